Background: an optimization exercise with open tools, aiming at small area and a short achievable clock period. Do not read the settings as production practice. Only simulation tests tie the RTL to the original design; equivalence was not proved. Order is by start time. A run may have started before the one above it ended, and the first run may already hold edits. Not every run is shown, and edits may drop behaviour that the tests do not exercise. Power and IR drop assume default switching activity.

==> design/flow/design.v <==
module ALU 
#(
        parameter WIDTH = 32
)
(
input          [2:0]    select,
input          [WIDTH-1:0]  a,
input          [WIDTH-1:0]  b,
output 							zero,
output reg		[WIDTH-1:0]  y
);          
reg z;
always @ (*)
begin
    case (select)
        3'b000:   y = a + b;
        3'b001:	y = a & b;
        3'b010:	y = a | b;
        3'b011:	y = a ^ b;
        3'b100:	y = ~a;
        3'b101:	y = a << 1;
        3'b110:	y = a >> 1;         
        3'b111:	y = 32'h0;           
        default:        y = 32'h0;
    endcase
	 	z = (y == 32'h0) ? 1:0;  
end
assign zero = z;
endmodule
module MUX4to1 #(
parameter WIDTH = 32
)(
	input [WIDTH-1:0] a,
	input [WIDTH-1:0] b,
	input [WIDTH-1:0] c,
	input [WIDTH-1:0] d,
	input [1:0] selec,
   output reg [WIDTH-1:0] SrcB
);
always @(*)
begin
case (selec) 
	0: begin
		SrcB = a;
	end
	1: begin
		SrcB = b;
	end
	2: begin
		SrcB = c;
	end
	3: begin
		SrcB = d;
	end
endcase	
end
endmodule
module register #(
parameter WHIDT = 32
)
(
		input		[WHIDT-1 : 0] d, 
		input 	clk, 
		input		reset, 
		output 	[WHIDT-1 : 0] q
);
		reg 		[WHIDT-1 : 0] q6;
   always @(posedge clk or negedge reset) begin
      if (!reset)
         q6 <= 0;
      else 
         q6 <= d;
   end
  assign q = q6;
endmodule
module registro_pc #(
parameter WHIDT = 32
)
(
		input		[WHIDT-1 : 0] d, 
		input 	clk, 
		input		reset, 
		input		enable,
		output 	[WHIDT-1 : 0] q
);
		reg 		[WHIDT-1 : 0] q6;
   always @(posedge clk or negedge reset) begin
      if (!reset)
         q6 <= 32'h400_000;
      else if(enable)
         q6 <= d;
   end
  assign q = q6;
endmodule
module sign_extend (
	input [15:0] sign_ext_i,
	output wire [31:0] sign_ext_o
);
assign sign_ext_o = {{16{sign_ext_i[15]}},sign_ext_i};
endmodule
module mux2to1 #(
  parameter DATA_WIDTH = 32
)(
   input [(DATA_WIDTH-1):0] x,
   input [(DATA_WIDTH-1):0] y,
	input Sel,
	output [(DATA_WIDTH-1):0] Data_out
);
assign Data_out = Sel ? x : y ; 
endmodule 
module single_port_ram #(
	parameter DATA_WIDTH=32,
	parameter MEMORY_DEPTH = 64
)
(
	input write_enable,		 
	input clk,
	input [DATA_WIDTH-1:0] WriteData, 
	input [DATA_WIDTH-1:0]  address,  
	output [DATA_WIDTH-1:0]  ReadData 
);
	reg [DATA_WIDTH-1:0] ram[MEMORY_DEPTH-1:0];
	localparam [DATA_WIDTH-1:0] ReadDataAux = 32'h1001_0000;
	wire [DATA_WIDTH-1:0] offset = address - ReadDataAux;
	always @ (posedge clk)
	begin
		if (write_enable)
			ram[offset[7:2]] <= WriteData;
	end
	assign ReadData = ram[offset[7:2]];
endmodule
module single_port_rom #(
	parameter DATA_WIDTH = 32,
	parameter ADDR_WIDTH = 64
)
(
	input [(DATA_WIDTH-1):0] addr,
	output [(DATA_WIDTH-1):0] q
);
	reg [DATA_WIDTH-1:0] rom [ADDR_WIDTH-1:0];
	localparam [(DATA_WIDTH-1):0] x = 32'h400_000;
	wire [(DATA_WIDTH-1):0] offset = addr - x;
	initial 
	begin 
		$readmemh("text.dat",rom);
	end
	assign q = rom[offset[7:2]];
endmodule
module memory_system
#(
	parameter MEMORY_DEPTH = 32,
	parameter DATA_WIDTH = 32
	)
	(
	input while_enable_i,
	input [(DATA_WIDTH-1):0] write_data, 
	input [(DATA_WIDTH-1):0] address_i,	 
	input clk,
	output [(DATA_WIDTH-1):0] instruction_o
	);
	wire [(DATA_WIDTH-1):0] rom_o;	 
	wire [(DATA_WIDTH-1):0] ram_o;	 
	wire addrs;
	localparam [(DATA_WIDTH-1):0] x = 32'h1000_0000;
	assign addrs = (address_i < x) ? 1 : 0;
	single_port_rom romx (	.addr(address_i),.q(rom_o));
	single_port_ram ramx(.write_enable(while_enable_i),.clk(clk),.WriteData(write_data),
	.address(address_i),.ReadData(ram_o));
	mux2to1 mux(.x(rom_o), .y(ram_o), .Sel(addrs), .Data_out(instruction_o));
endmodule
module memory_system_wrapper
#(
	parameter MEMORY_DEPTH = 32,
	parameter DATA_WIDTH = 32
	)
	(
	input while_enable_i,
	input [(DATA_WIDTH-1):0] write_data, 
	input [(DATA_WIDTH-1):0] address_i,	 
	input clk,
	output [(DATA_WIDTH-1):0] ReadData
	);
	memory_system conexion( 
	.while_enable_i(while_enable_i),
	.write_data(write_data), 
	.address_i(address_i), 
	.clk(clk),
	.instruction_o(ReadData)
	);
	endmodule
module ff #(
parameter WHIDT = 32
)
(
		input		[WHIDT-1 : 0] d, 
		input 	clk, 
		input		reset, 
		input		enable,
		output 	[WHIDT-1 : 0] q
);
		reg 		[WHIDT-1 : 0] q6;
   always @(posedge clk or negedge reset) begin
      if (!reset)
         q6 <= 0;
      else if(enable)
         q6 <= d;
   end
  assign q = q6;
endmodule
module cp5x32 
#( 
parameter WIDTH = 32, 
parameter SIZE = 5
)(
input [SIZE-1:0] entrada,  
output reg [WIDTH-1:0] salida
);
always @(*) begin 
case(entrada)
			default:	salida = 32'b00000000_00000000_00000000_00000000;
		5'b00001	:	salida = 32'b00000000_00000000_00000000_00000010;
		5'b00010	:	salida = 32'b00000000_00000000_00000000_00000100;
		5'b00011	:	salida = 32'b00000000_00000000_00000000_00001000;
		5'b00100	:	salida = 32'b00000000_00000000_00000000_00010000;
		5'b00101	:	salida = 32'b00000000_00000000_00000000_00100000;
		5'b00110	:	salida = 32'b00000000_00000000_00000000_01000000;
		5'b00111	:	salida = 32'b00000000_00000000_00000000_10000000;
		5'b01000	:	salida = 32'b00000000_00000000_00000001_00000000;
		5'b01001	:	salida = 32'b00000000_00000000_00000010_00000000;
		5'b01010	:	salida = 32'b00000000_00000000_00000100_00000000;
		5'b01011	:	salida = 32'b00000000_00000000_00001000_00000000;
		5'b01100	:	salida = 32'b00000000_00000000_00010000_00000000;
		5'b01101	:	salida = 32'b00000000_00000000_00100000_00000000;
		5'b01110	:	salida = 32'b00000000_00000000_01000000_00000000;
		5'b01111	:	salida = 32'b00000000_00000000_10000000_00000000;
		5'b10000	:	salida = 32'b00000000_00000001_00000000_00000000;
		5'b10001	:	salida = 32'b00000000_00000010_00000000_00000000;
		5'b10010	:	salida = 32'b00000000_00000100_00000000_00000000;
		5'b10011	:	salida = 32'b00000000_00001000_00000000_00000000;
		5'b10100	:	salida = 32'b00000000_00010000_00000000_00000000;
		5'b10101	:	salida = 32'b00000000_00100000_00000000_00000000;
		5'b10110	:	salida = 32'b00000000_01000000_00000000_00000000;
		5'b10111	:	salida = 32'b00000000_10000000_00000000_00000000;
		5'b11000	:	salida = 32'b00000001_00000000_00000000_00000000;
		5'b11001	:	salida = 32'b00000010_00000000_00000000_00000000;
		5'b11010	:	salida = 32'b00000100_00000000_00000000_00000000;
		5'b11011	:	salida = 32'b00001000_00000000_00000000_00000000;
		5'b11100	:	salida = 32'b00010000_00000000_00000000_00000000;
		5'b11101	:	salida = 32'b00100000_00000000_00000000_00000000;
		5'b11110	:	salida = 32'b01000000_00000000_00000000_00000000;
		5'b11111	:	salida = 32'b10000000_00000000_00000000_00000000;
	endcase
	end
endmodule
module MUX32_1
#(
	parameter WIDTH = 32,
	parameter SIZE = 5
	)
   (
	input [WIDTH-1:0] data_0, data_1, data_2, data_3, data_4, data_5,
	input [WIDTH-1:0] data_6, data_7, data_8, data_9, data_10, data_11,
	input [WIDTH-1:0] data_12, data_13, data_14, data_15, data_16, data_17,
	input [WIDTH-1:0] data_18, data_19, data_20, data_21, data_22, data_23,
	input [WIDTH-1:0] data_24, data_25, data_26, data_27, data_28, data_29,
	input [WIDTH-1:0] data_30, data_31,
   input [SIZE-1:0]selec,
   output reg [WIDTH-1:0] data_out
	);
always @(*)
begin
case (selec) 
	1: begin
		data_out = data_1;
	end
	2: begin
		data_out = data_2;
	end
	3: begin
		data_out = data_3;
	end
	4: begin
		data_out = data_4;
	end
	5: begin
		data_out = data_5;
	end
	6: begin
		data_out = data_6;
	end
	7: begin
		data_out = data_7;
	end
	8: begin
		data_out = data_8;
	end
	9: begin
		data_out = data_9;
	end
	10: begin
		data_out = data_10;
	end
	11: begin
		data_out = data_11;
	end
	12: begin
		data_out = data_12;
	end
	13: begin
		data_out = data_13;
	end
	14: begin
		data_out = data_14;
	end
	15: begin
		data_out = data_15;
	end
	16: begin
		data_out = data_16;
	end
	17: begin
		data_out = data_17;
	end
	18: begin
		data_out = data_18;
	end
	19: begin
		data_out = data_19;
	end
	20: begin
		data_out = data_20;
	end
	21: begin
		data_out = data_21;
	end
	22: begin
		data_out = data_22;
	end
	23: begin
		data_out = data_23;
	end	
	24: begin
		data_out = data_24;
	end	
	25: begin
		data_out = data_25;
	end	
	26: begin
		data_out = data_26;
	end	
	27: begin
		data_out = data_27;
	end	
	28: begin
		data_out = data_28;
	end	
	29: begin
		data_out = data_29;
	end	
	30: begin
		data_out = data_30;
	end	
	31: begin
		data_out = data_31;
	end
	default: 
	begin 
		data_out = data_0;
	end
endcase	
end
endmodule
module Registers_32
#(
	parameter WIDTH = 32
)
(
	input [WIDTH-1:0] Rd,
	input clk, reset,
	input reg_write_i,
	input [WIDTH-1:0] CP_o,
	output [WIDTH-1:0] Q, Q1, Q2, Q3, Q4, Q5, Q6, Q7, Q8, Q9, Q10, Q11, Q12, Q13, Q14, Q15,
	output [WIDTH-1:0] Q16, Q17, Q18, Q19, Q20, Q21, Q22, Q23, Q24, Q25, Q26, Q27, Q28, Q29, Q30, Q31
	);
	wire [WIDTH-1 : 0] Enable_dec;
generate
	genvar i;
		for (i = 0; i < WIDTH; i = i+1)
		begin: Reg
			and dec (Enable_dec[i], reg_write_i, CP_o[i]);
	end
endgenerate 
	ff Reg0 (.d(Rd), .clk(clk), .reset(reset), .enable(Enable_dec[0]), .q(Q));
	ff Reg1 (.d(Rd), .clk(clk), .reset(reset), .enable(Enable_dec[1]), .q(Q1));
	ff Reg2 (.d(Rd), .clk(clk), .reset(reset), .enable(Enable_dec[2]), .q(Q2));
	ff Reg3 (.d(Rd), .clk(clk), .reset(reset), .enable(Enable_dec[3]), .q(Q3));
	ff Reg4 (.d(Rd), .clk(clk), .reset(reset), .enable(Enable_dec[4]), .q(Q4));
	ff Reg5 (.d(Rd), .clk(clk), .reset(reset), .enable(Enable_dec[5]), .q(Q5));
	ff Reg6 (.d(Rd), .clk(clk), .reset(reset), .enable(Enable_dec[6]), .q(Q6));
	ff Reg7 (.d(Rd), .clk(clk), .reset(reset), .enable(Enable_dec[7]), .q(Q7));
	ff Reg8 (.d(Rd), .clk(clk), .reset(reset), .enable(Enable_dec[8]), .q(Q8));
	ff Reg9 (.d(Rd), .clk(clk), .reset(reset), .enable(Enable_dec[9]), .q(Q9));
	ff Reg10 (.d(Rd), .clk(clk), .reset(reset), .enable(Enable_dec[10]), .q(Q10));
	ff Reg11 (.d(Rd), .clk(clk), .reset(reset), .enable(Enable_dec[11]), .q(Q11));
	ff Reg12 (.d(Rd), .clk(clk), .reset(reset), .enable(Enable_dec[12]), .q(Q12));
	ff Reg13 (.d(Rd), .clk(clk), .reset(reset), .enable(Enable_dec[13]), .q(Q13));
	ff Reg14 (.d(Rd), .clk(clk), .reset(reset), .enable(Enable_dec[14]), .q(Q14));
	ff Reg15 (.d(Rd), .clk(clk), .reset(reset), .enable(Enable_dec[15]), .q(Q15));
	ff Reg16 (.d(Rd), .clk(clk), .reset(reset), .enable(Enable_dec[16]), .q(Q16));
	ff Reg17 (.d(Rd), .clk(clk), .reset(reset), .enable(Enable_dec[17]), .q(Q17));
	ff Reg18 (.d(Rd), .clk(clk), .reset(reset), .enable(Enable_dec[18]), .q(Q18));
	ff Reg19 (.d(Rd), .clk(clk), .reset(reset), .enable(Enable_dec[19]), .q(Q19));
	ff Reg20 (.d(Rd), .clk(clk), .reset(reset), .enable(Enable_dec[20]), .q(Q20));
	ff Reg21 (.d(Rd), .clk(clk), .reset(reset), .enable(Enable_dec[21]), .q(Q21));
	ff Reg22 (.d(Rd), .clk(clk), .reset(reset), .enable(Enable_dec[22]), .q(Q22));
	ff Reg23 (.d(Rd), .clk(clk), .reset(reset), .enable(Enable_dec[23]), .q(Q23));
	ff Reg24 (.d(Rd), .clk(clk), .reset(reset), .enable(Enable_dec[24]), .q(Q24));
	ff Reg25 (.d(Rd), .clk(clk), .reset(reset), .enable(Enable_dec[25]), .q(Q25));
	ff Reg26 (.d(Rd), .clk(clk), .reset(reset), .enable(Enable_dec[26]), .q(Q26));
	ff Reg27 (.d(Rd), .clk(clk), .reset(reset), .enable(Enable_dec[27]), .q(Q27));
	ff Reg28 (.d(Rd), .clk(clk), .reset(reset), .enable(Enable_dec[28]), .q(Q28));
	ff Reg29 (.d(Rd), .clk(clk), .reset(reset), .enable(Enable_dec[29]), .q(Q29));
	ff Reg30 (.d(Rd), .clk(clk), .reset(reset), .enable(Enable_dec[30]), .q(Q30));
	ff Reg31 (.d(Rd), .clk(clk), .reset(reset), .enable(Enable_dec[31]), .q(Q31));
endmodule 
module reg_file #(
parameter WIDTH = 32,
parameter SIZE = 5
)(
input clk,
input reset,
input	reg_write_i, 		 
input [SIZE-1:0] read_register_1_i,  
input [SIZE-1:0] read_register_2_i,  
input [SIZE-1:0] write_register_i,   
input [WIDTH-1:0] write_data_i,		 
output [WIDTH-1:0] read_data_1_o, 
output [WIDTH-1:0] read_data_2_o  
);
wire [WIDTH-1:0] Q [0:32];
wire [WIDTH-1:0] cp_o;
cp5x32 rd (.entrada(write_register_i), .salida(cp_o));
Registers_32 R32(
.Rd(write_data_i),
.clk(clk), 
.reset(reset),
.reg_write_i(reg_write_i),
.CP_o(cp_o),
.Q(Q[0]), .Q1(Q[1]), .Q2(Q[2]), .Q3(Q[3]), .Q4(Q[4]), .Q5(Q[5]), .Q6(Q[6]), .Q7(Q[7]), .Q8(Q[8]),
.Q9(Q[9]), .Q10(Q[10]), .Q11(Q[11]), .Q12(Q[12]), .Q13(Q[13]), .Q14(Q[14]), .Q15(Q[15]),
.Q16(Q[16]), .Q17(Q[17]), .Q18(Q[18]), .Q19(Q[19]), .Q20(Q[20]), .Q21(Q[21]), .Q22(Q[22]), .Q23(Q[23]),
.Q24(Q[24]), .Q25(Q[25]), .Q26(Q[26]), .Q27(Q[27]), .Q28(Q[28]), .Q29(Q[29]), .Q30(Q[30]), .Q31(Q[31])
	);
MUX32_1 MUX1 (
	.data_0(Q[0]), .data_1(Q[1]), .data_2(Q[2]), .data_3(Q[3]), .data_4(Q[4]), .data_5(Q[5]),
	.data_6(Q[6]), .data_7(Q[7]), .data_8(Q[8]), .data_9(Q[9]), .data_10(Q[10]), .data_11(Q[11]),
	.data_12(Q[12]), .data_13(Q[13]), .data_14(Q[14]), .data_15(Q[15]), .data_16(Q[16]), .data_17(Q[17]),
	.data_18(Q[18]), .data_19(Q[19]), .data_20(Q[20]), .data_21(Q[21]), .data_22(Q[22]), .data_23(Q[23]),
	.data_24(Q[24]), .data_25(Q[25]), .data_26(Q[26]), .data_27(Q[27]), .data_28(Q[28]), .data_29(Q[29]),
	.data_30(Q[30]), .data_31(Q[31]), .selec(read_register_1_i), .data_out(read_data_1_o)
	);
MUX32_1 MUX2 (
	.data_0(Q[0]), .data_1(Q[1]), .data_2(Q[2]), .data_3(Q[3]), .data_4(Q[4]), .data_5(Q[5]),
	.data_6(Q[6]), .data_7(Q[7]), .data_8(Q[8]), .data_9(Q[9]), .data_10(Q[10]), .data_11(Q[11]),
	.data_12(Q[12]), .data_13(Q[13]), .data_14(Q[14]), .data_15(Q[15]), .data_16(Q[16]), .data_17(Q[17]),
	.data_18(Q[18]), .data_19(Q[19]), .data_20(Q[20]), .data_21(Q[21]), .data_22(Q[22]), .data_23(Q[23]),
	.data_24(Q[24]), .data_25(Q[25]), .data_26(Q[26]), .data_27(Q[27]), .data_28(Q[28]), .data_29(Q[29]),
	.data_30(Q[30]), .data_31(Q[31]), .selec(read_register_2_i), .data_out(read_data_2_o)
	);
endmodule
module wrapper_register_file #(
	parameter WIDTH = 32,
	parameter SIZE = 5
)(
	input clk,
	input reset,
	input	reg_write_WE3_i, 						 
	input [SIZE-1:0] read_register_A1_i,  
	input [SIZE-1:0] read_register_A2_i,  
	input [SIZE-1:0] write_register_A3_i,   
	input [WIDTH-1:0] write_data_WD3_i,		 
	output [WIDTH-1:0] read_data_RD1_o, 
	output [WIDTH-1:0] read_data_RD2_o  
);
reg_file registerfile (
	.clk(clk), 
	.reset(reset), 
	.reg_write_i(reg_write_WE3_i),
	.read_register_1_i(read_register_A1_i), 
	.read_register_2_i(read_register_A2_i),
	.write_register_i(write_register_A3_i), 
	.write_data_i(write_data_WD3_i),	
	.read_data_1_o(read_data_RD1_o),
	.read_data_2_o(read_data_RD2_o) 
);
endmodule 
module data_path #(
	parameter WIDTH = 32
)(
	input clk, 
	input reset,
	input ALUSrcA,		
	input	[2:0]ALUControl,
	input [1:0]ALUSrcB,
	input PC_enable,  
	input IorD,			
	input MemWrite,	
	input IRWrite,		
	input RegDst,		
	input MemtoReg,	
	input RegWrite,	
	input PCSrc,		
	output zero,
	output [5:0] op,   
	output [5:0]Funct,	 
	output [7:0]GPIO,
	output [WIDTH-1:0] ffwd_disp,
	output [WIDTH-1:0] ffrd_disp,
	output [WIDTH-1:0] RD1_disp,
	output [WIDTH-1:0] RD2_disp,
	output [WIDTH-1:0] SrcB_disp
);
	wire [WIDTH-1:0] in_PC;
	wire [WIDTH-1:0] ffpc_o;
	wire [WIDTH-1:0] ffrd_o;
	wire [WIDTH-1:0] ffwd_o;
	wire [WIDTH-1:0] MUX2X1_1_o;
	wire [WIDTH-1:0] WD3_i;
	wire [WIDTH-1:0] ReadData_o;
	wire [4:0] A3_o;					 
	wire zero_1;
	wire [WIDTH-1:0] ALUResult;
	wire [WIDTH-1:0] ALU_o;
	wire [WIDTH-1:0] RD1_i;
	wire [WIDTH-1:0] RD2_i;
	wire [WIDTH-1:0] RD1_o;
	wire [WIDTH-1:0] RD2_o;
	wire  [4:0] rs_A1;
	wire  [4:0] rt_A2;
	wire  [4:0] rd_A3;
	wire	[WIDTH-1:0] SrcA;
	wire	[WIDTH-1:0] SrcB;
	wire [15:0] sign_extend_i;
	wire	[WIDTH-1:0] sign_extend_o;
	assign rs_A1 = ffrd_o [25:21];
	assign rt_A2 = ffrd_o [20:16];
	assign rd_A3 = ffrd_o [15:11];
	assign op [5:0] = ffrd_o [31:26];
	assign Funct [5:0] = ffrd_o [5:0];
	assign sign_extend_i = ffrd_o [15:0];
	assign zero = zero_1;
	assign GPIO [7:0] = ALUResult [7:0];
	assign ffrd_disp [WIDTH-1:0] = ffrd_o [WIDTH-1:0];
	assign ffwd_disp [WIDTH-1:0] = ffwd_o [WIDTH-1:0];
	assign RD1_disp [WIDTH-1:0] = RD1_o [WIDTH-1:0];
	assign RD2_disp [WIDTH-1:0] = RD2_o [WIDTH-1:0];
	assign SrcB_disp [WIDTH-1:0] = SrcB [WIDTH-1:0];
	registro_pc PC (
	.d(in_PC), 					 
	.clk(clk),
	.reset(reset),
	.enable(PC_enable),
	.q(ffpc_o)					 
	);
	mux2to1 first( 
	.x(ffpc_o), 
	.y(ALU_o), 
	.Sel(IorD),
	.Data_out(MUX2X1_1_o)
	);
	memory_system_wrapper data_memory(
	.while_enable_i(MemWrite),		 
	.write_data(RD2_o), 				 
	.address_i(MUX2X1_1_o),			 
	.clk(clk),							 
	.ReadData(ReadData_o)			 
	);
	ff RD (								 
	.d(ReadData_o), 					 
	.clk(clk),
	.reset(reset),
	.enable(IRWrite),
	.q(ffrd_o)							 
	);
	register RD_WD3 (					 
	.d(ReadData_o), 					 
	.clk(clk),
	.reset(reset),
	.q(ffwd_o)							 
	);
	mux2to1 RD_WD3_1( 
	.x(ALU_o), 
	.y(ffwd_o), 
	.Sel(MemtoReg),
	.Data_out(WD3_i)
	);
	mux2to1
	#(.DATA_WIDTH(5)) A3( 
	.x(rt_A2), 
	.y(rd_A3), 
	.Sel(RegDst),
	.Data_out(A3_o)
	);
	wrapper_register_file reg_file(
	.clk(clk),
	.reset(reset),
	.reg_write_WE3_i(RegWrite), 		 
	.read_register_A1_i(rs_A1), 	 
	.read_register_A2_i(rt_A2), 	 
	.write_register_A3_i(A3_o),	 
	.write_data_WD3_i(WD3_i),		 
   .read_data_RD1_o(RD1_i),		 
	.read_data_RD2_o(RD2_i) 		 
);
	register RD1_A (
	.d(RD1_i), 					 
	.clk(clk),
	.reset(reset),
	.q(RD1_o)					 
	);
	mux2to1 RD1_A_1( 
	.x(ffpc_o), 
	.y(RD1_o), 
	.Sel(ALUSrcA),
	.Data_out(SrcA)					 
	);
	register RD2_B (
	.d(RD2_i), 					 
	.clk(clk),
	.reset(reset),
	.q(RD2_o)					 
	);
	sign_extend Signlmm(
	.sign_ext_i(sign_extend_i),
	.sign_ext_o(sign_extend_o)
	);
	MUX4to1 Src(
	.a(RD2_o),   
	.b(32'h4),						
	.c(sign_extend_o),
	.d(sign_extend_o << 2),
	.selec(ALUSrcB),
   .SrcB(SrcB)					 
	);
	 ALU ALUC(
	.select(ALUControl),
	.a(SrcA),
	.b(SrcB),
	.zero(zero_1),
	.y(ALUResult)
	);
	register ALUR (
	.d(ALUResult), 			 
	.clk(clk),
	.reset(reset),
	.q(ALU_o)					 
	);
	mux2to1 ALU_result( 
	.x(ALUResult), 
	.y(ALU_o), 
	.Sel(PCSrc),
	.Data_out(in_PC)					 
	);
endmodule
==> design/flow/text.dat <==
20090003
200a0007
200b0001
01294820
01495020
01495820
ad73d1f7
360fb556
adb3263b
35bd6cdb
ac76ee88
2114a962
8d94d42a
8dba68b3
21c1a371
13477611
03b74025
ad30acad
8faaa9e3
00865824
adf629b2
024fe826
137a2446
8e718003
10df6410
ad6eb58f
34583cb2
00686800
01ff5020
00c13000
36808fda
21636b9b
11ac5f50
ae91e0d4
35b9d63b
110d9f90
ad8be920
3407017f
03426800
ac7b0574
12b07340
10db4436
00359826
02fdd800
8d423d0d
8f6b1bd7
37617639
22883752
acd1519a
00076000
135c7e9e
1251e65b
34f99036
8dcf742c
afb36344
ac706b43
8f4891da
3505ed56
1232c761
364bbac5
230433e5
ae8c822e
220c55e4
03d12020
==> design/flow/run.sh <==
#!/bin/bash
# synth_recipe.tcl (not shown) runs the flow's synth.tcl, then flattens the netlist and writes it again
# the make line also repeats each setting of config.mk as NAME=value (left out here)
make -C /OpenROAD-flow-scripts/flow DESIGN_CONFIG=/design/flow/config.mk WORK_HOME=/design/flow/orfs CLKGATE_MAP_FILE= SYNTH_SCRIPT=/design/flow/synth_recipe.tcl finish
==> design/flow/config.mk <==
export PLATFORM = sky130hd
export DESIGN_NAME = data_path
export DESIGN_NICKNAME = data_path
export VERILOG_FILES = /design/flow/design.v
export SDC_FILE = /design/flow/constraint.sdc
export NUM_CORES = 4
export LEC_CHECK = 0
export CAP_MARGIN = 20
export CORE_MARGIN = 2
export CORE_UTILIZATION = 25
export PLACE_DENSITY = 0.45
export SLEW_MARGIN = 20
==> design/flow/constraint.sdc <==
create_clock -name core_clock -period 11.5 [get_ports {clk}]
set_input_delay 2.3000 -clock core_clock [delete_from_list [all_inputs] [get_ports {clk}]]
set_output_delay 2.3000 -clock core_clock [all_outputs]
set_load 0.01 [all_outputs]
==> results.ini, run 1 <==
[routing]
ant_nets=0
drt_wl_total_um=679000
vias=113000
drtIter0Drc=16800
wl_per_cell_um=33.2
drt-pass1-iter-count=10
drc=0
vias_per_cell=5.53

[clock_network]
htree_levels=5
cts_tree=yes
clock-sinks=3232
cts.repair_timing.setup_buffer_count=0
clockBufferDepth=4
clk_latency_ns=1.04
cts_buffers=358
cts_root_buf=clkbuf_16
postCtsHoldBufs=0
cts_resized=0
clk_pin_slew_ns=0.06

[worst_setup_path]
r2r_cells=12
startpoint_type=input pin
critPathKind=in -> out
crit_fanout=15
cp.arrival_ns=8.39
crit_required_ns=9.20
cp-end-kind=output pin
r2r_setup_slack_ns=6.06

[sta]
fin_setup_tns_ns=0
period_needed_ns=10.69
clock-skew-final_ns=0.0951
period_share=0.930
drv_slew=0
worst_slack_ns=0.807
worst-slew-pin-transition_ns=1.35
setup_viol=0
relSlewSlack=0.0958
rsz0062_at_grt=false
final-hold-violation-count=0
max_freq_ghz=0.0935

[synth]
synth_top_cell_area_share=0.436
synth_compound_area_frac=0.143
yosys.area_share.adder=0.00751
netlist_area_um2=141000
synthDistinctLibCells=87
yosys_warnings=10
ys.flop_type=edfxtp_1
synth_xor_area_frac=0.000994
synth_mux_area_frac=0.0127
synth_edf_count=2048
postSynthCellCount=12800
ys_seq_area_frac=0.647
async_flop_share=0.366
synthSimpleGateAreaFrac=0.155
synthTopCellsByCount=2396 x nand2_1, 2048 x edfxtp_1, 1189 x nand3_1
ys_seq_elements=3232
synth_area_leaders=edfxtp_1 44%, dfrtp_1 21%, nand2_1 6.4%, nand3_1 4.2%, a21oi_1 3.4%
avgSynthCellArea_um2=11.1
synth_most_common_cell=nand2_1
synth_top_family_by_area=simple AND/OR/NAND/NOR gates
synth_top_area_cell=edfxtp_1

[min_path]
hold_depth=2
hold_path.class=reg -> reg

[global_route]
grt_usage=0.229
grt_pass1_wl_um=920000
grt-busiest-layer=met2
grt_antenna_before_repair=69
use_met3=0.0545
first_global_vias=105000
grt_max_degree=146
met2_usage=0.340
grt_use_met1=0.311
overflow=0

[floorplanning]
die_w_um=755
start_util=0.251
dieArea_um2=570000
placementRows=275
ios=197
coreArea_um2=561000
die_y_um=755

[placement]
post-place-ws_ns=0.983
dp_hpwl_um=395000
finalWeightedCongestion=0.910
portBuffers=196
placed_area_um2=153000
dp_cells=19800

[final_layout]
final_cells=20500
area_growth_syn_to_layout_pct=16.9
fin_area_um2=165000
drive_gt1_frac=0.0973
nets=12700
largest_reg_flops=2048

[power_and_ir_drop]
vdd_drop_max_v=0.000147
p_per_area_nw_per_um2=276
leakage_uw=0.0602

[outcome]
status=no timing/DRC/antenna violations

[run]
cap_viol_max_count=0

## stage by stage
stage	util	hold slack, ns	total power [uW]
finish	0.294	0.482	45500
global route	0.293	0.503	47000
CTS	0.293	0.486	45200
detailed placement	0.273	0.479	33700
global placement	0.273	0.473	33600
floorplan	-	0.444	24900
## power by group
group	switching, uW	total, uW	internal (uW)
sequential	2790	18100	15300
combinational	11500	15800	4330
clock	5050	11500	6450
total	19400	45500	26100
## final timing paths
path	start	endpoint
max in group asynchronous	reset	RD2_B.q6[3]
hold reg to reg	PC.q6[22]	PC.q6[22]
setup reg to reg	PC.q6[3]	RD.q6[10]
setup / recovery	ALUSrcB[0]	zero
hold / removal	PC.q6[22]	PC.q6[22]
min in group asynchronous	reset	reg_file.registerfile.R32.Reg5.q6[18]
## critical path, stage by stage
cell	delay, ns
clkdlybuf4s50_1	0.63
buf_4	0.30
mux2_2	0.36
a22o_1	0.23
ha_1	0.43
o211ai_1	0.16
nor3_1	0.64
nor2_1	0.13
o21ai_0	0.32
mux2i_1	0.16
a2111oi_0	0.72
buf_4	0.23
nand4_1	0.10
nor4_1	0.50
nand4_1	0.24
nor4_2	0.26
clkdlybuf4s50_1	0.67
## layout by cell type (no fill, tap or decap), types with 101 or more instances in the layout
| cell | Yosys | layout |
|---|---|---|
| nand4_1 | 115 | 115 |
| edfxtp_1 | 2048 | 2048 |
| clkdlybuf4s50_1 | 0 | 187 |
| a221oi_1 | 173 | 173 |
| a22o_1 | 175 | 175 |
| dfrtp_1 | 1183 | 1151 |
| and3_1 | 144 | 144 |
| a21oi_1 | 955 | 954 |
| nor2_1 | 1080 | 929 |
| o21ai_0 | 317 | 316 |
| nor2_4 | 0 | 149 |
| a22oi_1 | 609 | 609 |
| buf_4 | 22 | 390 |
| nand3_1 | 1189 | 1187 |
| nand2_1 | 2396 | 2392 |
| clkbuf_16 | 0 | 362 |
| a311oi_1 | 275 | 275 |
| clkbuf_1 | 750 | 101 |
## cell families after synthesis
kind of cell,count (synthesis)
AOI/OAI and AO/OA,2958
buffers and inverters,1182
adders and majority gates,84
muxes,169
xor gates and xnor gates,16
DFF,3232
and+or+nand+nor,5113
## metal layers
| layer | wire, um | vias up | share of wire |
|---|---|---|---|
| li1 | - | 47000 | - |
| met1 | 281000 | 57800 | 0.41 |
| met2 | 292000 | 6557 | 0.43 |
| met3 | 65900 | 1652 | 0.097 |
| met4 | 39300 | 14 | 0.058 |
| met5 | 98 | - | 0.00014 |
## area by class of cell
class                           count  area [um2]
Inverter                           95         379
Sequential cell                  3232       91200
Multi-Input combinational cell   8340       46700
Tap cell                         7479        9360
Clock inverter                    150        1440
Antenna cell                       33        82.6
Clock buffer                      499        9930
Fill cell                       57800      396000
Timing Repair Buffer              622        5600
==> run 2, diff against run 1 <==
==> design/flow/design.v (replaced) <==
module data_path #(
	parameter WIDTH = 32
)(
	input clk,
	input reset,
	input ALUSrcA,
	input [2:0] ALUControl,
	input [1:0] ALUSrcB,
	input PC_enable,
	input IorD,
	input MemWrite,
	input IRWrite,
	input RegDst,
	input MemtoReg,
	input RegWrite,
	input PCSrc,
	output zero,
	output [5:0] op,
	output [5:0] Funct,
	output [7:0] GPIO,
	output [WIDTH-1:0] ffwd_disp,
	output [WIDTH-1:0] ffrd_disp,
	output [WIDTH-1:0] RD1_disp,
	output [WIDTH-1:0] RD2_disp,
	output [WIDTH-1:0] SrcB_disp
);
	integer k;
	genvar g;
	reg [31:0] pc, ir, mdr, ra, rb, alu_out;
	wire [31:0] imm  = {{16{ir[15]}}, ir[15:0]};
	wire [31:0] imm4 = {imm[29:0], 2'b00};
	wire [4:0] rs = ir[25:21];
	wire [4:0] rt = ir[20:16];
	wire [4:0] rd = ir[15:11];
	wire [31:0] srca = ALUSrcA ? pc : ra;
	reg  [31:0] srcb;
	always @(*) begin
		case (ALUSrcB)
			2'd0: srcb = rb;
			2'd1: srcb = 32'd4;
			2'd2: srcb = imm;
			default: srcb = imm4;
		endcase
	end
	wire [31:0] s_ab = ra + rb;
	wire [31:0] s_a4 = ra + 32'd4;
	wire [31:0] s_ai = ra + imm;
	wire [31:0] s_aj = ra + imm4;
	wire [31:0] s_pb = pc + rb;
	wire [31:0] s_p4 = pc + 32'd4;
	wire [31:0] s_pi = pc + imm;
	wire [31:0] s_pj = pc + imm4;
	reg [31:0] sum;
	always @(*) begin
		case ({ALUSrcA, ALUSrcB})
			3'd0: sum = s_ab;
			3'd1: sum = s_a4;
			3'd2: sum = s_ai;
			3'd3: sum = s_aj;
			3'd4: sum = s_pb;
			3'd5: sum = s_p4;
			3'd6: sum = s_pi;
			default: sum = s_pj;
		endcase
	end
	reg [31:0] y;
	always @(*) begin
		case (ALUControl)
			3'd0: y = sum;
			3'd1: y = srca & srcb;
			3'd2: y = srca | srcb;
			3'd3: y = srca ^ srcb;
			3'd4: y = ~srca;
			3'd5: y = {srca[30:0], 1'b0};
			3'd6: y = {1'b0, srca[31:1]};
			default: y = 32'd0;
		endcase
	end
	wire za = ~|ra;
	wire zp = ~|pc;
	wire zb = ~|rb;
	wire zi = ~|ir[15:0];        
	reg [7:0] z_add, z_and, z_or, z_xor;
	always @(*) begin
		z_add[0] = ~|s_ab; z_add[1] = ~|s_a4; z_add[2] = ~|s_ai; z_add[3] = ~|s_aj;
		z_add[4] = ~|s_pb; z_add[5] = ~|s_p4; z_add[6] = ~|s_pi; z_add[7] = ~|s_pj;
		z_and[0] = ~|(ra & rb); z_and[1] = ~ra[2]; z_and[2] = ~|(ra & imm); z_and[3] = ~|(ra & imm4);
		z_and[4] = ~|(pc & rb); z_and[5] = ~pc[2]; z_and[6] = ~|(pc & imm); z_and[7] = ~|(pc & imm4);
		z_or[0] = za & zb; z_or[1] = 1'b0; z_or[2] = za & zi; z_or[3] = za & zi;
		z_or[4] = zp & zb; z_or[5] = 1'b0; z_or[6] = zp & zi; z_or[7] = zp & zi;
		z_xor[0] = (ra == rb); z_xor[1] = (ra == 32'd4); z_xor[2] = (ra == imm); z_xor[3] = (ra == imm4);
		z_xor[4] = (pc == rb); z_xor[5] = (pc == 32'd4); z_xor[6] = (pc == imm); z_xor[7] = (pc == imm4);
	end
	wire [1:0] z_not = {&pc, &ra};
	wire [1:0] z_shl = {~|pc[30:0], ~|ra[30:0]};
	wire [1:0] z_shr = {~|pc[31:1], ~|ra[31:1]};
	reg zf;
	always @(*) begin
		case (ALUControl)
			3'd0: zf = z_add[{ALUSrcA, ALUSrcB}];
			3'd1: zf = z_and[{ALUSrcA, ALUSrcB}];
			3'd2: zf = z_or[{ALUSrcA, ALUSrcB}];
			3'd3: zf = z_xor[{ALUSrcA, ALUSrcB}];
			3'd4: zf = z_not[ALUSrcA];
			3'd5: zf = z_shl[ALUSrcA];
			3'd6: zf = z_shr[ALUSrcA];
			default: zf = 1'b1;
		endcase
	end
	wire [31:0] adr = IorD ? pc : alu_out;
	wire [5:0] idx = adr[7:2];
	wire isrom = ~|adr[31:28];
	reg [63:0] msel;
	always @(*) begin
		for (k = 0; k < 64; k = k + 1)
			msel[k] = (idx == k);
	end
	reg [31:0] rom [0:63];
	initial begin
		$readmemh("text.dat", rom);
	end
	wire [31:0] romq = rom[idx];
	wire [31:0] ramw [0:63];
	generate
		for (g = 0; g < 64; g = g + 1) begin : ram
			reg [31:0] q;
			always @(posedge clk)
				if (MemWrite && msel[g])
					q <= rb;
			assign ramw[g] = q;
		end
	endgenerate
	reg [31:0] ramq;
	always @(*) begin
		ramq = 32'd0;
		for (k = 0; k < 64; k = k + 1)
			ramq = ramq | (ramw[k] & {32{msel[k]}});
	end
	wire [31:0] memq = isrom ? romq : ramq;
	wire [31:0] wd = MemtoReg ? alu_out : mdr;
	reg [31:0] rwe, sel1, sel2;
	reg [31:1] rv;
	always @(*) begin
		for (k = 0; k < 32; k = k + 1) begin
			rwe[k] = RegWrite && (k != 0) && ((RegDst ? rt : rd) == k);
			sel1[k] = (k != 0) && (rs == k);
			sel2[k] = (k != 0) && (rt == k);
		end
	end
	wire [31:0] rfw [1:31];
	generate
		for (g = 1; g < 32; g = g + 1) begin : rf
			reg [31:0] q;
			always @(posedge clk)
				if (rwe[g])
					q <= wd;
			assign rfw[g] = q;
		end
	endgenerate
	always @(posedge clk or negedge reset) begin
		if (!reset)
			rv <= 31'd0;
		else
			rv <= rv | rwe[31:1];
	end
	reg [31:0] rd1, rd2;
	always @(*) begin
		rd1 = 32'd0;
		rd2 = 32'd0;
		for (k = 1; k < 32; k = k + 1) begin
			rd1 = rd1 | (rfw[k] & {32{sel1[k] & rv[k]}});
			rd2 = rd2 | (rfw[k] & {32{sel2[k] & rv[k]}});
		end
	end
	always @(posedge clk or negedge reset) begin
		if (!reset) begin
			pc <= 32'h0040_0000;
			ir <= 32'd0;
			mdr <= 32'd0;
			ra <= 32'd0;
			rb <= 32'd0;
			alu_out <= 32'd0;
		end else begin
			if (PC_enable)
				pc <= PCSrc ? y : alu_out;
			if (IRWrite)
				ir <= memq;
			mdr <= memq;
			ra <= rd1;
			rb <= rd2;
			alu_out <= y;
		end
	end
	assign zero = zf;
	assign op = ir[31:26];
	assign Funct = ir[5:0];
	assign GPIO = y[7:0];
	assign ffwd_disp = mdr;
	assign ffrd_disp = ir;
	assign RD1_disp = ra;
	assign RD2_disp = rb;
	assign SrcB_disp = srcb;
endmodule
==> run 2 against run 1 <==
Net effect:
- die area grew 0.43%
- critical path depth decreased by 2
- clock skew increased by 0.0020 ns
- combinational power decreased by 8%
- worst hold slack worse by 0.0049 ns
- sequential power fell by 12%
- setup slack gained 0.26 ns
- register-to-register slack got worse by 0.94 ns
- final cell count decreased by 11%
- total power down 8.1%
- core utilization rose by 0.14 points
- first-iteration DRC count grew 41%
==> results.ini, run 2 <==
[outcome]
status=no timing/DRC/antenna violations

[synth]
yosys.area_share.adder=0.0223
ys.flop_type=edfxtp_1
netlist_area_um2=142000
yosys_warnings=1
ys_seq_area_frac=0.684
synth_most_common_cell=edfxtp_1
synth_top_family_by_area=compound AO/OA/AOI/OAI gates
synth_xor_area_frac=0.0137
synth_top_cell_area_share=0.645
synth_top_area_cell=edfxtp_1
synthTopCellsByCount=3040 x edfxtp_1, 1066 x a22oi_1, 627 x clkbuf_1
synthSimpleGateAreaFrac=0.0755
avgSynthCellArea_um2=14.2
synthDistinctLibCells=90
postSynthCellCount=9978
ys_seq_elements=3263
synth_mux_area_frac=0.0129
synth_edf_count=3040
async_flop_share=0.0683
synth_compound_area_frac=0.167
synth_area_leaders=edfxtp_1 64%, a22oi_1 5.7%, dfrtp_1 3.9%, a221oi_1 2.7%, a22o_1 2.6%

[sta]
clock-skew-final_ns=0.0971
fin_setup_tns_ns=0
drv_slew=0
period_needed_ns=10.43
setup_viol=0
period_share=0.907
worst-slew-pin-transition_ns=1.28
final-hold-violation-count=0
rsz0062_at_grt=false
max_freq_ghz=0.0959
relSlewSlack=0.143

[global_route]
overflow=0
grt_pass1_wl_um=1060000
first_global_vias=105000
grt_max_degree=70
grt_antenna_before_repair=74
grt_usage=0.275

[floorplanning]
placementRows=276
die_w_um=756
start_util=0.251
dieArea_um2=572000
ios=197
coreArea_um2=565000
die_y_um=756

[worst_setup_path]
cp-startpoint=ALUControl[1]
crit_fanout=6
cp.arrival_ns=8.13
cp-end-kind=output pin
critPathKind=in -> out
startpoint_type=input pin
crit_required_ns=9.20
rr_startpoint=pc[4]

[clock_network]
postCtsHoldBufs=0
cts_resized=0
clock-sinks=3263
cts.repair_timing.setup_buffer_count=0
clk_latency_ns=1.07
cts_buffers=345
clockBufferDepth=4
htree_levels=5
cts_root_buf=clkbuf_16
cts_tree=yes
clk_pin_slew_ns=0.06

[routing]
drtIter0Drc=23600
ant_nets=0
drt-pass1-iter-count=9
vias_per_cell=6.30
drc=0
vias=114000
wl_per_cell_um=45.5
drt_wl_total_um=824000

[run]
cap_viol_max_count=0

[final_layout]
final_common_cell=edfxtp_1
reg_top3=ram.q: 2048 flops, rf.q: 992 flops
seq_area_um2=97000
mostFrequentLayoutCells=3040 x edfxtp_1, 1066 x a22oi_1, 479 x buf_4
fillerInstances=56400
drive_gt1_frac=0.137
largest_reg_flops=2048
nets=10500
area_growth_syn_to_layout_pct=17.7
final_cells=18100
multiInputGateArea_um2=42400

[placement]
dp_cells=17400
portBuffers=196
dp_hpwl_um=493000
finalWeightedCongestion=1.01

[min_path]
hold_path.startpoint=rv[22]
hold_path.class=reg -> reg

[power_and_ir_drop]
vdd_drop_max_v=0.000149
leakage_uw=0.0545
p_per_area_nw_per_um2=251

[run 2: cells by family (layout without fill, tap and decap cells)]
| kind of cell | count (synthesis) | in the layout |
|---|---|---|
| fa+ha+maj | 249 | 249 |
| simple gates | 2050 | 2050 |
| compound gates | 3167 | 3167 |
| xor+xnor | 221 | 221 |
| mux | 158 | 158 |
| flops | 3263 | 3263 |
| other cells | 0 | 38 |
| buf+inv | 870 | 1459 |
[run 2: where the power goes]
part | total (uW) | switching, uW | internal [uW]
registers | 15900 | 1060 | 14900
logic | 14500 | 10800 | 3660
clock network | 11400 | 4990 | 6420
[run 2: layer usage]
layer,GRT usage,vias to the layer above,wire length (um)
met2,0.411,10500,353000
met5,0,-,102
met4,0.151,16,54100
met3,0.0724,2312,103000
li1,-,41800,-
met1,0.363,59500,315000
[run 2: final cells by class]
cell class                 count  area share
antenna                       38    0.000571
clock buffer                 445      0.0560
clock inverter               186      0.0113
inverter                     137     0.00309
multi-input combinational   5845       0.255
sequential                  3263       0.582
tap                         7506      0.0564
timing repair buffer         691      0.0356
[run 2: worst max-delay path, cell delays in order]
cell	delay, ns
clkdlybuf4s50_1	0.58
nor2_1	0.32
nor2_1	0.12
buf_4	0.20
or3_1	0.34
or4_1	0.41
or4_1	0.49
or4_1	0.42
nor4_1	0.35
and4b_1	0.27
nand4_1	0.12
a22oi_1	0.41
a31oi_1	0.19
o41ai_2	0.90
clkdlybuf4s50_1	0.70
[run 2: final timing paths]
kind	to	slack [ns]	cells after the start
worst max-delay path	zero	1.07	15
worst min-delay path	rv[22]	0.48	1
min in group asynchronous	pc[26]	1.25	1
worst max register to register	ir[5]	5.12	15
max in group asynchronous	rb[5]	7.71	3
worst min register to register	rv[22]	0.48	1
[run 2: metrics by stage]
stage                     hold WS [ns]  instance area, um2  power, uW  utilization  worst slack, ns
final                            0.477              167000      41800        0.295             1.07
after global routing             0.490              166000      42400        0.295             1.12
after CTS                        0.475              166000      41100        0.295             1.11
after detailed placement         0.462              155000      29900        0.275             1.13
after global placement           0.460              155000      29900        0.275            0.948
after floorplan                  0.446              142000      21900            -             3.88
==> run 3, diff against run 2 <==
--- a/design/flow/design.v
+++ b/design/flow/design.v
@@ -44,22 +44,32 @@
 	end
-	wire [31:0] s_ab = ra + rb;
-	wire [31:0] s_a4 = ra + 32'd4;
-	wire [31:0] s_ai = ra + imm;
-	wire [31:0] s_aj = ra + imm4;
-	wire [31:0] s_pb = pc + rb;
-	wire [31:0] s_p4 = pc + 32'd4;
-	wire [31:0] s_pi = pc + imm;
-	wire [31:0] s_pj = pc + imm4;
-	reg [31:0] sum;
-	always @(*) begin
-		case ({ALUSrcA, ALUSrcB})
-			3'd0: sum = s_ab;
-			3'd1: sum = s_a4;
-			3'd2: sum = s_ai;
-			3'd3: sum = s_aj;
-			3'd4: sum = s_pb;
-			3'd5: sum = s_p4;
-			3'd6: sum = s_pi;
-			default: sum = s_pj;
-		endcase
+	reg [7:0] co, cs;
+	always @(*) begin
+		for (k = 0; k < 8; k = k + 1) begin
+			co[k] = (ALUControl == k);
+			cs[k] = ({ALUSrcA, ALUSrcB} == k);
+		end
+	end
+	wire [31:0] sum = srca + srcb;
+	wire [8:0] la [0:1];
+	assign la[0] = ra[8:0];
+	assign la[1] = pc[8:0];
+	wire [7:0] lb [0:3];
+	assign lb[0] = rb[7:0];
+	assign lb[1] = 8'd4;
+	assign lb[2] = imm[7:0];
+	assign lb[3] = imm4[7:0];
+	reg [7:0] lsum, gpio;
+	integer ka, kb;
+	always @(*) begin
+		lsum = 8'd0;
+		for (ka = 0; ka < 2; ka = ka + 1)
+			for (kb = 0; kb < 4; kb = kb + 1)
+				lsum = lsum | ({8{cs[ka*4+kb]}} & (la[ka][7:0] + lb[kb]));
+		gpio = ({8{co[0]}} & lsum)
+			| ({8{co[1]}} & (srca[7:0] & srcb[7:0]))
+			| ({8{co[2]}} & (srca[7:0] | srcb[7:0]))
+			| ({8{co[3]}} & (srca[7:0] ^ srcb[7:0]))
+			| ({8{co[4]}} & ~srca[7:0])
+			| ({8{co[5]}} & {srca[6:0], 1'b0})
+			| ({8{co[6]}} & srca[8:1]);
 	end
@@ -78,33 +88,40 @@
 	end
-	wire za = ~|ra;
-	wire zp = ~|pc;
-	wire zb = ~|rb;
-	wire zi = ~|ir[15:0];        
-	reg [7:0] z_add, z_and, z_or, z_xor;
-	always @(*) begin
-		z_add[0] = ~|s_ab; z_add[1] = ~|s_a4; z_add[2] = ~|s_ai; z_add[3] = ~|s_aj;
-		z_add[4] = ~|s_pb; z_add[5] = ~|s_p4; z_add[6] = ~|s_pi; z_add[7] = ~|s_pj;
-		z_and[0] = ~|(ra & rb); z_and[1] = ~ra[2]; z_and[2] = ~|(ra & imm); z_and[3] = ~|(ra & imm4);
-		z_and[4] = ~|(pc & rb); z_and[5] = ~pc[2]; z_and[6] = ~|(pc & imm); z_and[7] = ~|(pc & imm4);
-		z_or[0] = za & zb; z_or[1] = 1'b0; z_or[2] = za & zi; z_or[3] = za & zi;
-		z_or[4] = zp & zb; z_or[5] = 1'b0; z_or[6] = zp & zi; z_or[7] = zp & zi;
-		z_xor[0] = (ra == rb); z_xor[1] = (ra == 32'd4); z_xor[2] = (ra == imm); z_xor[3] = (ra == imm4);
-		z_xor[4] = (pc == rb); z_xor[5] = (pc == 32'd4); z_xor[6] = (pc == imm); z_xor[7] = (pc == imm4);
-	end
-	wire [1:0] z_not = {&pc, &ra};
-	wire [1:0] z_shl = {~|pc[30:0], ~|ra[30:0]};
-	wire [1:0] z_shr = {~|pc[31:1], ~|ra[31:1]};
-	reg zf;
-	always @(*) begin
-		case (ALUControl)
-			3'd0: zf = z_add[{ALUSrcA, ALUSrcB}];
-			3'd1: zf = z_and[{ALUSrcA, ALUSrcB}];
-			3'd2: zf = z_or[{ALUSrcA, ALUSrcB}];
-			3'd3: zf = z_xor[{ALUSrcA, ALUSrcB}];
-			3'd4: zf = z_not[ALUSrcA];
-			3'd5: zf = z_shl[ALUSrcA];
-			3'd6: zf = z_shr[ALUSrcA];
-			default: zf = 1'b1;
-		endcase
-	end
+	function [37:0] zflags;
+		input [31:0] p, a, b, i;
+		reg [31:0] m, m4;
+		reg [7:0] zadd, zand, zor, zxor;
+		reg za, zp, zb, zi;
+		begin
+			m  = {{16{i[15]}}, i[15:0]};
+			m4 = {m[29:0], 2'b00};
+			za = ~|a; zp = ~|p; zb = ~|b; zi = ~|i[15:0];
+			zadd[0] = &((a ^ b) ~^ {a[30:0] | b[30:0], 1'b0});
+			zadd[1] = (a == 32'hFFFF_FFFC);
+			zadd[2] = &((a ^ m) ~^ {a[30:0] | m[30:0], 1'b0});
+			zadd[3] = &((a ^ m4) ~^ {a[30:0] | m4[30:0], 1'b0});
+			zadd[4] = &((p ^ b) ~^ {p[30:0] | b[30:0], 1'b0});
+			zadd[5] = (p == 32'hFFFF_FFFC);
+			zadd[6] = &((p ^ m) ~^ {p[30:0] | m[30:0], 1'b0});
+			zadd[7] = &((p ^ m4) ~^ {p[30:0] | m4[30:0], 1'b0});
+			zand[0] = ~|(a & b); zand[1] = ~a[2]; zand[2] = ~|(a & m); zand[3] = ~|(a & m4);
+			zand[4] = ~|(p & b); zand[5] = ~p[2]; zand[6] = ~|(p & m); zand[7] = ~|(p & m4);
+			zor[0] = za & zb; zor[1] = 1'b0; zor[2] = za & zi; zor[3] = za & zi;
+			zor[4] = zp & zb; zor[5] = 1'b0; zor[6] = zp & zi; zor[7] = zp & zi;
+			zxor[0] = (a == b); zxor[1] = (a == 32'd4); zxor[2] = (a == m); zxor[3] = (a == m4);
+			zxor[4] = (p == b); zxor[5] = (p == 32'd4); zxor[6] = (p == m); zxor[7] = (p == m4);
+			zflags = {~|p[31:1], ~|a[31:1], ~|p[30:0], ~|a[30:0], &p, &a, zxor, zor, zand, zadd};
+		end
+	endfunction
+	reg [37:0] zr;
+	wire [7:0] z_add = zr[7:0];
+	wire [7:0] z_and = zr[15:8];
+	wire [7:0] z_or  = zr[23:16];
+	wire [7:0] z_xor = zr[31:24];
+	wire [1:0] z_not = zr[33:32];
+	wire [1:0] z_shl = zr[35:34];
+	wire [1:0] z_shr = zr[37:36];
+	wire zf = |(cs & ((z_add & {8{co[0]}}) | (z_and & {8{co[1]}})
+	                 | (z_or & {8{co[2]}}) | (z_xor & {8{co[3]}})))
+	        | (co[4] & z_not[ALUSrcA]) | (co[5] & z_shl[ALUSrcA])
+	        | (co[6] & z_shr[ALUSrcA]) | co[7];
 	wire [31:0] adr = IorD ? pc : alu_out;
@@ -174,2 +191,4 @@
 	end
+	wire [31:0] pc_n = PC_enable ? (PCSrc ? y : alu_out) : pc;
+	wire [31:0] ir_n = IRWrite ? memq : ir;
 	always @(posedge clk or negedge reset) begin
@@ -182,7 +201,6 @@
 			alu_out <= 32'd0;
+			zr <= zflags(32'h0040_0000, 32'd0, 32'd0, 32'd0);
 		end else begin
-			if (PC_enable)
-				pc <= PCSrc ? y : alu_out;
-			if (IRWrite)
-				ir <= memq;
+			pc <= pc_n;
+			ir <= ir_n;
 			mdr <= memq;
@@ -191,2 +209,3 @@
 			alu_out <= y;
+			zr <= zflags(pc_n, rd1, rd2, ir_n);
 		end
@@ -196,3 +215,3 @@
 	assign Funct = ir[5:0];
-	assign GPIO = y[7:0];
+	assign GPIO = gpio;
 	assign ffwd_disp = mdr;
--- a/design/flow/config.mk
+++ b/design/flow/config.mk
@@ -9,4 +9,7 @@
 export CORE_MARGIN = 2
-export CORE_UTILIZATION = 25
-export PLACE_DENSITY = 0.45
+export CORE_UTILIZATION = 40
+export CTS_BUF_LIST = sky130_fd_sc_hd__clkbuf_8
+export CTS_CLUSTER_SIZE = 30
+export PLACE_DENSITY = 0.55
+export SETUP_SLACK_MARGIN = 5
 export SLEW_MARGIN = 20
==> run 3 against run 2 <==
Net effect:
- final cell count shrank 14%
- total power is 4.6% higher
- highest routed layer unchanged
- clock power decreased by 11%
- largest power group is now combinational logic
==> results.ini, run 3 <==
[outcome]
status=no timing/DRC/antenna violations

[final_layout]
drive_gt1_frac=0.190
nets=10800
largest_reg_flops=2048
reg_top3=ram.q: 2048 flops, rf.q: 992 flops, zr: 34 flops
final_common_cell=edfxtp_1
mostFrequentLayoutCells=3040 x edfxtp_1, 1143 x a22oi_1, 580 x clkbuf_8
area_growth_syn_to_layout_pct=16.7
fillerInstances=31000

[synth]
ys_seq_area_frac=0.686
ys_seq_elements=3297
synthDistinctLibCells=107
synth_most_common_cell=edfxtp_1
synth_top_cell_area_share=0.641
async_flop_share=0.0779
synth_mux_area_frac=0.0145
synth_top_area_cell=edfxtp_1
synth_compound_area_frac=0.150
synth_xor_area_frac=0.0125
ys.flop_type=edfxtp_1
synth_edf_count=3040
synthTopCellsByCount=3040 x edfxtp_1, 1155 x a22oi_1, 514 x clkbuf_1
synth_top_family_by_area=compound AO/OA/AOI/OAI gates
yosys.area_share.adder=0.0404
postSynthCellCount=9676
avgSynthCellArea_um2=14.7
synthSimpleGateAreaFrac=0.0703
synth_area_leaders=edfxtp_1 64%, a22oi_1 6.1%, dfrtp_1 4.2%, ha_1 3.9%, a22o_1 2.1%
yosys_warnings=1
netlist_area_um2=142000

[sta]
worst-slew-pin-transition_ns=1.30
relSlewSlack=0.126
rsz0062_at_grt=true
fin_setup_tns_ns=0
period_share=0.579
drv_slew=0
final-hold-violation-count=0
max_freq_ghz=0.150
setup_viol=0
period_needed_ns=6.66
clock-skew-final_ns=0.0926

[floorplanning]
placementRows=219
die_w_um=601
die_y_um=601
coreArea_um2=355000
start_util=0.401
dieArea_um2=361000
ios=197

[clock_network]
clockBufferDepth=4
cts_buffers=559
clock-sinks=3297
cts_root_buf=clkbuf_8
htree_levels=6
clk_pin_slew_ns=0.06
cts_tree=yes
clk_latency_ns=1.27

[worst_setup_path]
cp.arrival_ns=7.76
crit_fanout=16
cp-end-kind=flop
critPathKind=in -> reg
crit_required_ns=12.60
startpoint_type=input pin

[routing]
wl_per_cell_um=47.8
ant_nets=0
vias=113000
drt-pass1-iter-count=10
drt_wl_total_um=744000
vias_per_cell=7.26
drtIter0Drc=25000
drc=0

[power_and_ir_drop]
seqPwrFrac=0.364
combPwrFrac=0.403
vdd_drop_max_v=0.000178
p_per_area_nw_per_um2=263
p_sw_uw=18500
p_int_uw=25200
power_uw=43700
p_sw_frac=0.423
clockPowerShare=0.233
leakage_uw=0.0570

[placement]
finalWeightedCongestion=0.984
portBuffers=196
dp_hpwl_um=443000

[global_route]
grt_antenna_before_repair=58
grt_max_degree=106
grt_pass1_wl_um=969000
grt_usage=0.396
overflow=0
first_global_vias=105000

[min_path]
hold_path.class=reg -> reg

[run]
cap_viol_max_count=0

run 3: cell types whose count changed after synthesis, moves of 94 or more:
cell      delta
ha_1       +206
inv_1       +94
o21ai_0     -99
a21oi_1    -160
clkbuf_1   -113
a221oi_1   -183
run 3: layout make-up:
cell class	instances	area (um2)	share of cell area
Sequential cell	3297	97800	0.588
Clock buffer	580	7980	0.0480
Timing Repair Buffer	794	7230	0.0435
Antenna cell	24	60.1	0.000361
Inverter	233	907	0.00546
Multi-Input combinational cell	5472	43900	0.264
Clock inverter	411	2400	0.0144
Tap cell	4751	5940	0.0358
Timing Repair inverter	1	7.51	0.0000452
run 3: metrics by stage:
stage / cell area, um2 / utilization / worst slack, ns / std cells / hold slack [ns]
finish: 166000 / 0.468 / 4.84 / 15600 / 0.500
global route: 166000 / 0.468 / 4.85 / 15500 / 0.502
CTS: 165000 / 0.464 / 4.83 / 15500 / 0.493
detailed placement: 152000 / 0.429 / 1.60 / 14400 / 0.475
global placement: 152000 / 0.429 / 1.41 / 14400 / 0.465
floorplan: 143000 / - / 4.22 / 9676 / 0.446
run 3: power groups by stage:
stage	logic, uW	registers [uW]	clock network [uW]
2_1_floorplan	7550	16000	0
3_3_place_gp	16000	16100	0
3_5_place_dp	15900	16100	0
4_1_cts	16500	15900	10200
5_1_grt	17800	15900	10700
6_report	17600	15900	10200
run 3: path summary, 6_finish.rpt:
kind / startpoint / endpoint / slack [ns] / cells after the start
worst max-delay path: IorD / ir[24] / 4.84 / 17
worst min-delay path: rv[16] / rv[16] / 0.50 / 1
worst max register to register: pc[3] / ir[24] / 5.28 / 16
worst min register to register: rv[16] / rv[16] / 0.50 / 1
max in group asynchronous: reset / ir[1] / 8.28 / 3
min in group asynchronous: reset / alu_out[29] / 1.11 / 1
run 3: worst max-delay path, cell delays in order:
cell     delay (ns)
buf_8          0.14
mux2i_4        0.24
buf_4          0.20
buf_4          0.13
ha_4           0.20
buf_12         0.17
and4b_1        0.24
nor2_2         0.30
buf_6          0.25
nor2_2         0.13
buf_4          0.36
a22oi_1        0.24
nand4_1        0.15
or4_1          0.71
nor4_1         0.91
a21oi_1        0.56
mux2_2         0.43
run 3: kinds of logic after synthesis:
kind of cell | Yosys count
xor gates and xnor gates | 203
AOI/OAI and AO/OA | 2782
buffers and inverters | 913
muxes | 168
adders and majority gates | 456
and+or+nand+nor | 1857
DFF | 3297
run 3: metal layers:
layer / up-vias / track usage / routed length [um]
li1: 41200 / - / -
met5: - / 0 / 295
met3: 2604 / 0.136 / 117000
met1: 57500 / 0.529 / 268000
met4: 46 / 0.217 / 50400
met2: 11700 / 0.563 / 308000
run 3: what timing repair did:
item	CTS	global route
pin swaps	50	63
setup buffers	87	52
endpoints found under the hold margin	0	0
hold buffers	0	0
endpoints found under the setup margin	109	37
gates cloned	12	7
gates resized for setup	267	171
==> run 4, diff against run 3 <==
--- a/design/flow/design.v
+++ b/design/flow/design.v
@@ -1 +1,58 @@
+module alu_sel (
+	input ALUSrcA,
+	input [1:0] ALUSrcB,
+	input [2:0] ALUControl,
+	input [31:0] rb,
+	input [31:0] imm,
+	input [31:0] imm4,
+	input [8:0] ra_lo,
+	input [8:0] pc_lo,
+	input [71:0] lsums,
+	input [37:0] zr,
+	output [31:0] srcb,
+	output [7:0] gpio,
+	output lcarry,
+	output zero
+);
+	integer k;
+	reg [7:0] co, cs;
+	reg [3:0] cb;
+	always @(*) begin
+		for (k = 0; k < 8; k = k + 1) begin
+			co[k] = (ALUControl == k);
+			cs[k] = ({ALUSrcA, ALUSrcB} == k);
+		end
+		for (k = 0; k < 4; k = k + 1)
+			cb[k] = (ALUSrcB == k);
+	end
+	assign srcb = ({32{cb[0]}} & rb) | ({32{cb[1]}} & 32'd4)
+	            | ({32{cb[2]}} & imm) | ({32{cb[3]}} & imm4);
+	reg [8:0] lsum;
+	always @(*) begin
+		lsum = 9'd0;
+		for (k = 0; k < 8; k = k + 1)
+			lsum = lsum | ({9{cs[k]}} & lsums[9*k +: 9]);
+	end
+	assign lcarry = lsum[8];
+	wire [8:0] sa = ALUSrcA ? pc_lo : ra_lo;
+	wire [7:0] sb = srcb[7:0];
+	assign gpio = ({8{co[0]}} & lsum[7:0])
+	            | ({8{co[1]}} & (sa[7:0] & sb))
+	            | ({8{co[2]}} & (sa[7:0] | sb))
+	            | ({8{co[3]}} & (sa[7:0] ^ sb))
+	            | ({8{co[4]}} & ~sa[7:0])
+	            | ({8{co[5]}} & {sa[6:0], 1'b0})
+	            | ({8{co[6]}} & sa[8:1]);
+	wire [7:0] z_add = zr[7:0];
+	wire [7:0] z_and = zr[15:8];
+	wire [7:0] z_or  = zr[23:16];
+	wire [7:0] z_xor = zr[31:24];
+	wire [1:0] z_not = zr[33:32];
+	wire [1:0] z_shl = zr[35:34];
+	wire [1:0] z_shr = zr[37:36];
+	assign zero = |(cs & ((z_add & {8{co[0]}}) | (z_and & {8{co[1]}})
+	                   | (z_or & {8{co[2]}}) | (z_xor & {8{co[3]}})))
+	            | (co[4] & z_not[ALUSrcA]) | (co[5] & z_shl[ALUSrcA])
+	            | (co[6] & z_shr[ALUSrcA]) | co[7];
+endmodule
 module data_path #(
@@ -35,19 +92,5 @@
 	wire [31:0] srca = ALUSrcA ? pc : ra;
-	reg  [31:0] srcb;
-	always @(*) begin
-		case (ALUSrcB)
-			2'd0: srcb = rb;
-			2'd1: srcb = 32'd4;
-			2'd2: srcb = imm;
-			default: srcb = imm4;
-		endcase
-	end
-	reg [7:0] co, cs;
-	always @(*) begin
-		for (k = 0; k < 8; k = k + 1) begin
-			co[k] = (ALUControl == k);
-			cs[k] = ({ALUSrcA, ALUSrcB} == k);
-		end
-	end
-	wire [31:0] sum = srca + srcb;
+	wire [31:0] srcb;
+	wire [7:0] ylo;
+	wire lcarry, zf;
 	wire [8:0] la [0:1];
@@ -60,53 +103,79 @@
 	assign lb[3] = imm4[7:0];
-	reg [7:0] lsum, gpio;
+	reg [71:0] lsums;
 	integer ka, kb;
 	always @(*) begin
-		lsum = 8'd0;
 		for (ka = 0; ka < 2; ka = ka + 1)
 			for (kb = 0; kb < 4; kb = kb + 1)
-				lsum = lsum | ({8{cs[ka*4+kb]}} & (la[ka][7:0] + lb[kb]));
-		gpio = ({8{co[0]}} & lsum)
-			| ({8{co[1]}} & (srca[7:0] & srcb[7:0]))
-			| ({8{co[2]}} & (srca[7:0] | srcb[7:0]))
-			| ({8{co[3]}} & (srca[7:0] ^ srcb[7:0]))
-			| ({8{co[4]}} & ~srca[7:0])
-			| ({8{co[5]}} & {srca[6:0], 1'b0})
-			| ({8{co[6]}} & srca[8:1]);
-	end
-	reg [31:0] y;
+				lsums[9*(ka*4+kb) +: 9] = {1'b0, la[ka][7:0]} + {1'b0, lb[kb]};
+	end
+	wire [37:0] zr;
+	alu_sel sel (
+		.ALUSrcA(ALUSrcA), .ALUSrcB(ALUSrcB), .ALUControl(ALUControl),
+		.rb(rb), .imm(imm), .imm4(imm4), .ra_lo(ra[8:0]), .pc_lo(pc[8:0]),
+		.lsums(lsums), .zr(zr),
+		.srcb(srcb), .gpio(ylo), .lcarry(lcarry), .zero(zf)
+	);
+	wire [23:0] hsum = srca[31:8] + srcb[31:8] + {23'd0, lcarry};
+	reg [31:8] yhi;
 	always @(*) begin
 		case (ALUControl)
-			3'd0: y = sum;
-			3'd1: y = srca & srcb;
-			3'd2: y = srca | srcb;
-			3'd3: y = srca ^ srcb;
-			3'd4: y = ~srca;
-			3'd5: y = {srca[30:0], 1'b0};
-			3'd6: y = {1'b0, srca[31:1]};
-			default: y = 32'd0;
+			3'd0: yhi = hsum;
+			3'd1: yhi = srca[31:8] & srcb[31:8];
+			3'd2: yhi = srca[31:8] | srcb[31:8];
+			3'd3: yhi = srca[31:8] ^ srcb[31:8];
+			3'd4: yhi = ~srca[31:8];
+			3'd5: yhi = srca[30:7];
+			3'd6: yhi = {1'b0, srca[31:9]};
+			default: yhi = 24'd0;
 		endcase
 	end
+	wire [31:0] y = {yhi, ylo};
 	function [37:0] zflags;
 		input [31:0] p, a, b, i;
-		reg [31:0] m, m4;
+		reg [31:0] m4;
+		reg [15:0] h;
+		reg s;
 		reg [7:0] zadd, zand, zor, zxor;
 		reg za, zp, zb, zi;
+		reg a16z, a16o, a15z, a15o, a18z, a18o, a17z, a17o;
+		reg p16z, p16o, p15z, p15o, p18z, p18o, p17z, p17o;
 		begin
-			m  = {{16{i[15]}}, i[15:0]};
-			m4 = {m[29:0], 2'b00};
-			za = ~|a; zp = ~|p; zb = ~|b; zi = ~|i[15:0];
+			h = i[15:0];
+			s = i[15];
+			m4 = {{14{s}}, h, 2'b00};
+			za = ~|a; zp = ~|p; zb = ~|b; zi = ~|h;
+			a16z = ~|a[31:16]; a16o = &a[31:16]; a15z = ~|a[31:15]; a15o = &a[31:15];
+			a18z = ~|a[31:18]; a18o = &a[31:18]; a17z = ~|a[31:17]; a17o = &a[31:17];
+			p16z = ~|p[31:16]; p16o = &p[31:16]; p15z = ~|p[31:15]; p15o = &p[31:15];
+			p18z = ~|p[31:18]; p18o = &p[31:18]; p17z = ~|p[31:17]; p17o = &p[31:17];
 			zadd[0] = &((a ^ b) ~^ {a[30:0] | b[30:0], 1'b0});
 			zadd[1] = (a == 32'hFFFF_FFFC);
-			zadd[2] = &((a ^ m) ~^ {a[30:0] | m[30:0], 1'b0});
-			zadd[3] = &((a ^ m4) ~^ {a[30:0] | m4[30:0], 1'b0});
+			zadd[2] = &((a[15:0] ^ h) ~^ {a[14:0] | h[14:0], 1'b0})
+				& (s ? a16z : (a15z | a15o));
+			zadd[3] = &((a[17:0] ^ m4[17:0]) ~^ {a[16:0] | m4[16:0], 1'b0})
+				& (s ? a18z : (a17z | a17o));
 			zadd[4] = &((p ^ b) ~^ {p[30:0] | b[30:0], 1'b0});
 			zadd[5] = (p == 32'hFFFF_FFFC);
-			zadd[6] = &((p ^ m) ~^ {p[30:0] | m[30:0], 1'b0});
-			zadd[7] = &((p ^ m4) ~^ {p[30:0] | m4[30:0], 1'b0});
-			zand[0] = ~|(a & b); zand[1] = ~a[2]; zand[2] = ~|(a & m); zand[3] = ~|(a & m4);
-			zand[4] = ~|(p & b); zand[5] = ~p[2]; zand[6] = ~|(p & m); zand[7] = ~|(p & m4);
+			zadd[6] = &((p[15:0] ^ h) ~^ {p[14:0] | h[14:0], 1'b0})
+				& (s ? p16z : (p15z | p15o));
+			zadd[7] = &((p[17:0] ^ m4[17:0]) ~^ {p[16:0] | m4[16:0], 1'b0})
+				& (s ? p18z : (p17z | p17o));
+			zand[0] = ~|(a & b);
+			zand[1] = ~a[2];
+			zand[2] = ~|(a[15:0] & h) & (~s | a16z);
+			zand[3] = ~|(a[17:2] & h) & (~s | a18z);
+			zand[4] = ~|(p & b);
+			zand[5] = ~p[2];
+			zand[6] = ~|(p[15:0] & h) & (~s | p16z);
+			zand[7] = ~|(p[17:2] & h) & (~s | p18z);
 			zor[0] = za & zb; zor[1] = 1'b0; zor[2] = za & zi; zor[3] = za & zi;
 			zor[4] = zp & zb; zor[5] = 1'b0; zor[6] = zp & zi; zor[7] = zp & zi;
-			zxor[0] = (a == b); zxor[1] = (a == 32'd4); zxor[2] = (a == m); zxor[3] = (a == m4);
-			zxor[4] = (p == b); zxor[5] = (p == 32'd4); zxor[6] = (p == m); zxor[7] = (p == m4);
+			zxor[0] = (a == b);
+			zxor[1] = (a == 32'd4);
+			zxor[2] = (a[15:0] == h) & (s ? a16o : a16z);
+			zxor[3] = (a[1:0] == 2'b00) & (a[17:2] == h) & (s ? a18o : a18z);
+			zxor[4] = (p == b);
+			zxor[5] = (p == 32'd4);
+			zxor[6] = (p[15:0] == h) & (s ? p16o : p16z);
+			zxor[7] = (p[1:0] == 2'b00) & (p[17:2] == h) & (s ? p18o : p18z);
 			zflags = {~|p[31:1], ~|a[31:1], ~|p[30:0], ~|a[30:0], &p, &a, zxor, zor, zand, zadd};
@@ -114,14 +183,3 @@
 	endfunction
-	reg [37:0] zr;
-	wire [7:0] z_add = zr[7:0];
-	wire [7:0] z_and = zr[15:8];
-	wire [7:0] z_or  = zr[23:16];
-	wire [7:0] z_xor = zr[31:24];
-	wire [1:0] z_not = zr[33:32];
-	wire [1:0] z_shl = zr[35:34];
-	wire [1:0] z_shr = zr[37:36];
-	wire zf = |(cs & ((z_add & {8{co[0]}}) | (z_and & {8{co[1]}})
-	                 | (z_or & {8{co[2]}}) | (z_xor & {8{co[3]}})))
-	        | (co[4] & z_not[ALUSrcA]) | (co[5] & z_shl[ALUSrcA])
-	        | (co[6] & z_shr[ALUSrcA]) | co[7];
+	assign zr = zflags(pc, ra, rb, ir);
 	wire [31:0] adr = IorD ? pc : alu_out;
@@ -201,3 +259,2 @@
 			alu_out <= 32'd0;
-			zr <= zflags(32'h0040_0000, 32'd0, 32'd0, 32'd0);
 		end else begin
@@ -209,3 +266,2 @@
 			alu_out <= y;
-			zr <= zflags(pc_n, rd1, rd2, ir_n);
 		end
@@ -215,3 +271,3 @@
 	assign Funct = ir[5:0];
-	assign GPIO = gpio;
+	assign GPIO = ylo;
 	assign ffwd_disp = mdr;
==> design/flow/flow/run.sh (new file) <==
#!/bin/bash
set -euo pipefail
bash standard.sh finish SETUP_SLACK_MARGIN=5.6 > run_make.log 2>&1
==> design/flow/standard.sh (new file) <==
#!/bin/bash
# synth_recipe.tcl (not shown) runs the flow's synth.tcl, then flattens the netlist and writes it again
# the make line also repeats each setting of config.mk as NAME=value (left out here)
make -C /OpenROAD-flow-scripts/flow DESIGN_CONFIG=/design/flow/config.mk WORK_HOME=/design/flow/orfs CLKGATE_MAP_FILE= SYNTH_SCRIPT=/design/flow/synth_recipe.tcl "${@:-finish}"
--- a/design/flow/config.mk
+++ b/design/flow/config.mk
@@ -9,7 +9,6 @@
 export CORE_MARGIN = 2
-export CORE_UTILIZATION = 40
-export CTS_BUF_LIST = sky130_fd_sc_hd__clkbuf_8
-export CTS_CLUSTER_SIZE = 30
-export PLACE_DENSITY = 0.55
-export SETUP_SLACK_MARGIN = 5
+export CORE_UTILIZATION = 30
+export PLACE_DENSITY = 0.5
 export SLEW_MARGIN = 20
+export SYNTH_HIERARCHICAL = 1
+export SYNTH_MINIMUM_KEEP_SIZE = 0
removed: design/flow/run.sh
==> run 4 against run 3 <==
Net effect:
- design area grew 0.62%
- die area grew 30%
- clock skew grew 0.061 ns
- worst hold slack lost 0.018 ns
- non-clock buffer count grew 103
- global-route usage shrank 7.1 points
- maximum frequency grew 0.79%
- total power shrank 4.3%
- register-to-register slack gained 0.48 ns
- sequential power is essentially flat
- largest cell class unchanged
- highest routed layer unchanged
==> results.ini, run 4 <==
[sta]
fin_setup_tns_ns=0
final-hold-violation-count=0
period_needed_ns=6.60
worst_slack_ns=4.90
clock-skew-final_ns=0.154
max_freq_ghz=0.151
drv_slew=0
hold_ws_ns=0.482
relSlewSlack=0.0620
period_share=0.574
setup_viol=0
worst-slew-pin-transition_ns=1.40
rsz0062_at_grt=true

[clock_network]
htree_levels=5
cts_root_buf=clkbuf_16
clk_pin_slew_ns=0.06
clock-sinks=3263
cts_buffers=348
cts_tree=yes
clk_latency_ns=1.03
postCtsHoldBufs=0
clockBufferDepth=4

[synth]
synth_most_common_cell=edfxtp_1
synthDistinctLibCells=104
synth_top_cell_area_share=0.657
ys_seq_elements=3263
ys.flop_type=edfxtp_1
synth_edf_count=3040
synthTopCellsByCount=3040 x edfxtp_1, 1268 x a22oi_1, 386 x clkbuf_1
avgSynthCellArea_um2=14.9
synth_top_area_cell=edfxtp_1
yosys_warnings=8
async_flop_share=0.0683
postSynthCellCount=9304
netlist_area_um2=139000
synth_area_leaders=edfxtp_1 66%, a22oi_1 6.8%, dfrtp_1 4.0%, ha_1 3.0%, a221oi_1 1.7%
ys_seq_area_frac=0.697

[final_layout]
nets=10200
area_growth_syn_to_layout_pct=20.3
fillerInstances=43500
final_core_util=0.363
mostFrequentLayoutCells=3040 x edfxtp_1, 1262 x a22oi_1, 571 x buf_4
final_cells=16400
final_common_cell=edfxtp_1
drive_gt1_frac=0.196
reg_top3=ram.q: 2048 flops, rf.q: 992 flops
largest_reg_flops=2048
seq_area_um2=97000
multiInputGateArea_um2=41400

[worst_setup_path]
critPathMaxStageDelay_ns=0.51
cp-end-kind=output pin
r2r-end=pc[18]
critPathKind=reg -> out
crit_fanout=9
cp.arrival_ns=4.30
startpoint_type=flop
crit_buf_inv=4
slowest_stage=dfrtp_2
r2r_setup_slack_ns=5.76
r2r_cells=25
rr_startpoint=rb[1]
cp_top_family=simple AND/OR/NAND/NOR gates
crit_required_ns=9.20
cp_cell_sequence=buf_12 -> buf_4 -> buf_4 -> ha_1 -> nor4_2 -> nand4_1 -> a21oi_1 -> mux4_2 -> mux2i_2 -> nor4_2 -> nor3_2 -> nand3_4 -> buf_6

[global_route]
grt_pass1_wl_um=1020000
overflow=0
grt_antenna_before_repair=77
grt_max_degree=107
first_global_vias=102000
grt_usage=0.324

[routing]
vias=111000
drtIter0Drc=24400
drc=0
ant_nets=0
drt-pass1-iter-count=13
vias_per_cell=6.76
wl_per_cell_um=48.5
drt_wl_total_um=795000

[placement]
post-place-ws_ns=3.07
finalWeightedCongestion=0.961
dp_hpwl_um=454000
dp_cells=15400
portBuffers=196

[outcome]
status=no timing/DRC/antenna violations

[min_path]
hold_depth=1
hold_end=rv[12]
hold_path.startpoint=rv[12]
hold_path.class=reg -> reg

[floorplanning]
coreArea_um2=461000
placementRows=249
ios=197
die_y_um=685
dieArea_um2=469000
start_util=0.302
die_w_um=685

[power_and_ir_drop]
p_per_area_nw_per_um2=250
vdd_drop_max_v=0.000159
leakage_uw=0.0554

[run]
cap_viol_max_count=0

==> run 4: power breakdown <==
group	switching [uW]	leakage [uW]	internal, uW
clock network	5040	0.00551	6390
logic	10300	0.0195	4090
registers	1210	0.0305	14900
==> run 4: cell families after synthesis <==
group | Yosys count | share of synthesized area
xor gates and xnor gates | 167 | 0.0105
muxes | 211 | 0.0178
and+or+nand+nor | 1584 | 0.0616
DFF | 3263 | 0.697
AOI/OAI and AO/OA | 2844 | 0.155
buffers and inverters | 893 | 0.0271
other | 1 | 0.0000270
adders and majority gates | 341 | 0.0311
==> run 4: worst max-delay path by stage <==
stage / end / slack (ns) / depth (start not counted) / startpoint
after floorplan: GPIO[1] / 5.30 / 10 / ALUSrcB[0]
after detailed placement: ir[30] / 3.07 / 16 / IorD
after global placement: ir[25] / 2.64 / 16 / IorD
final: zero / 4.90 / 13 / ir[5]
after global routing: zero / 4.94 / 13 / ra[5]
after CTS: GPIO[6] / 4.99 / 15 / ir[1]
==> run 4: Yosys stat by module (local to each module, per instance) <==
| module | flops+latches | cells inside | area (um2) | times used |
|---|---|---|---|---|
| alu_sel | 0 | 320 | 2500 | 1 |
| data_path | 3263 | 8984 | 136000 | 1 |
==> run 4: metal layers <==
metal  wire length (um)  share of wire  track usage
met1             281000           0.35        0.410
met2             323000           0.41        0.456
met3             124000           0.16        0.129
met4              66800          0.084        0.217
met5                385        0.00048     0.000918
==> run 4: metrics by stage <==
step	power (uW)	instance area, um2
CTS	40600	166000
global placement	28400	151000
floorplan	21100	139000
finish	41900	167000
global route	42200	167000
detailed placement	28400	151000
==> run 4: worst reg2reg max path, stage by stage (launching register included) <==
cell	delay, ns
dfrtp_4	0.56
buf_16	0.19
clkinvlp_4	0.10
buf_4	0.14
fa_2	0.22
inv_1	0.06
a21oi_2	0.13
o21ai_2	0.08
a21oi_1	0.16
o21bai_1	0.12
buf_4	0.15
a21o_1	0.17
a21o_1	0.23
mux4_1	0.49
mux2_2	0.33
fa_2	0.41
inv_1	0.10
fa_2	0.23
nor2b_1	0.06
o31a_1	0.29
o211ai_1	0.19
buf_4	0.16
a21boi_0	0.12
o31ai_1	0.72
o211ai_1	0.17
o21ai_0	0.12
==> run 4: cell type report <==
type                       instances  area share
clock buffer                     467      0.0569
multi-input combinational       5152       0.247
tap                             6149      0.0460
timing repair buffer             897      0.0517
inverter                         230     0.00580
antenna                           74     0.00111
clock inverter                   172      0.0109
sequential                      3263       0.580
==> run 4: timing repair <==
action / 4_1_cts / 5_1_grt
pin swaps: 71 / 66
setup buffers: 169 / 77
endpoints found under the setup margin: 1332 / 103
cloned: 15 / 6
resized for setup: 519 / 152
==> run 5, diff against run 4 <==
--- a/design/flow/design.v
+++ b/design/flow/design.v
@@ -1,58 +1 @@
-module alu_sel (
-	input ALUSrcA,
-	input [1:0] ALUSrcB,
-	input [2:0] ALUControl,
-	input [31:0] rb,
-	input [31:0] imm,
-	input [31:0] imm4,
-	input [8:0] ra_lo,
-	input [8:0] pc_lo,
-	input [71:0] lsums,
-	input [37:0] zr,
-	output [31:0] srcb,
-	output [7:0] gpio,
-	output lcarry,
-	output zero
-);
-	integer k;
-	reg [7:0] co, cs;
-	reg [3:0] cb;
-	always @(*) begin
-		for (k = 0; k < 8; k = k + 1) begin
-			co[k] = (ALUControl == k);
-			cs[k] = ({ALUSrcA, ALUSrcB} == k);
-		end
-		for (k = 0; k < 4; k = k + 1)
-			cb[k] = (ALUSrcB == k);
-	end
-	assign srcb = ({32{cb[0]}} & rb) | ({32{cb[1]}} & 32'd4)
-	            | ({32{cb[2]}} & imm) | ({32{cb[3]}} & imm4);
-	reg [8:0] lsum;
-	always @(*) begin
-		lsum = 9'd0;
-		for (k = 0; k < 8; k = k + 1)
-			lsum = lsum | ({9{cs[k]}} & lsums[9*k +: 9]);
-	end
-	assign lcarry = lsum[8];
-	wire [8:0] sa = ALUSrcA ? pc_lo : ra_lo;
-	wire [7:0] sb = srcb[7:0];
-	assign gpio = ({8{co[0]}} & lsum[7:0])
-	            | ({8{co[1]}} & (sa[7:0] & sb))
-	            | ({8{co[2]}} & (sa[7:0] | sb))
-	            | ({8{co[3]}} & (sa[7:0] ^ sb))
-	            | ({8{co[4]}} & ~sa[7:0])
-	            | ({8{co[5]}} & {sa[6:0], 1'b0})
-	            | ({8{co[6]}} & sa[8:1]);
-	wire [7:0] z_add = zr[7:0];
-	wire [7:0] z_and = zr[15:8];
-	wire [7:0] z_or  = zr[23:16];
-	wire [7:0] z_xor = zr[31:24];
-	wire [1:0] z_not = zr[33:32];
-	wire [1:0] z_shl = zr[35:34];
-	wire [1:0] z_shr = zr[37:36];
-	assign zero = |(cs & ((z_add & {8{co[0]}}) | (z_and & {8{co[1]}})
-	                   | (z_or & {8{co[2]}}) | (z_xor & {8{co[3]}})))
-	            | (co[4] & z_not[ALUSrcA]) | (co[5] & z_shl[ALUSrcA])
-	            | (co[6] & z_shr[ALUSrcA]) | co[7];
-endmodule
 module data_path #(
@@ -92,5 +35,18 @@
 	wire [31:0] srca = ALUSrcA ? pc : ra;
-	wire [31:0] srcb;
-	wire [7:0] ylo;
-	wire lcarry, zf;
+	reg  [31:0] srcb;
+	always @(*) begin
+		case (ALUSrcB)
+			2'd0: srcb = rb;
+			2'd1: srcb = 32'd4;
+			2'd2: srcb = imm;
+			default: srcb = imm4;
+		endcase
+	end
+	reg [7:0] co, cs;
+	always @(*) begin
+		for (k = 0; k < 8; k = k + 1) begin
+			co[k] = (ALUControl == k);
+			cs[k] = ({ALUSrcA, ALUSrcB} == k);
+		end
+	end
 	wire [8:0] la [0:1];
@@ -103,19 +59,21 @@
 	assign lb[3] = imm4[7:0];
-	reg [71:0] lsums;
+	reg [8:0] lsum;
 	integer ka, kb;
 	always @(*) begin
+		lsum = 9'd0;
 		for (ka = 0; ka < 2; ka = ka + 1)
 			for (kb = 0; kb < 4; kb = kb + 1)
-				lsums[9*(ka*4+kb) +: 9] = {1'b0, la[ka][7:0]} + {1'b0, lb[kb]};
-	end
-	wire [37:0] zr;
-	alu_sel sel (
-		.ALUSrcA(ALUSrcA), .ALUSrcB(ALUSrcB), .ALUControl(ALUControl),
-		.rb(rb), .imm(imm), .imm4(imm4), .ra_lo(ra[8:0]), .pc_lo(pc[8:0]),
-		.lsums(lsums), .zr(zr),
-		.srcb(srcb), .gpio(ylo), .lcarry(lcarry), .zero(zf)
-	);
-	wire [23:0] hsum = srca[31:8] + srcb[31:8] + {23'd0, lcarry};
+				lsum = lsum | ({9{cs[ka*4+kb]}} & ({1'b0, la[ka][7:0]} + {1'b0, lb[kb]}));
+	end
+	wire [23:0] hsum = srca[31:8] + srcb[31:8] + {23'd0, lsum[8]};
+	reg [7:0] ylo;
 	reg [31:8] yhi;
 	always @(*) begin
+		ylo = ({8{co[0]}} & lsum[7:0])
+			| ({8{co[1]}} & (srca[7:0] & srcb[7:0]))
+			| ({8{co[2]}} & (srca[7:0] | srcb[7:0]))
+			| ({8{co[3]}} & (srca[7:0] ^ srcb[7:0]))
+			| ({8{co[4]}} & ~srca[7:0])
+			| ({8{co[5]}} & {srca[6:0], 1'b0})
+			| ({8{co[6]}} & srca[8:1]);
 		case (ALUControl)
@@ -183,3 +141,14 @@
 	endfunction
-	assign zr = zflags(pc, ra, rb, ir);
+	wire [37:0] zr = zflags(pc, ra, rb, ir);
+	wire [7:0] z_add = zr[7:0];
+	wire [7:0] z_and = zr[15:8];
+	wire [7:0] z_or  = zr[23:16];
+	wire [7:0] z_xor = zr[31:24];
+	wire [1:0] z_not = zr[33:32];
+	wire [1:0] z_shl = zr[35:34];
+	wire [1:0] z_shr = zr[37:36];
+	wire zf = |(cs & ((z_add & {8{co[0]}}) | (z_and & {8{co[1]}})
+	                 | (z_or & {8{co[2]}}) | (z_xor & {8{co[3]}})))
+	        | (co[4] & z_not[ALUSrcA]) | (co[5] & z_shl[ALUSrcA])
+	        | (co[6] & z_shr[ALUSrcA]) | co[7];
 	wire [31:0] adr = IorD ? pc : alu_out;
==> design/flow/run.sh (new file) <==
#!/bin/bash
# synth_recipe.tcl (not shown) runs the flow's synth.tcl, then flattens the netlist and writes it again
# the make line also repeats each setting of config.mk as NAME=value (left out here)
make -C /OpenROAD-flow-scripts/flow DESIGN_CONFIG=/design/flow/config.mk WORK_HOME=/design/flow/orfs CLKGATE_MAP_FILE= SYNTH_SCRIPT=/design/flow/synth_recipe.tcl finish
--- a/design/flow/config.mk
+++ b/design/flow/config.mk
@@ -9,6 +9,7 @@
 export CORE_MARGIN = 2
-export CORE_UTILIZATION = 30
-export PLACE_DENSITY = 0.5
+export CORE_UTILIZATION = 40
+export CTS_CLUSTER_DIAMETER = 100
+export CTS_CLUSTER_SIZE = 20
+export PLACE_DENSITY = 0.55
+export SETUP_SLACK_MARGIN = 5
 export SLEW_MARGIN = 20
-export SYNTH_HIERARCHICAL = 1
-export SYNTH_MINIMUM_KEEP_SIZE = 0
removed: design/flow/flow/run.sh
removed: design/flow/standard.sh
==> run 5 against run 4 <==
Net effect:
- largest cell class unchanged
- flip-flop and latch count did not move
- still clean on timing, DRC and antenna
- critical endpoint is now GPIO[7]
- core utilization rose by 9.0 points
- non-clock buffer count fell by 180
- final cell count fell by 14%
- worst hold slack improved by 0.014 ns
- via count fell by 4.2%
==> results.ini, run 5 <==
[outcome]
status=no timing/DRC/antenna violations

[floorplanning]
ios=197
die_w_um=592
placementRows=215
die_y_um=592
dieArea_um2=350000
coreArea_um2=343000
start_util=0.402

[sta]
fin_setup_tns_ns=0
rsz0062_at_grt=true
period_needed_ns=6.94
worst-slew-pin-transition_ns=1.37
drv_slew=0
clock-skew-final_ns=0.120
max_freq_ghz=0.144
setup_viol=0
period_share=0.604
relSlewSlack=0.0865
worst_slack_ns=4.56
final-hold-violation-count=0

[routing]
vias=106000
drt_wl_total_um=723000
drc=0
wl_per_cell_um=51.1
vias_per_cell=7.51
drt-pass1-iter-count=13
drtIter0Drc=23900
ant_nets=0

[worst_setup_path]
crit_fanout=7
cp_common_cell=o2111ai_1
slowest_stage=dfrtp_1
cp_cell_sequence=inv_1 -> ha_1 -> or4b_2 -> o2111ai_1 -> a32oi_1 -> o2111ai_1 -> nor4_2 -> buf_4 -> a21oi_4 -> buf_6
startpoint_type=flop
cp.arrival_ns=4.64
cp-end-kind=output pin
crit_buf_inv=3
cp_top_family=compound AO/OA/AOI/OAI gates
critPathMaxStageDelay_ns=0.75
crit_required_ns=9.20
critPathKind=reg -> out

[placement]
dp_hpwl_um=435000
dp_cells=13700
portBuffers=196
placed_area_um2=148000
finalWeightedCongestion=1.09
post-place-ws_ns=2.55

[synth]
avgSynthCellArea_um2=15.1
ys_seq_elements=3263
synth_top_area_cell=edfxtp_1
postSynthCellCount=9149
synth_area_leaders=edfxtp_1 66%, a22oi_1 6.6%, dfrtp_1 4.0%, ha_1 3.0%, a22o_1 2.1%
synthTopCellsByCount=3040 x edfxtp_1, 1206 x a22oi_1, 399 x clkbuf_1
synth_most_common_cell=edfxtp_1
ys.flop_type=edfxtp_1
synth_top_cell_area_share=0.661
yosys_warnings=1
synthDistinctLibCells=99
netlist_area_um2=138000
async_flop_share=0.0683
synth_edf_count=3040
ys_seq_area_frac=0.701

[final_layout]
fin_area_um2=155000
final_common_cell=edfxtp_1
fillerInstances=30100
drive_gt1_frac=0.138
nets=9753
mostFrequentLayoutCells=3040 x edfxtp_1, 1205 x a22oi_1, 469 x buf_4
reg_top3=ram.q: 2048 flops, rf.q: 992 flops
largest_reg_flops=2048
final_cells=14100
area_growth_syn_to_layout_pct=12.5

[clock_network]
clk_pin_slew_ns=0.09
clockBufferDepth=4
clock-sinks=3263
cts_buffers=189
htree_levels=4
clk_latency_ns=0.99
cts_tree=yes
cts_root_buf=clkbuf_16
postCtsHoldBufs=0

[power_and_ir_drop]
combPwrFrac=0.355
p_int_uw=21400
clockPowerShare=0.198
vdd_drop_max_v=0.000146
p_sw_frac=0.415
seqPwrFrac=0.448
p_sw_uw=15200
leakage_uw=0.0512
p_per_area_nw_per_um2=236

[run]
cap_viol_max_count=0

[min_path]
hold_path.class=reg -> reg

[global_route]
grt_max_degree=105
grt_usage=0.401
grt_pass1_wl_um=935000
grt_antenna_before_repair=87
first_global_vias=96000
overflow=0

==> run 5: cell types whose count changed after synthesis, sizes merged, moves of 62 or more <==
cell    before   now
a22oi     1268  1206
xor2        16   108
xnor2      151    53
a221oi     286   349
nand4      155   256
a21oi      259   189
==> run 5: final timing paths <==
path	start	end	slack, ns	cells past startpoint
min in group asynchronous	reset	ra[10]	1.36	1
min reg2reg	rv[24]	rv[24]	0.50	1
max in group asynchronous	reset	rb[21]	8.54	2
max reg2reg	pc[4]	pc[27]	5.15	20
max	ra[7]	GPIO[7]	4.56	10
min	rv[24]	rv[24]	0.50	1
==> run 5: layout make-up <==
| type | instances | area [um2] | share of cell area |
|---|---|---|---|
| clock inverters | 19 | 295 | 0.00190 |
| diodes | 71 | 178 | 0.00114 |
| clock buffers | 295 | 5190 | 0.0334 |
| repair buffers | 717 | 6400 | 0.0412 |
| multi-input cells | 5024 | 39700 | 0.256 |
| inverters | 201 | 811 | 0.00522 |
| well taps | 4557 | 5700 | 0.0367 |
| flip-flops and latches | 3263 | 97000 | 0.625 |
==> run 5: worst register-to-register path: stages, from the launching register on <==
cell	delay, ns
dfrtp_1	0.33
buf_4	0.41
inv_1	0.32
ha_1	0.53
a21o_1	0.17
a21oi_1	0.09
nor2b_1	0.13
o21ai_0	0.20
and3b_1	0.24
o21ai_0	0.20
o21ai_0	0.10
and4_1	0.29
fa_1	0.51
nand2b_1	0.22
a2111oi_1	0.69
o21ai_0	0.40
a31oi_1	0.37
mux2i_1	0.14
a221o_1	0.37
mux2_2	0.28
mux2_2	0.26
==> run 5: what timing repair did <==
item                       in CTS  in global routing
setup endpoints to repair     167                 33
resized for setup             293                 49
buffers inserted               73                 10
pin swaps                      39                 25
cloned                          6                  0
==> run 5: per-layer routing <==
metal / track usage / vias to the layer above / wire length (um)
met5: 0 / - / 453
met4: 0.228 / 52 / 52400
met3: 0.168 / 2482 / 119000
met2: 0.552 / 11200 / 292000
met1: 0.529 / 54300 / 260000
li1: - / 38200 / -
==> run 5: logic make-up (layout without fill, tap and decap cells) <==
family	Yosys count	in the layout	share of synthesized area
buf+inv	862	1232	0.0263
simple gates	1642	1642	0.0655
other cells	0	71	0
mux	125	125	0.0102
compound gates	2755	2755	0.155
fa+ha+maj	341	341	0.0313
xor+xnor	161	161	0.0102
flops	3263	3263	0.701
==> run 5: power groups by stage <==
stage | combinational (uW) | clock (uW) | sequential, uW
2_1_floorplan | 4920 | 0 | 16000
3_3_place_gp | 11700 | 0 | 16600
3_5_place_dp | 11700 | 0 | 16600
4_1_cts | 12100 | 7190 | 16300
5_1_grt | 12900 | 7580 | 16300
6_report | 13000 | 7240 | 16400
==> run 5: metrics by stage <==
step / total power [uW] / utilization / hold WS, ns
after global routing: 36900 / 0.452 / 0.503
after detailed placement: 28300 / 0.430 / 0.466
final: 36600 / 0.452 / 0.495
after CTS: 35500 / 0.451 / 0.488
after floorplan: 20900 / - / 0.446
after global placement: 28300 / 0.430 / 0.461
==> run 6, diff against run 5 <==
--- a/design/flow/design.v
+++ b/design/flow/design.v
@@ -1,55 +1,14 @@
-module data_path #(
-	parameter WIDTH = 32
-)(
-	input clk,
-	input reset,
-	input ALUSrcA,
-	input [2:0] ALUControl,
-	input [1:0] ALUSrcB,
-	input PC_enable,
-	input IorD,
-	input MemWrite,
-	input IRWrite,
-	input RegDst,
-	input MemtoReg,
-	input RegWrite,
-	input PCSrc,
-	output zero,
-	output [5:0] op,
-	output [5:0] Funct,
-	output [7:0] GPIO,
-	output [WIDTH-1:0] ffwd_disp,
-	output [WIDTH-1:0] ffrd_disp,
-	output [WIDTH-1:0] RD1_disp,
-	output [WIDTH-1:0] RD2_disp,
-	output [WIDTH-1:0] SrcB_disp
+module alu_pre (
+	input [31:0] pc,
+	input [31:0] ra,
+	input [31:0] rb,
+	input [15:0] h,
+	output reg [71:0] lsums,
+	output reg [191:0] lops
 );
-	integer k;
-	genvar g;
-	reg [31:0] pc, ir, mdr, ra, rb, alu_out;
-	wire [31:0] imm  = {{16{ir[15]}}, ir[15:0]};
+	wire [31:0] imm  = {{16{h[15]}}, h};
 	wire [31:0] imm4 = {imm[29:0], 2'b00};
-	wire [4:0] rs = ir[25:21];
-	wire [4:0] rt = ir[20:16];
-	wire [4:0] rd = ir[15:11];
-	wire [31:0] srca = ALUSrcA ? pc : ra;
-	reg  [31:0] srcb;
-	always @(*) begin
-		case (ALUSrcB)
-			2'd0: srcb = rb;
-			2'd1: srcb = 32'd4;
-			2'd2: srcb = imm;
-			default: srcb = imm4;
-		endcase
-	end
-	reg [7:0] co, cs;
-	always @(*) begin
-		for (k = 0; k < 8; k = k + 1) begin
-			co[k] = (ALUControl == k);
-			cs[k] = ({ALUSrcA, ALUSrcB} == k);
-		end
-	end
-	wire [8:0] la [0:1];
-	assign la[0] = ra[8:0];
-	assign la[1] = pc[8:0];
+	wire [7:0] la [0:1];
+	assign la[0] = ra[7:0];
+	assign la[1] = pc[7:0];
 	wire [7:0] lb [0:3];
@@ -59,33 +18,18 @@
 	assign lb[3] = imm4[7:0];
-	reg [8:0] lsum;
 	integer ka, kb;
 	always @(*) begin
-		lsum = 9'd0;
 		for (ka = 0; ka < 2; ka = ka + 1)
-			for (kb = 0; kb < 4; kb = kb + 1)
-				lsum = lsum | ({9{cs[ka*4+kb]}} & ({1'b0, la[ka][7:0]} + {1'b0, lb[kb]}));
-	end
-	wire [23:0] hsum = srca[31:8] + srcb[31:8] + {23'd0, lsum[8]};
-	reg [7:0] ylo;
-	reg [31:8] yhi;
-	always @(*) begin
-		ylo = ({8{co[0]}} & lsum[7:0])
-			| ({8{co[1]}} & (srca[7:0] & srcb[7:0]))
-			| ({8{co[2]}} & (srca[7:0] | srcb[7:0]))
-			| ({8{co[3]}} & (srca[7:0] ^ srcb[7:0]))
-			| ({8{co[4]}} & ~srca[7:0])
-			| ({8{co[5]}} & {srca[6:0], 1'b0})
-			| ({8{co[6]}} & srca[8:1]);
-		case (ALUControl)
-			3'd0: yhi = hsum;
-			3'd1: yhi = srca[31:8] & srcb[31:8];
-			3'd2: yhi = srca[31:8] | srcb[31:8];
-			3'd3: yhi = srca[31:8] ^ srcb[31:8];
-			3'd4: yhi = ~srca[31:8];
-			3'd5: yhi = srca[30:7];
-			3'd6: yhi = {1'b0, srca[31:9]};
-			default: yhi = 24'd0;
-		endcase
+			for (kb = 0; kb < 4; kb = kb + 1) begin
+				lsums[9*(ka*4+kb) +: 9] = {1'b0, la[ka]} + {1'b0, lb[kb]};
+				lops[24*(ka*4+kb) +: 24] = {la[ka] ^ lb[kb], la[ka] | lb[kb], la[ka] & lb[kb]};
+			end
 	end
-	wire [31:0] y = {yhi, ylo};
+endmodule
+module alu_zf (
+	input [31:0] p,
+	input [31:0] a,
+	input [31:0] b,
+	input [15:0] h,
+	output [37:0] zr
+);
 	function [37:0] zflags;
@@ -141,14 +85,237 @@
 	endfunction
-	wire [37:0] zr = zflags(pc, ra, rb, ir);
-	wire [7:0] z_add = zr[7:0];
-	wire [7:0] z_and = zr[15:8];
-	wire [7:0] z_or  = zr[23:16];
-	wire [7:0] z_xor = zr[31:24];
-	wire [1:0] z_not = zr[33:32];
-	wire [1:0] z_shl = zr[35:34];
-	wire [1:0] z_shr = zr[37:36];
-	wire zf = |(cs & ((z_add & {8{co[0]}}) | (z_and & {8{co[1]}})
-	                 | (z_or & {8{co[2]}}) | (z_xor & {8{co[3]}})))
-	        | (co[4] & z_not[ALUSrcA]) | (co[5] & z_shl[ALUSrcA])
-	        | (co[6] & z_shr[ALUSrcA]) | co[7];
+	assign zr = zflags(p, a, b, {16'd0, h});
+endmodule
+module alu_sel (
+	input ALUSrcA,
+	input [1:0] ALUSrcB,
+	input [2:0] ALUControl,
+	input [31:0] rb,
+	input [31:0] imm,
+	input [31:0] imm4,
+	input [8:0] ra_lo,
+	input [8:0] pc_lo,
+	input [71:0] lsums,
+	input [191:0] lops,
+	input [37:0] zr,
+	output [31:0] srcb,
+	output [7:0] gpio,
+	output lcarry,
+	output zero
+);
+	integer k, t;
+	genvar g;
+	wire [38:0] sel;
+	wire [7:0] cs;
+	wire [3:0] cb;
+	alu_dec dec (.ALUSrcA(ALUSrcA), .ALUSrcB(ALUSrcB), .ALUControl(ALUControl),
+		.sel(sel), .cs(cs), .cb(cb));
+	assign srcb = ({32{cb[0]}} & rb) | ({32{cb[1]}} & 32'd4)
+	            | ({32{cb[2]}} & imm) | ({32{cb[3]}} & imm4);
+	wire [8:0] la [0:1];
+	assign la[0] = ra_lo;
+	assign la[1] = pc_lo;
+	reg [38:0] gd [0:7];
+	reg [38:0] zd;
+	integer i;
+	always @(*) begin
+		for (i = 0; i < 8; i = i + 1) begin
+			for (k = 0; k < 8; k = k + 1) begin
+				gd[i][k]      = lsums[9*k + i];
+				gd[i][8 + k]  = lops[24*k + i];
+				gd[i][16 + k] = lops[24*k + 8 + i];
+				gd[i][24 + k] = lops[24*k + 16 + i];
+			end
+			for (k = 0; k < 2; k = k + 1) begin
+				gd[i][32 + k] = ~la[k][i];
+				gd[i][34 + k] = (i == 0) ? 1'b0 : la[k][(i == 0) ? 0 : i - 1];
+				gd[i][36 + k] = la[k][i + 1];
+			end
+			gd[i][38] = 1'b0;
+		end
+		zd = {1'b1, zr};
+	end
+	generate
+		for (g = 0; g < 8; g = g + 1) begin : gp
+			sel39 u (.sel(sel), .d(gd[g]), .y(gpio[g]));
+		end
+	endgenerate
+	sel39 uz (.sel(sel), .d(zd), .y(zero));
+	wire [2:0] cn;
+	ao222n c0 (.s(cs[2:0]), .d({lsums[26], lsums[17], lsums[8]}), .y_n(cn[0]));
+	ao222n c1 (.s(cs[5:3]), .d({lsums[53], lsums[44], lsums[35]}), .y_n(cn[1]));
+	ao222n c2 (.s({1'b0, cs[7:6]}), .d({1'b0, lsums[71], lsums[62]}), .y_n(cn[2]));
+	assign lcarry = ~&cn;
+endmodule
+module alu_dec (
+	input ALUSrcA,
+	input [1:0] ALUSrcB,
+	input [2:0] ALUControl,
+	output [38:0] sel,
+	output reg [7:0] cs,
+	output reg [3:0] cb
+);
+	integer k;
+	genvar g, h;
+	always @(*) begin
+		for (k = 0; k < 8; k = k + 1)
+			cs[k] = ({ALUSrcA, ALUSrcB} == k);
+		for (k = 0; k < 4; k = k + 1)
+			cb[k] = (ALUSrcB == k);
+	end
+	wire [5:0] l1 = {ALUControl, ALUSrcA, ALUSrcB};
+	wire [5:0] l0;
+	generate
+		for (g = 0; g < 6; g = g + 1) begin : li
+			invm u (.a(l1[g]), .y(l0[g]));
+		end
+	endgenerate
+	wire [7:0] con, csn;
+	generate
+		for (g = 0; g < 8; g = g + 1) begin : dc
+			nand3m uo (.a({g[2] ? l1[5] : l0[5], g[1] ? l1[4] : l0[4], g[0] ? l1[3] : l0[3]}), .y(con[g]));
+			nand3m us (.a({g[2] ? l1[2] : l0[2], g[1] ? l1[1] : l0[1], g[0] ? l1[0] : l0[0]}), .y(csn[g]));
+		end
+		for (g = 0; g < 4; g = g + 1) begin : sj
+			for (h = 0; h < 8; h = h + 1) begin : sk
+				nor2m u (.a({con[g], csn[h]}), .y(sel[8*g + h]));
+			end
+		end
+		for (g = 4; g < 7; g = g + 1) begin : sa
+			for (h = 0; h < 2; h = h + 1) begin : sk
+				nor2m u (.a({con[g], h ? l0[2] : l1[2]}), .y(sel[32 + 2*(g-4) + h]));
+			end
+		end
+	endgenerate
+	invm u7 (.a(con[7]), .y(sel[38]));
+endmodule
+module nand3m (
+	input [2:0] a,
+	output y
+);
+	assign y = ~&a;
+endmodule
+module sel39 (
+	input [38:0] sel,
+	input [38:0] d,
+	output y
+);
+	wire [12:0] n;
+	genvar g;
+	generate
+		for (g = 0; g < 13; g = g + 1) begin : a
+			ao222n u (.s(sel[3*g +: 3]), .d(d[3*g +: 3]), .y_n(n[g]));
+		end
+	endgenerate
+	wire [3:0] m;
+	wire [1:0] q;
+	nand4m m0 (.a(n[3:0]), .y(m[0]));
+	nand4m m1 (.a(n[7:4]), .y(m[1]));
+	nand4m m2 (.a(n[11:8]), .y(m[2]));
+	invm m3 (.a(n[12]), .y(m[3]));
+	nor2m q0 (.a(m[1:0]), .y(q[0]));
+	nor2m q1 (.a(m[3:2]), .y(q[1]));
+	nand2m r (.a(q), .y(y));
+endmodule
+module ao222n (
+	input [2:0] s,
+	input [2:0] d,
+	output y_n
+);
+	assign y_n = ~|(s & d);
+endmodule
+module nand4m (
+	input [3:0] a,
+	output y
+);
+	assign y = ~&a;
+endmodule
+module nand2m (
+	input [1:0] a,
+	output y
+);
+	assign y = ~&a;
+endmodule
+module nor2m (
+	input [1:0] a,
+	output y
+);
+	assign y = ~|a;
+endmodule
+module invm (
+	input a,
+	output y
+);
+	assign y = ~a;
+endmodule
+module data_path #(
+	parameter WIDTH = 32
+)(
+	input clk,
+	input reset,
+	input ALUSrcA,
+	input [2:0] ALUControl,
+	input [1:0] ALUSrcB,
+	input PC_enable,
+	input IorD,
+	input MemWrite,
+	input IRWrite,
+	input RegDst,
+	input MemtoReg,
+	input RegWrite,
+	input PCSrc,
+	output zero,
+	output [5:0] op,
+	output [5:0] Funct,
+	output [7:0] GPIO,
+	output [WIDTH-1:0] ffwd_disp,
+	output [WIDTH-1:0] ffrd_disp,
+	output [WIDTH-1:0] RD1_disp,
+	output [WIDTH-1:0] RD2_disp,
+	output [WIDTH-1:0] SrcB_disp
+);
+	integer k;
+	genvar g;
+	reg [31:0] pc, ir, mdr, ra, rb, alu_out;
+	wire [31:0] imm  = {{16{ir[15]}}, ir[15:0]};
+	wire [31:0] imm4 = {imm[29:0], 2'b00};
+	wire [4:0] rs = ir[25:21];
+	wire [4:0] rt = ir[20:16];
+	wire [4:0] rd = ir[15:11];
+	wire [31:0] srca = ALUSrcA ? pc : ra;
+	wire [31:0] srcb;
+	wire [7:0] ylo;
+	wire lcarry, zf;
+	wire [71:0] lsums;
+	wire [191:0] lops;
+	wire [37:0] zr;
+	wire [31:0] pc_n, ir_n;
+	alu_pre pre (
+		.pc(pc), .ra(ra), .rb(rb), .h(ir[15:0]),
+		.lsums(lsums), .lops(lops)
+	);
+	alu_zf zfl (
+		.p(pc), .a(ra), .b(rb), .h(ir[15:0]),
+		.zr(zr)
+	);
+	alu_sel sel (
+		.ALUSrcA(ALUSrcA), .ALUSrcB(ALUSrcB), .ALUControl(ALUControl),
+		.rb(rb), .imm(imm), .imm4(imm4), .ra_lo(ra[8:0]), .pc_lo(pc[8:0]),
+		.lsums(lsums), .lops(lops), .zr(zr),
+		.srcb(srcb), .gpio(ylo), .lcarry(lcarry), .zero(zf)
+	);
+	wire [23:0] hsum = srca[31:8] + srcb[31:8] + {23'd0, lcarry};
+	reg [31:8] yhi;
+	always @(*) begin
+		case (ALUControl)
+			3'd0: yhi = hsum;
+			3'd1: yhi = srca[31:8] & srcb[31:8];
+			3'd2: yhi = srca[31:8] | srcb[31:8];
+			3'd3: yhi = srca[31:8] ^ srcb[31:8];
+			3'd4: yhi = ~srca[31:8];
+			3'd5: yhi = srca[30:7];
+			3'd6: yhi = {1'b0, srca[31:9]};
+			default: yhi = 24'd0;
+		endcase
+	end
+	wire [31:0] y = {yhi, ylo};
 	wire [31:0] adr = IorD ? pc : alu_out;
@@ -218,4 +385,4 @@
 	end
-	wire [31:0] pc_n = PC_enable ? (PCSrc ? y : alu_out) : pc;
-	wire [31:0] ir_n = IRWrite ? memq : ir;
+	assign pc_n = PC_enable ? (PCSrc ? y : alu_out) : pc;
+	assign ir_n = IRWrite ? memq : ir;
 	always @(posedge clk or negedge reset) begin
--- a/design/flow/config.mk
+++ b/design/flow/config.mk
@@ -15 +15,3 @@
 export SLEW_MARGIN = 20
+export SYNTH_HIERARCHICAL = 1
+export SYNTH_MINIMUM_KEEP_SIZE = 0
==> run 6 against run 5 <==
Net effect:
- still clean
- first-iteration DRC count grew 16%
- highest routed layer unchanged
- largest power group unchanged
- critical endpoint is now ir[18]
- register-to-register slack gained 0.34 ns
- largest cell class unchanged
- flip-flop and latch count did not move
==> results.ini, run 6 <==
[clock_network]
clock-sinks=3263
postCtsHoldBufs=0
htree_levels=4
clk_pin_slew_ns=0.09
cts_tree=yes
clk_latency_ns=1.00
clockBufferDepth=4
cts_root_buf=clkbuf_16
cts_buffers=189

[final_layout]
drive_gt1_frac=0.140
fillerInstances=31000
largest_reg_flops=2048
area_growth_syn_to_layout_pct=12.5
reg_top3=ram.q: 2048 flops, rf.q: 992 flops
seq_area_um2=97000
multiInputGateArea_um2=42700
final_common_cell=edfxtp_1
mostFrequentLayoutCells=3040 x edfxtp_1, 1154 x a22oi_1, 520 x buf_4
nets=10400

[routing]
wl_met1_um=268000
vias=113000
route.met2.wl_um=303000
wl_met3_um=136000
ant_nets=0
drc=0
vias_per_cell=7.56
wl_per_cell_um=51.3
drtIter0Drc=27700
drt_wl_total_um=767000
drt-pass1-iter-count=15
dr.max_layer_used=met5

[synth]
async_flop_share=0.0683
ys.flop_type=edfxtp_1
synth_most_common_cell=edfxtp_1
postSynthCellCount=9760
synth_top_area_cell=edfxtp_1
netlist_area_um2=142000
ys_seq_area_frac=0.683
avgSynthCellArea_um2=14.5
synthTopCellsByCount=3040 x edfxtp_1, 1164 x a22oi_1, 448 x clkbuf_1
yosys_warnings=13
synth_area_leaders=edfxtp_1 64%, a22oi_1 6.2%, dfrtp_1 3.9%, ha_1 3.5%, a222oi_1 1.8%
synthDistinctLibCells=102
ys_seq_elements=3263
synth_top_cell_area_share=0.644
synth_edf_count=3040

[floorplanning]
start_util=0.402
die_y_um=599
placementRows=218
ios=197
coreArea_um2=353000
dieArea_um2=359000
die_w_um=599

[power_and_ir_drop]
p_sw_frac=0.425
p_sw_uw=16100
seqPwrFrac=0.429
combPwrFrac=0.381
vdd_drop_max_v=0.000163
p_int_uw=21900
clockPowerShare=0.190
leakage_uw=0.0524
p_per_area_nw_per_um2=238

[worst_setup_path]
cp-startpoint=IorD
cp.arrival_ns=7.51
r2r_setup_slack_ns=5.49
r2r_cells=18
cp-end-kind=flop
r2r-end=pc[30]
startpoint_type=input pin
endpoint=ir[18]
rr_startpoint=rb[0]
crit_fanout=24
critPathKind=in -> reg
crit_required_ns=12.34

[placement]
dp_hpwl_um=462000
finalWeightedCongestion=1.01
portBuffers=196

[global_route]
grt_usage=0.414
grt_pass1_wl_um=989000
overflow=0
grt_antenna_before_repair=71
grt_max_degree=86
first_global_vias=102000

[sta]
hold_ws_ns=0.501
max_freq_ghz=0.150
period_share=0.580
period_needed_ns=6.67
relSlewSlack=0.155
clock-skew-final_ns=0.125
worst-slew-pin-transition_ns=1.27
fin_setup_tns_ns=0
drv_slew=0
setup_viol=0
final-hold-violation-count=0
rsz0062_at_grt=true

[run]
cap_viol_max_count=0

[min_path]
hold_path.class=reg -> reg

[outcome]
status=no timing/DRC/antenna violations

## run 6: cell types whose count changed after synthesis, sizes merged, moves of 89 or more
cell / previous run / this run
inv: 199 / 343
a222oi: 126 / 258
nand3: 254 / 356
nor2: 179 / 277
nand4: 256 / 159
xnor2: 53 / 147
a221oi: 349 / 260
## run 6: worst min-delay path by stage
stage               startpoint     end  slack (ns)  cells past startpoint
finish                  rv[18]  rv[18]        0.50                      1
global placement        rv[18]  rv[18]        0.46                      1
floorplan               rv[10]  rv[10]        0.45                      1
detailed placement      rv[29]  rv[29]        0.47                      1
global route             rv[8]   rv[8]        0.51                      1
CTS                      rv[8]   rv[8]        0.50                      1
## run 6: per-module statistics from Yosys, one instance, submodules excluded, a selection
module,times used,cells,flip-flops and latches
nand4m,27,1,0
nand2m,9,1,0
alu_zf,1,732,0
invm,16,1,0
data_path,1,8238,3263
nor2m,56,1,0
alu_dec,1,14,0
alu_sel,1,93,0
nand3m,16,1,0
alu_pre,1,439,0
ao222n,120,1,0
## run 6: through the flow
stage	instances	setup WS [ns]	util	total power (uW)	instance area, um2
after CTS	14800	4.95	0.451	36900	159000
after detailed placement	14400	2.76	0.429	29600	151000
after floorplan	9791	5.03	-	21900	142000
final	14900	4.83	0.452	38000	160000
after global routing	14900	4.83	0.452	38200	159000
after global placement	14400	2.76	0.429	29500	151000
## run 6: cells by family after synthesis
logic type	synth area share
flops	0.683
buf+inv	0.0327
simple gates	0.0664
xor+xnor	0.0103
mux	0.0115
compound gates	0.159
fa+ha+maj	0.0365
other cells	0.000159
## run 6: what timing repair did
| item | 4_1_cts | 5_1_grt |
|---|---|---|
| cloned | 11 | 0 |
| gates resized for setup | 341 | 55 |
| pin swaps | 85 | 40 |
| setup buffers | 102 | 15 |
| setup endpoints to repair | 226 | 68 |
## run 6: worst max-delay path, stage by stage
cell,delay (ns)
buf_4,0.32
mux2i_2,0.11
buf_4,0.26
ha_2,0.23
buf_4,0.27
and4b_1,0.28
nor2_2,0.34
buf_4,0.47
nor2_2,0.22
buf_4,0.29
a221oi_1,1.09
nand3_1,0.16
or3_1,0.48
o31a_1,0.34
mux2_2,0.26
## run 6: cell type report
cell class | instances | area share
diodes | 81 | 0.00127
clock buffers | 289 | 0.0327
clock inverters | 16 | 0.00118
inverters | 345 | 0.00846
multi-input cells | 5445 | 0.268
flip-flops and latches | 3263 | 0.608
well taps | 4730 | 0.0371
repair buffers | 780 | 0.0439
## run 6: layer usage
| metal | global-route usage | vias to the layer above |
|---|---|---|
| met5 | 0.00936 | - |
| li1 | - | 40600 |
| met1 | 0.529 | 57300 |
| met3 | 0.198 | 2696 |
| met4 | 0.252 | 56 |
| met2 | 0.562 | 12400 |
## run 6: power groups by stage
| stage | Combinational [uW] | Clock [uW] | Sequential (uW) |
|---|---|---|---|
| global route | 14500 | 7570 | 16200 |
| CTS | 13500 | 7170 | 16200 |
| finish | 14500 | 7240 | 16300 |
| floorplan | 5780 | 0 | 16100 |
| detailed placement | 13000 | 0 | 16500 |
| global placement | 13000 | 0 | 16500 |
==> run 7, diff against run 6 <==
==> design/flow/design.v: back to that of run 4 <==
==> design/flow/flow/run.sh (new file) <==
#!/bin/bash
set -euo pipefail
bash standard.sh finish SETUP_SLACK_MARGIN=5.6 > run_make.log 2>&1
==> design/flow/standard.sh (new file) <==
#!/bin/bash
# synth_recipe.tcl (not shown) runs the flow's synth.tcl, then flattens the netlist and writes it again
# the make line also repeats each setting of config.mk as NAME=value (left out here)
make -C /OpenROAD-flow-scripts/flow DESIGN_CONFIG=/design/flow/config.mk WORK_HOME=/design/flow/orfs CLKGATE_MAP_FILE= SYNTH_SCRIPT=/design/flow/synth_recipe.tcl "${@:-finish}"
--- a/design/flow/config.mk
+++ b/design/flow/config.mk
@@ -9,7 +9,6 @@
 export CORE_MARGIN = 2
-export CORE_UTILIZATION = 40
+export CORE_UTILIZATION = 30
 export CTS_CLUSTER_DIAMETER = 100
 export CTS_CLUSTER_SIZE = 20
-export PLACE_DENSITY = 0.55
-export SETUP_SLACK_MARGIN = 5
+export PLACE_DENSITY = 0.5
 export SLEW_MARGIN = 20
removed: design/flow/run.sh
==> run 7 against run 6 <==
Net effect:
- still clean
- combinational power hardly changed
- die area up 30%
- global-route usage is 9.2 points lower
- via count is 3.1% lower
- final cell count up 7.5%
- routed wire length up 3.2%
- clock skew grew 0.049 ns
- clock power is 3% higher
- first-iteration DRC count shrank 17%
- critical endpoint is now zero
- largest power group unchanged
==> results.ini, run 7 <==
[placement]
dp_hpwl_um=454000
post-place-ws_ns=3.07
finalWeightedCongestion=0.961
portBuffers=196

[sta]
hold_ws_ns=0.487
worst-slew-pin-transition_ns=1.31
period_share=0.566
fin_setup_tns_ns=0
setup_viol=0
period_needed_ns=6.51
worst_slack_ns=4.99
relSlewSlack=0.127
max_freq_ghz=0.154
clock-skew-final_ns=0.173
drv_slew=0
final-hold-violation-count=0
rsz0062_at_grt=true

[synth]
netlist_area_um2=139000
ys_seq_area_frac=0.697
synth_xor_area_frac=0.0105
synthDistinctLibCells=104
ys.flop_type=edfxtp_1
synth_top_area_cell=edfxtp_1
yosys.area_share.adder=0.0311
yosys_warnings=8
synth_edf_count=3040
postSynthCellCount=9304
synthTopCellsByCount=3040 x edfxtp_1, 1268 x a22oi_1, 386 x clkbuf_1
synth_top_family_by_area=compound AO/OA/AOI/OAI gates
synth_compound_area_frac=0.155
ys_seq_elements=3263
synth_area_leaders=edfxtp_1 66%, a22oi_1 6.8%, dfrtp_1 4.0%, ha_1 3.0%, a221oi_1 1.7%
synth_top_cell_area_share=0.657
synth_mux_area_frac=0.0178
avgSynthCellArea_um2=14.9
synthSimpleGateAreaFrac=0.0616
async_flop_share=0.0683
synth_most_common_cell=edfxtp_1

[worst_setup_path]
startpoint_type=flop
crit_required_ns=9.20
cp-end-kind=output pin
cp.arrival_ns=4.21
critPathKind=reg -> out
crit_fanout=4

[floorplanning]
die_w_um=685
ios=197
start_util=0.302
die_y_um=685
dieArea_um2=469000
coreArea_um2=461000
placementRows=249

[power_and_ir_drop]
p_sw_uw=15700
vdd_drop_max_v=0.000142
p_per_area_nw_per_um2=234
combPwrFrac=0.379
seqPwrFrac=0.425
clockPowerShare=0.196
p_sw_frac=0.415
leakage_uw=0.0525
p_int_uw=22100

[clock_network]
clk_latency_ns=1.02
cts_root_buf=clkbuf_16
htree_levels=4
clock-sinks=3263
cts_buffers=191
clk_pin_slew_ns=0.09
cts_tree=yes
clockBufferDepth=4

[routing]
drt_wl_total_um=792000
wl_per_cell_um=49.3
vias=109000
drc=0
drtIter0Drc=22800
vias_per_cell=6.81
drt-pass1-iter-count=10
ant_nets=0

[final_layout]
area_growth_syn_to_layout_pct=16.1
fillerInstances=44000
reg_top3=ram.q: 2048 flops, rf.q: 992 flops
drive_gt1_frac=0.169
final_common_cell=edfxtp_1
mostFrequentLayoutCells=3040 x edfxtp_1, 1260 x a22oi_1, 546 x buf_4
nets=10100
largest_reg_flops=2048

[min_path]
hold_path.class=reg -> reg

[global_route]
grt_antenna_before_repair=73
first_global_vias=100000
overflow=0
grt_max_degree=107
grt_usage=0.322
grt_pass1_wl_um=1010000

[run]
cap_viol_max_count=0

[outcome]
status=no timing/DRC/antenna violations

[run 7: changes by cell type after synthesis, sizes merged, moves of 20 or more]
cell,previous run,this run
a221oi,260,286
a222oi,258,113
a32o,39,12
o21ai,163,189
clkbuf,450,387
nand2,273,231
inv,343,230
mux2i,78,106
nand3,356,313
a221o,45,25
a22oi,1165,1268
ha,401,333
nor2,277,233
a32oi,48,19
[run 7: logic make-up (layout without fill, tap and decap cells)]
logic type | after synthesis | after routing
adders and majority gates | 341 | 341
xor gates and xnor gates | 167 | 167
DFF | 3263 | 3263
and+or+nand+nor | 1584 | 1585
muxes | 211 | 211
AOI/OAI and AO/OA | 2844 | 2844
buffers and inverters | 893 | 1424
other | 1 | 81
[run 7: final timing paths]
kind / start / to / slack (ns) / cells past startpoint
worst min register to register: rv[12] / rv[12] / 0.49 / 1
min in group asynchronous: reset / alu_out[16] / 1.31 / 1
worst min-delay path: rv[12] / rv[12] / 0.49 / 1
worst max register to register: ir[2] / pc[18] / 5.67 / 23
worst max-delay path: rb[7] / zero / 4.99 / 12
max in group asynchronous: reset / rb[3] / 8.57 / 2
[run 7: what timing repair did]
item / in CTS / in global routing
pin swaps: 66 / 72
hold buffers: 0 / 0
buffers inserted: 158 / 72
gates resized for setup: 516 / 121
endpoints found under the setup margin: 1314 / 92
gates cloned: 16 / 7
[run 7: metrics by stage]
step	util	area [um2]	power, uW	std cells
final	0.350	161000	37900	16100
after global routing	0.350	161000	38100	16000
after CTS	0.347	160000	36600	15900
after detailed placement	0.327	151000	28400	15400
after global placement	0.327	151000	28400	15400
after floorplan	-	139000	21100	9307
[run 7: critical path, cell delays in order, from the launching register on]
cell     delay [ns]
dfrtp_4        0.68
inv_1          0.20
ha_1           0.42
xnor2_1        0.33
nor4_1         0.10
nand4_1        0.10
nor2_1         0.08
mux4_2         0.48
mux2i_2        0.25
nor4_2         0.07
nor3_2         0.24
nand3_4        0.17
buf_6          0.17
[run 7: layer usage]
metal,share of wire,GRT usage,vias to the layer above
met5,0.00072,0.000816,-
met4,0.079,0.206,38
met3,0.15,0.122,2431
met2,0.41,0.458,11200
met1,0.36,0.411,56700
li1,-,-,39000
[run 7: layout make-up]
cell class                      instances  area, um2  share of cell area
Multi-Input combinational cell       5152      41300               0.256
Timing Repair Buffer                  881       8630              0.0535
Tap cell                             6149       7690              0.0477
Sequential cell                      3263      97000               0.601
Clock inverter                         24        385             0.00239
Clock buffer                          289       5190              0.0321
Antenna cell                           77        193             0.00119
Inverter                              230        970             0.00601
[run 7: power groups by stage]
stage	combinational (uW)	sequential, uW	clock, uW
detailed placement	11900	16500	0
global route	14300	16000	7780
global placement	11900	16500	0
floorplan	5130	15900	0
CTS	13200	16000	7370
finish	14300	16100	7430
[run 7: Yosys stat by module (local to each module, per instance)]
module     flip-flops and latches  area, um2  cells inside
data_path                    3263     136000          8984
alu_sel                         0       2500           320

-- afterwards: timing with drivers on the ports --
In the flow no input, the clock included, has a driving cell. The finished layouts below were timed again as built, in two steps.
Step 1, drivers: a clkbuf_16 drives clk and a buf_2 each remaining input, both assumed.
Step 2 times the ports against the registers' clock, not the clock port: input delays grow and output delays shrink by t, the midpoint of the rising clock arrivals with the driver on.
Slacks: no drivers / after step 1 / after step 2; pairs: no drivers / after step 1.
run	t, ns	slack for setup (ns)	worst setup path at the end
run 1	1.111	0.807 / 0.703 / 0.703	input to output
run 2	1.117	1.070 / 1.031 / 1.031	input to output
run 3	1.329	4.844 / 4.770 / 3.573	input to register
run 4	1.069	4.896 / 4.779 / 4.309	input to register
run 5	1.022	4.558 / 4.465 / 3.876	input to register
run 6	1.040	4.833 / 4.790 / 3.860	input to register
run 7	1.058	4.987 / 4.864 / 4.219	input to register
After both steps setup and hold are still met in every run listed. For run 3, which loses most, drivers alone change the setup slack by -0.074 ns; drivers and shift together by -1.271 ns.
